Source: an optimization exercise on an open RTL-to-GDS flow (aim: small area and a short achievable clock period). Production flows keep margins and buffers that such runs may drop.
Where RTL was checked, it was by simulation tests only, not by an equivalence proof against the original.
Runs are listed by start time; runs that overlapped did not see each other's results, and the first one shown may already differ from the original design.
Not every run is shown, and edits may drop behaviour that the tests do not exercise.
For run 1, only the layout was checked, not whether the RTL still works.
The clock cells of runs 7 to 13 come from the design's own scripts or RTL, not from TritonCTS.
The flow treats the clock pin as an ideal source. Dropping or thinning the clock tree relies on that and would not hold on a real chip.

File: flow/config.mk
export PLATFORM = sky130hd
export DESIGN_NAME = top
export DESIGN_NICKNAME = top
export VERILOG_FILES = /design/flow/design.v
export SDC_FILE = /design/flow/constraint.sdc
export NUM_CORES = 4
export LEC_CHECK = 0
export CAP_MARGIN = 20
export CORE_MARGIN = 2
export CORE_UTILIZATION = 40
export SLEW_MARGIN = 20
File: flow/constraint.sdc
create_clock -name core_clock -period 90.0 [get_ports {clk}]
set_input_delay 18.0000 -clock core_clock [delete_from_list [all_inputs] [get_ports {clk}]]
set_output_delay 18.0000 -clock core_clock [all_outputs]
set_load 0.01 [all_outputs]
File: flow/design.v
module tx#(parameter clock_frequency = 100000000)(
	input clk,
	input reset,
	input [31:0]baud_rate,
	input [7:0] data_in,
	input input_valid,
	output reg data_out,
	output valid_out,
	output tx_done
	);
localparam wait1 = 3'd0,
		   send_start = 3'd1,
		   send_data = 3'd2,
		   send_stop = 3'd3,
		   wait2 = 3'd4;
reg [2:0]state;
reg [31:0] count;
reg [3:0]index;
reg [7:0]reg_data_in;
reg reg_valid_out;
reg reg_tx_done;
always @(posedge clk)
if(reset)
	begin
		reg_valid_out <= 1'b0;
		state <= wait1;
		count <= 0;
		index <= 0;
		reg_valid_out <= 0;
		reg_tx_done <= 1'b0;
		data_out <= 1'b1;
	end
else begin
	case(state)
	wait1 : begin
				if(input_valid)
				begin
					reg_data_in <= data_in;
					reg_valid_out = 1'b1;
					state <= send_start;			
				end		
			end
	send_start : begin
					if(count < (clock_frequency/baud_rate) - 1)
					begin
						data_out <= 1'b0;
						count <= count + 1;
					end
					else begin
						count <= 0;
						state <= send_data;
					end
				 end
	send_data :  begin
	                if(index < 8)
	                data_out <= reg_data_in [index];
					if(count  < (clock_frequency/baud_rate) -1)
						count <= count + 1; 
					else begin
						count <= 0;
						if(index < 8)
						begin
						index <= index + 1;
						end
						else begin
							index <= 0;
							state <= send_stop;
						end
					end
				 end
	send_stop : begin
					data_out <= 1'b1;
					if(count < (clock_frequency/baud_rate) -1)
					count <= count + 1;
					else begin
						reg_tx_done <= 1;
						count <= 0;
						reg_valid_out <= 0;
						state <= wait2;
					end
				end
	wait2 : begin
				reg_tx_done <= 1'b0;
				state <= wait1;
			end
	default : state <= wait1;
	endcase	
end
assign valid_out = reg_valid_out;
assign tx_done = reg_tx_done;
endmodule
module rx #(parameter clock_frequency = 100000000 )(  
input clk,
input reset,
input data_in,
input [31:0] baud_rate,
output [7:0]data_out,
output finished
	);
localparam  start_bit = 2'b00 , 
			data_bits = 2'b01 , 
			stop_bit = 2'b10 , 
			wait_state =2'b11;
reg [1:0] state;
reg [7:0] reg_data_out;
reg reg_finished;
reg [31:0]count;
reg [3:0] index;
always @(posedge clk)
if(reset)
begin
	reg_finished <= 1'b0;
	state <= start_bit;
	count <= 0;
	index <= 0;
end
else 
begin
	case(state)
	start_bit : begin
					if(data_in == 1'b0 && count == ((clock_frequency/baud_rate)-1)/2 )		 
					begin
						count <= 0;
						state <= data_bits;
					end
					else if(data_in == 1'b0) begin
						count <= count + 1;
					end
					else begin
						count <= 0;
					end
				end
	data_bits : begin
					if(count == (clock_frequency/baud_rate)-1)
					begin
						count <=0;
						if(index < 8)
						begin
							reg_data_out[index] = data_in;
							index <= index + 1; 
						end
						else begin
							index <= 0;
							state <= stop_bit;
						end
					end
					else begin
						count <= count + 1;
					end
				end
	stop_bit : begin
				   if(data_in == 1'b1)
				   begin
				   	state <= wait_state;
				   	reg_finished <= 1'b1;
				   end
			   end
	wait_state : begin
					reg_finished <= 1'b0;
					state <= start_bit;
				 end
	default : state <= start_bit;
	endcase
end
assign data_out = reg_data_out;
assign finished = reg_finished;
endmodule
module top #(parameter clock_frequency = 100000000 )(
	input clk,
	input reset,
	input [31:0]baud_rate,
	input [7:0]data_in,
	input input_valid,
	output [7:0]data_out,
	output finished
	);
wire tx_data_out;
wire tx_done;
wire valid_out;
tx #(.clock_frequency(clock_frequency)) inst1  (
	.clk(clk), 
	.reset(reset),
	.baud_rate(baud_rate),
	.data_in(data_in),
	.data_out(tx_data_out), 
	.tx_done(tx_done),
	.input_valid(input_valid),
	.valid_out(valid_out)
);
rx #(.clock_frequency(clock_frequency)) inst2  (
	.clk(clk), 
	.reset(reset),
	.baud_rate(baud_rate),
	.data_in(tx_data_out),
	.data_out(data_out), 
	.finished(finished)
);
endmodule
File: flow/run.sh
#!/bin/bash
# synth_recipe.tcl (not shown) runs the flow's synth.tcl, then flattens the netlist and writes it again
# the make line also repeats each setting of config.mk as NAME=value (left out here)
make -C /OpenROAD-flow-scripts/flow DESIGN_CONFIG=/design/flow/config.mk WORK_HOME=/design/flow/orfs CLKGATE_MAP_FILE= SYNTH_SCRIPT=/design/flow/synth_recipe.tcl finish
==> results of run 1 <==
cell type report:
| class | count | area (µm²) | share of cell area, % |
|---|---|---|---|
| multi-input combinational | 5146 | 35520 | 82.01 |
| timing repair buffer | 376 | 3033 | 7.003 |
| sequential | 95 | 2062 | 4.761 |
| tap | 1265 | 1583 | 3.655 |
| inverter | 219 | 822.0 | 1.898 |
| clock buffer | 9 | 225.2 | 0.5201 |
| clock inverter | 7 | 61.31 | 0.1416 |
| antenna | 1 | 2.502 | 0.005778 |
synth_stat cells, drive strengths merged (17+ instances only):
cell / number
a21boi: 33
a2111oi: 18
dfxtp: 79
a21o: 190
xor2: 189
o31a: 22
nor3: 166
a211o: 20
nand4: 83
or3: 62
o21bai: 54
a31o: 22
or2: 37
o22ai: 18
ha: 539
mux2: 74
a31oi: 94
nand3: 182
a22oi: 17
nand2: 593
a211oi: 54
a21oi: 473
o21ai: 373
o221ai: 21
o21a: 143
nand3b: 19
inv: 219
o31ai: 44
nor2b: 55
mux2i: 31
nor2: 663
buf: 60
and3: 79
a311oi: 21
xnor2: 287
and2: 50
nor4: 41
clkbuf: 137
o211ai: 47
nand2b: 88
sequential cells by signal, indices dropped and copies added (netlist names):
| name | flops |
|---|---|
| inst2.reg_data_out | 8 |
| inst2.index | 4 |
| inst1.reg_data_in | 8 |
| inst2.count | 32 |
| inst2.reg_finished | 1 |
| inst1.state | 3 |
| inst1.data_out | 1 |
| inst2.state | 2 |
| inst1.count | 32 |
| inst1.index | 4 |
kinds of logic (layout without fill, tap and decap cells):
kind of cell | count (synthesis) | after routing
multiplexers | 107 | 107
buffers and inverters | 416 | 611
adder cells (fa/ha/maj) | 539 | 539
XOR/XNOR | 480 | 480
flip-flops | 95 | 95
other | 1 | 2
AO/OA/AOI/OAI | 1839 | 1839
AND/OR/NAND/NOR | 2180 | 2180
metal layers:
metal	share of wire [%]	routed length, µm
met5	0.0077	13
met4	3.8	6357
met3	8.5	14410
met2	43	72330
met1	45	76010
worst paths after layout:
path | start | to | slack (ns) | cells after the start
worst max-delay path | baud_rate[31] | inst1.count[25]$_SDFFE_PP0P_ | 3.43 | 315
worst min-delay path | inst2.reg_finished$_SDFFE_PP0P_ | inst2.reg_finished$_SDFFE_PP0P_ | 0.49 | 2
worst max register to register | inst2.count[0]$_SDFFE_PP0P_ | inst2.count[15]$_SDFFE_PP0P_ | 86.16 | 16
worst min register to register | inst2.reg_finished$_SDFFE_PP0P_ | inst2.reg_finished$_SDFFE_PP0P_ | 0.49 | 2
layout by cell type, fill, tap and decap left out, types with 49 or more instances in the layout:
cell type        netlist  final
xnor2_1              287    287
a21oi_1              466    446
nand4_1               81     81
nand2b_1              88     87
o21bai_1              54     53
clkdlybuf4s50_1        0     49
o21a_1               142    140
o21ai_0              351    327
nor3_1               161    151
buf_4                  2    312
a31oi_1               94     87
nor2b_1               55     55
ha_1                 539    535
mux2_2                74     74
a21o_1               190    186
nand3_1              177    177
dfxtp_1               79     79
inv_1                219    212
or3_1                 62     62
xor2_1               189    189
nor2_1               660    650
and3_1                77     76
nand2_1              592    584
stage by stage:
| stage | area [µm²] | setup TNS [ns] | setup WS [ns] | hold WS (ns) |
|---|---|---|---|---|
| floorplan | 38570 | 0 | 0.2614 | 0.4746 |
| detailed placement | 42140 | -66.11 | -1.233 | 0.4800 |
| CTS | 42480 | 0 | 0.1286 | 0.4912 |
| finish | 43310 | 0 | 3.434 | 0.4863 |
| global route | 43310 | -4.421 | -0.1157 | 0.5385 |
| global placement | 42140 | -44.76 | -0.9126 | 0.4801 |
repair_timing:
action	in CTS	in global routing
endpoints found under the hold margin	0	0
setup buffers	0	27
cloned	0	0
pin swaps	0	23
resized for setup	14	167
setup endpoints to repair	85	86
critical path: cells and delay by family:
| family | cells | cell delay (ns) |
|---|---|---|
| xor gates and xnor gates | 3 | 0.61 |
| muxes | 12 | 3.73 |
| and+or+nand+nor | 72 | 13.67 |
| AOI/OAI and AO/OA | 165 | 34.71 |
| buffers and inverters | 31 | 5.92 |
| adders and majority gates | 32 | 9.99 |
==> impl_metrics.csv, run 1 <==
group,metric,value,unit
floorplan,die_w,314.5,µm
clock_network,ctsHtreeMaxLevel,3,
worst_setup_path,cpPeakStageDelay,0.59,ns
clock_network,clkLatencyLatePin,0.38,ns
worst_setup_path,worstSetupPathType,"in -> reg",
global_routing,busiest_layer,"met2",
floorplan,dieArea,0.09892,mm²
global_routing,grt_overflow_total,0,
clock_network,tritoncts,"yes",
place,portBuffers,51,
logic_synthesis,synth_flop_cell,"dfxtp_1",
worst_setup_path,worstPathArrival,86.87,ns
timing,finalSetupViolCount,0,
logic_synthesis,yosys.area.top_type,"ha_1",
clock_network,cts-buffers-inserted,9,
layout,synthToLayoutAreaGrowth,12.29,%
global_routing,grt_pass1_vias,41381,
layout,post-route-util,45.45,%
routing,drtAntennaViolNets,0,
timing,fmax,0.01155,GHz
clock_network,cts_buffer_depth,2,
global_routing,grt_pass1_wl,252.9,mm
global_routing,grt_use_met1,46.18,%
timing,relSlewSlack,26.35,%
routing,dr.first_iter.drc_count,4618,
timing,worstMarginPinSlew,1.090,ns
logic_synthesis,synth_top_cell_area_share,17.49,%
place,dp.cells,7074,
global_routing,use_met3,4.150,%
worst_setup_path,crit_slowest_cell,"or4_4",
logic_synthesis,synth_compound_area_share,31.84,%
clock_network,hold_buffers,0,
logic_synthesis,synth_adder_area_share,17.49,%
logic_synthesis,synthXorXnorAreaFrac,11.04,%
logic_synthesis,async_flop_share,0,%
logic_synthesis,muxShareOfSynthArea,3.082,%
clock_network,path_clk_slew,0.08,ns
logic_synthesis,synthCells,5657,
floorplan,ios,52,
floorplan,initial_utilization,40.47,%
floorplan,num_rows,113,
layout,final_nets,6429,
logic_synthesis,ys_ff_latch,95,
logic_synthesis,synth_top_family_by_area,"compound AO/OA/AOI/OAI gates",
global_routing,met2_usage,51.20,%
routing,viasPerCell,6.334,
worst_setup_path,start_kind,"input port",
job,max-cap-violations,0,
routing,routedWlPerCell,23.76,µm
worst_setup_path,crit_required,90.31,ns
global_routing,grt_max_degree,45,
global_routing,grt.total_usage,32.67,%
clock_network,clock-sinks,95,
layout,fillCellCount,10031,
logic_synthesis,synth_area_leaders,"ha_1, xnor2_1, nor2_1, a21oi_1, nand2_1",
layout,layoutNonFillerInstCount,7118,
worst_setup_path,worstPathMaxFanout,30,
run_status,status,"complete, no violations",
clock_network,cts_root_buffer,"clkbuf_16",
layout,layout-drive-gt1-share,11.52,%
logic_synthesis,synth_area,0.03857,mm²
logic_synthesis,ys_seq_area_share,5.346,%
routing,drt_drc_violations_left,0,
timing,finalCriticalPeriod,86.57,ns
routing,wl,169.1,mm
routing,vias,45083,
timing,fin_crit_sh,96.18,%
timing,hold_violations,0,
place,hpwl,136.0,mm
worst_setup_path,end_kind,"register",
logic_synthesis,ys_types,118,
logic_synthesis,yosys.area_share.simple,26.87,%
global_routing,antenna_found_initial,4,
floorplan,die_y,314.5,µm
place,finalWeightedCongestion,1.014,
logic_synthesis,yosys_warnings,2,
min_path,worst_hold_path_type,"reg -> reg",
worst_setup_path,crit_top_cell,"ha_1",
logic_synthesis,syn_area_per_cell,6.818,µm²
timing,fin_worst_skew,0.01329,ns
floorplan,design.core.area,0.09529,mm²
routing,drtPass1Iterations,6,
timing,final_max_slew_viol_count,0,
logic_synthesis,synth-edff-count,16,
logic_synthesis,syn_nets,6239,
Power of run 1 is not shown: the default activity estimate is doubtful for this run.
==> inputs of run 2 (changes only) <==
==> flow/design.v (replaced) <==
module top #(parameter clock_frequency = 100000000 )(
	input clk,
	input reset,
	input [31:0]baud_rate,
	input [7:0]data_in,
	input input_valid,
	output [7:0]data_out,
	output finished
	);
localparam [26:0] C_FULL = clock_frequency;
localparam [26:0] C_HALF = clock_frequency / 2;
localparam [3:0] S_P8 = 4'd8, S_P9 = 4'd9, S_P10 = 4'd10, S_G2 = 4'd11,
                 S_PAUSE = 4'd12, S_IDLE = 4'd13, S_ST1 = 4'd14, S_ST2 = 4'd15;
reg [25:0] b;         
reg [26:0] acc;
reg [3:0] state;
reg [7:0] data;
reg par;              
reg fin;
wire last = acc[26:1] < b;              
wire ready = (state == S_IDLE) | ((state == S_P10) & last);
wire force_ = (state == S_PAUSE) | (state == S_IDLE) | (state == S_ST1) | (state == S_ST2);
wire half = data[7] & ((state == S_P8) | (state == S_P9) | (state == S_PAUSE));
always @(posedge clk) begin
	b <= baud_rate[25:0];
	if (force_ | last)
		acc <= half ? C_HALF : C_FULL;
	else
		acc <= acc - {1'b0, b};
	par <= ready ? 1'b0 : ~par;
	if (ready & input_valid)
		data <= data_in;
	if (reset) begin
		state <= S_IDLE;
		fin <= 1'b0;
	end else begin
		fin <= (state == S_P9) & last;
		case (state)
		S_IDLE: if (input_valid) state <= S_ST1;
		S_ST1: state <= S_ST2;
		S_ST2: state <= 4'd0;
		S_PAUSE: state <= S_P9;
		S_P8: if (last) state <= (data[7] & ~par) ? S_PAUSE : S_P9;
		S_P9: if (last) state <= data[7] ? S_G2 : S_P10;
		S_G2: if (last) state <= S_P10;
		S_P10: if (last) state <= input_valid ? S_ST1 : S_IDLE;
		default: if (last) state <= state + 4'd1;
		endcase
	end
end
assign data_out = data;
assign finished = fin;
endmodule
==> run 2 against run 1 <==
  * Clock skew is 0.0031 ns higher
  * Sequential cell count is 28 lower
  * Sequential share of layout area is 25 points higher
  * Area after synthesis is 90% lower
  * Highest routed layer is now met4
  * Synthesized cell count is 92% lower
  * Critical path depth is 314 lower
  * Still clean
  * Register-to-register slack better by 0.85 ns
  * Via count is 93% lower
  * Largest cell class unchanged
  * First-iteration DRC count is 98% lower
==> impl_metrics.csv, run 2 <==
group,metric,value,unit
worst_setup_path,cpPeakStageDelay,0.58,ns
floorplan,dieArea,0.01072,mm²
timing,relSlewSlack,51.64,%
logic_synthesis,synth_flop_cell,"dfxtp_1",
timing,fin_crit_sh,21.49,%
worst_setup_path,path_cells,"clkdlybuf4s50_1",
global_routing,grt.total_usage,17.12,%
global_routing,grt_overflow_total,0,
run_status,status,"complete, no violations",
global_routing,antenna_found_initial,0,
logic_synthesis,synth_area_leaders,"dfxtp_1, ha_1, edfxtp_1, a21oi_1, inv_1",
layout,layout-drive-gt1-share,4.938,%
clock_network,hold_buffers,0,
clock_network,cts-buffers-inserted,9,
routing,vias,3234,
logic_synthesis,synth_top_cell_area_share,29.79,%
floorplan,design.core.area,0.009684,mm²
logic_synthesis,yosys.area.top_type,"dfxtp_1",
routing,wl,8.530,mm
logic_synthesis,synth-edff-count,8,
floorplan,num_rows,36,
routing,viasPerCell,5.225,
timing,hold_violations,0,
floorplan,ios,52,
layout,final_common_cell,"dfxtp_1",
layout,reg.largest.list,"acc x27, b x26, data x8",
logic_synthesis,async_flop_share,0,%
logic_synthesis,synth_area,0.003965,mm²
clock_network,post_cts_buffers,0,
logic_synthesis,ys_seq_area_share,35.85,%
place,portBuffers,45,
timing,worstMarginPinSlew,0.7254,ns
logic_synthesis,ys_types,61,
layout,fillCellCount,954,
logic_synthesis,yosysMostFrequentCell,"dfxtp_1",
layout,diodes,0,
routing,drtPass1Iterations,4,
clock_network,clkLatencyLatePin,0.36,ns
floorplan,die_y,103.6,µm
global_routing,grt_pass1_vias,3325,
worst_setup_path,path_buf_inv,1,
logic_synthesis,syn_area_per_cell,9.200,µm²
timing,rsz0062_at_grt,"no",
clock_network,path_clk_slew,0.08,ns
worst_setup_path,reg2reg_slack,87.01,ns
min_path,worst_hold_path_type,"reg -> reg",
floorplan,die_w,103.6,µm
clock_network,cts_root_buffer,"clkbuf_8",
worst_setup_path,start_kind,"register",
timing,finalCriticalPeriod,19.34,ns
logic_synthesis,synthCells,431,
logic_synthesis,synth_common_cells,"dfxtp_1, ha_1, inv_1",
clock_network,ctsHtreeMaxLevel,3,
global_routing,grt_pass1_wl,15.02,mm
logic_synthesis,ys_ff_latch,67,
logic_synthesis,yosys_warnings,1,
worst_setup_path,crit_slowest_cell,"clkdlybuf4s50_1",
worst_setup_path,worstPathArrival,1.34,ns
timing,fin_worst_skew,0.01640,ns
layout,top_register,"acc",
timing,finalSetupTns,0,ns
layout,layout_common_cells,"dfxtp_1, ha_1, clkdlybuf4s50_1",
place,finalWeightedCongestion,0.8156,
clock_network,cts_buffer_depth,2,
timing,finalSetupViolCount,0,
routing,dr.first_iter.drc_count,77,
clock_network,cts-resized-gates,0,
worst_setup_path,worstPathMaxFanout,4,
timing,final_max_slew_viol_count,0,
logic_synthesis,syn_nets,530,
worst_setup_path,end_kind,"output port",
global_routing,grt_max_degree,19,
clock_network,clock-sinks,67,
worst_setup_path,crit_required,72.00,ns
layout,synthToLayoutAreaGrowth,20.57,%
floorplan,initial_utilization,40.94,%
worst_setup_path,cp_top_family,"buffers and inverters",
timing,hold_slack,0.4076,ns
place,hpwl,6.633,mm
layout,largest_register_ffs,27,
layout,post-route-util,49.37,%
routing,drtAntennaViolNets,0,
routing,routedWlPerCell,13.78,µm
clock_network,tritoncts,"yes",
timing,fmax,0.05170,GHz
layout,final_nets,580,
worst_setup_path,worstSetupPathType,"reg -> out",
job,max-cap-violations,0,
routing,drt_drc_violations_left,0,
==> run 2: changes by cell type after synthesis, moves of 182 or more <==
cell,previous run,this run
nor2_1,660,19
nand2_1,592,28
ha_1,539,55
a21oi_1,466,31
o21ai_0,351,16
xnor2_1,287,8
inv_1,219,36
xor2_1,189,7
==> run 2: layout make-up <==
class | instances | area [µm²] | share of cell area [%]
tap | 133 | 166.4 | 3.481
multi-input combinational | 321 | 2379 | 49.75
inverter | 36 | 135.1 | 2.826
clock buffer | 11 | 162.7 | 3.402
sequential | 67 | 1421 | 29.73
timing repair buffer | 46 | 457.9 | 9.579
clock inverter | 5 | 58.81 | 1.230
==> run 2: kinds of logic (layout without fill, tap and decap cells) <==
kind of cell	Yosys count	after routing	synth area share (%)
AO/OA/AOI/OAI	128	128	22.15
AND/OR/NAND/NOR	119	119	15.90
flip-flops	67	67	35.85
adder cells (fa/ha/maj)	56	56	17.86
buffers and inverters	43	98	4.165
XOR/XNOR	15	15	3.313
multiplexers	3	3	0.7574
==> run 2: per-layer routing <==
metal  track usage (%)  vias up  part of all wire [%]
li1                  -     1682                     -
met1             21.18     1485                    47
met3             5.601        8                   5.2
met2             28.19       59                    46
met5                 0        -                     0
met4             5.695        0                   1.3
==> run 2: path summary, 6_finish.rpt <==
kind / startpoint / end / cells past startpoint
hold reg to reg: par$_SDFF_PP0_ / par$_SDFF_PP0_ / 1
hold / removal: par$_SDFF_PP0_ / par$_SDFF_PP0_ / 1
setup reg to reg: b[13]$_DFF_P_ / data[1]$_DFFE_PP_ / 9
setup / recovery: data[7]$_DFFE_PP_ / data_out[7] / 1
==> run 2: through the flow <==
stage	instance area, µm²	instances	setup slack, ns
2_1_floorplan	3965	431	71.13
3_3_place_gp	4559	603	70.54
3_5_place_dp	4559	603	70.50
4_1_cts	4781	619	70.63
5_1_grt	4781	619	70.59
6_report	4781	619	70.66
Power of run 2 is not shown: the default activity estimate is doubtful for this run.
==> inputs of run 3 (changes only) <==
--- a/flow/design.v
+++ b/flow/design.v
@@ -7,8 +7,8 @@
 	output [7:0]data_out,
 	output finished
 	);
-localparam [26:0] C_FULL = clock_frequency;
-localparam [26:0] C_HALF = clock_frequency / 2;
+localparam [27:0] L_FULL = clock_frequency;
+localparam [27:0] L_HALF = clock_frequency / 2;
 localparam [3:0] S_P8 = 4'd8, S_P9 = 4'd9, S_P10 = 4'd10, S_G2 = 4'd11,
                  S_PAUSE = 4'd12, S_IDLE = 4'd13, S_ST1 = 4'd14, S_ST2 = 4'd15;
 reg [25:0] b;         
@@ -17,16 +17,30 @@
 reg [7:0] data;
 reg par;              
 reg fin;
-wire last = acc[26:1] < b;              
+wire [27:0] sum;
+wire [27:0] cy;
+assign cy[0] = 1'b0;
+genvar i;
+generate for (i = 0; i < 27; i = i + 1) begin : add
+	wire bi = (i < 26) ? b[i] : 1'b0;
+	assign sum[i] = acc[i] ^ bi ^ cy[i];
+	assign cy[i+1] = (acc[i] & bi) | (cy[i] & (acc[i] ^ bi));
+end endgenerate
+assign sum[27] = cy[27];
+wire [28:0] gtf, gth;
+assign gtf[0] = 1'b0;
+assign gth[0] = 1'b0;
+generate for (i = 0; i < 28; i = i + 1) begin : cmp
+	assign gtf[i+1] = L_FULL[i] ? (sum[i] & gtf[i]) : (sum[i] | gtf[i]);
+	assign gth[i+1] = L_HALF[i] ? (sum[i] & gth[i]) : (sum[i] | gth[i]);
+end endgenerate
+wire half = (data[7] & (state == S_P9)) | (state == S_G2);
+wire last = half ? gth[28] : gtf[28];
 wire ready = (state == S_IDLE) | ((state == S_P10) & last);
 wire force_ = (state == S_PAUSE) | (state == S_IDLE) | (state == S_ST1) | (state == S_ST2);
-wire half = data[7] & ((state == S_P8) | (state == S_P9) | (state == S_PAUSE));
 always @(posedge clk) begin
 	b <= baud_rate[25:0];
-	if (force_ | last)
-		acc <= half ? C_HALF : C_FULL;
-	else
-		acc <= acc - {1'b0, b};
+	acc <= (force_ | last) ? {1'b0, b} : sum[26:0];
 	par <= ready ? 1'b0 : ~par;
 	if (ready & input_valid)
 		data <= data_in;
==> run 3 against run 2 <==
  * Still clean
  * Area after synthesis down 26%
  * Cell area down 23%
  * Hold slack better by 0.031 ns
  * Sequential share of layout area up 8.9 points
  * Die area down 25%
==> impl_metrics.csv, run 3 <==
group,metric,value,unit
worst_setup_path,worstReg2RegEnd,"data[0]$_DFFE_PP_",
clock_network,cts-buffers-inserted,9,
global_routing,grt_overflow_total,0,
clock_network,cts-resized-gates,0,
routing,wl,4.679,mm
min_path,hold_path_depth,1,
global_routing,grt_use_met1,17.35,%
place,portBuffers,45,
place,place_area,0.003485,mm²
worst_setup_path,worstPathMaxFanout,4,
place,hpwl,3.529,mm
timing,finalSetupTns,0,ns
routing,drt_drc_violations_left,0,
logic_synthesis,async_flop_share,0,%
logic_synthesis,syn_nets,313,
worst_setup_path,cpPeakStageDelay,0.56,ns
timing,fmax,0.05180,GHz
routing,routedWlPerCell,11.88,µm
logic_synthesis,ys_ff_latch,67,
place,finalWeightedCongestion,0.7746,
timing,rsz0062_at_grt,"no",
logic_synthesis,synth-edff-count,8,
logic_synthesis,yosys_warnings,1,
global_routing,grt_max_degree,17,
logic_synthesis,ys_seq_area_share,48.26,%
layout,final_common_cell,"dfxtp_1",
logic_synthesis,synth_area,0.002945,mm²
global_routing,use_met3,3.521,%
min_path,min_to,"par$_SDFF_PP0_",
worst_setup_path,start_kind,"register",
timing,worstMarginPinSlew,0.5960,ns
floorplan,num_rows,31,
job,max-cap-violations,0,
run_status,status,"complete, no violations",
clock_network,ctsHtreeMaxLevel,3,
global_routing,grt_pass1_vias,1868,
layout,stdcell_area,0.003675,mm²
routing,drtAntennaViolNets,0,
min_path,hp-start,"par$_SDFF_PP0_",
logic_synthesis,synth_flop_cell,"dfxtp_1",
clock_network,cts_root_buffer,"clkbuf_8",
floorplan,dieArea,0.008066,mm²
floorplan,initial_utilization,41.05,%
timing,relSlewSlack,60.12,%
worst_setup_path,cp_top_family,"buffers and inverters",
layout,reg.largest.list,"acc x27, b x26, data x8",
worst_setup_path,path_cells,"clkdlybuf4s50_1",
clock_network,clock-sinks,67,
layout,final_nets,364,
layout,multi_input_area,0.001339,mm²
logic_synthesis,yosys.area.top_type,"dfxtp_1",
global_routing,grt.total_usage,13.42,%
layout,layout_common_cells,"dfxtp_1, clkdlybuf4s50_1, inv_1",
logic_synthesis,synth_area_leaders,"dfxtp_1, fa_1, edfxtp_1, inv_1, mux2i_1",
worst_setup_path,rr_worst_depth,35,
global_routing,met2_usage,20.45,%
clock_network,path_clk_slew,0.07,ns
timing,hold_slack,0.4390,ns
worst_setup_path,crit_slowest_cell,"clkdlybuf4s50_1",
worst_setup_path,worstPathArrival,1.30,ns
global_routing,busiest_layer,"met2",
logic_synthesis,syn_area_per_cell,12.32,µm²
worst_setup_path,crit_required,72.00,ns
clock_network,clkLatencyLatePin,0.35,ns
layout,fillCellCount,650,
logic_synthesis,ys_types,46,
routing,vias,1848,
floorplan,ios,52,
routing,viasPerCell,4.690,
clock_network,cts_buffer_depth,2,
timing,final_max_slew_viol_count,0,
timing,finalSetupViolCount,0,
floorplan,die_w,89.81,µm
worst_setup_path,path_buf_inv,1,
layout,largest_register_ffs,27,
timing,fin_worst_skew,0.01485,ns
routing,drtPass1Iterations,4,
clock_network,tritoncts,"yes",
worst_setup_path,reg2reg_slack,79.87,ns
routing,dr.first_iter.drc_count,38,
layout,layout-drive-gt1-share,11.53,%
layout,top_register,"acc",
floorplan,die_y,89.81,µm
timing,fin_crit_sh,21.45,%
layout,diodes,0,
global_routing,grt_pass1_wl,8.549,mm
worst_setup_path,worstSetupPathType,"reg -> out",
worst_setup_path,end_kind,"output port",
global_routing,antenna_found_initial,0,
timing,hold_violations,0,
layout,regArea,0.001421,mm²
clock_network,hold_buffers,0,
floorplan,design.core.area,0.007176,mm²
timing,finalCriticalPeriod,19.30,ns
min_path,worst_hold_path_type,"reg -> reg",
logic_synthesis,synthCells,239,
layout,synthToLayoutAreaGrowth,24.77,%
worst_setup_path,worstReg2RegStart,"b[0]$_DFF_P_",
logic_synthesis,synth_top_cell_area_share,40.10,%
logic_synthesis,synth_common_cells,"dfxtp_1, inv_1, fa_1",
clock_network,post_cts_buffers,0,
logic_synthesis,yosysMostFrequentCell,"dfxtp_1",
-- run 3: cell types whose count changed in the layout (fill, tap and decap cells not counted), moves of 9 or more --
cell	change
nand2b_1	-12
mux2i_1	+10
nand2_1	-26
o21ai_1	-11
nor2_1	-11
nor3_1	-9
fa_1	+24
a21oi_1	-25
ha_1	-49
a21o_1	-10
-- run 3: cell families (layout without fill, tap and decap cells) --
family | after synthesis | count (layout) | synth area share (%)
DFF | 67 | 67 | 48.26
AOI/OAI and AO/OA | 38 | 38 | 9.049
adders and majority gates | 31 | 31 | 19.54
muxes | 26 | 26 | 10.28
and+or+nand+nor | 33 | 33 | 6.585
buffers and inverters | 44 | 100 | 6.287
-- run 3: worst max path at each step --
stage,startpoint,to,depth (start not counted)
floorplan,input_valid,data[0]$_DFFE_PP_,2
CTS,data[7]$_DFFE_PP_,data_out[7],1
detailed placement,input_valid,data[4]$_DFFE_PP_,3
global route,data[7]$_DFFE_PP_,data_out[7],1
finish,data[7]$_DFFE_PP_,data_out[7],1
global placement,input_valid,data[4]$_DFFE_PP_,3
-- run 3: metrics by stage --
stage / std cells / worst slack (ns) / util, %
after floorplan: 239 / 71.20 / -
after global placement: 378 / 70.56 / 48.56
final: 394 / 70.70 / 51.21
after global routing: 394 / 70.65 / 51.21
after CTS: 394 / 70.68 / 51.21
after detailed placement: 378 / 70.55 / 48.56
-- run 3: metal layers --
| metal | share of wire [%] | up-vias | routed length (µm) |
|---|---|---|---|
| li1 | - | 907 | - |
| met2 | 44 | 52 | 2064 |
| met5 | 0 | - | 0 |
| met3 | 5.9 | 11 | 278 |
| met1 | 47 | 878 | 2200 |
| met4 | 2.9 | 0 | 134 |
-- run 3: layout make-up --
| cell class | count | share of cell area, % |
|---|---|---|
| sequential | 67 | 38.68 |
| multi-input combinational | 128 | 36.43 |
| timing repair buffer | 46 | 12.46 |
| clock buffer | 13 | 4.597 |
| inverter | 38 | 3.882 |
| tap | 99 | 3.371 |
| clock inverter | 3 | 0.5788 |
Power of run 3 is not shown: the default activity estimate is doubtful for this run.
==> inputs of run 4 (changes only) <==
--- a/flow/config.mk
+++ b/flow/config.mk
@@ -8,4 +8,5 @@
 export CAP_MARGIN = 20
 export CORE_MARGIN = 2
 export CORE_UTILIZATION = 40
+export CTS_BUF_LIST = sky130_fd_sc_hd__clkbuf_2 sky130_fd_sc_hd__clkbuf_4
 export SLEW_MARGIN = 20
==> run 4 against run 3 <==
  * Die area stayed put
  * Via count is 0.16% higher
  * Fmax is 0.38% lower
  * Sequential share of layout area is 0.89 points higher
  * Critical path depth stayed put
  * Highest routed layer unchanged
==> impl_metrics.csv, run 4 <==
group,metric,value,unit
layout,reg.largest.list,"acc x27, b x26, data x8",
logic_synthesis,synth_area_leaders,"dfxtp_1, fa_1, edfxtp_1, inv_1, mux2i_1",
logic_synthesis,synth_adder_area_share,19.54,%
layout,layout-drive-gt1-share,10.85,%
logic_synthesis,async_flop_share,0,%
routing,viasPerCell,4.698,
floorplan,ios,52,
routing,dr.first_iter.drc_count,40,
timing,finalSetupTns,0,ns
timing,finalCriticalPeriod,19.38,ns
routing,drtAntennaViolNets,0,
logic_synthesis,yosysMostFrequentCell,"dfxtp_1",
clock_network,clock-sinks,67,
worst_setup_path,cpPeakStageDelay,0.55,ns
place,portBuffers,45,
timing,hold_violations,0,
routing,wl,4.678,mm
layout,synthToLayoutAreaGrowth,21.96,%
timing,rsz0062_at_grt,"no",
layout,layout_common_cells,"dfxtp_1, clkdlybuf4s50_1, inv_1",
min_path,worst_hold_path_type,"reg -> reg",
worst_setup_path,crit_slowest_cell,"clkdlybuf4s50_1",
worst_setup_path,path_buf_inv,1,
floorplan,num_rows,31,
layout,top_register,"acc",
clock_network,path_clk_slew,0.11,ns
timing,fmax,0.05160,GHz
timing,hold_slack,0.4458,ns
place,finalWeightedCongestion,0.7746,
clock_network,ctsHtreeMaxLevel,3,
global_routing,antenna_found_initial,0,
logic_synthesis,synthCells,239,
floorplan,dieArea,0.008066,mm²
logic_synthesis,ys_types,46,
worst_setup_path,crit_start,"data[7]$_DFFE_PP_",
timing,finalSetupViolCount,0,
timing,worstMarginPinSlew,0.5974,ns
place,post-place-ws,70.55,ns
logic_synthesis,yosys.area.top_type,"dfxtp_1",
logic_synthesis,yosys.area_share.simple,6.585,%
clock_network,hold_buffers,0,
logic_synthesis,ys_ff_latch,67,
layout,post-route-util,50.06,%
logic_synthesis,ys_seq_area_share,48.26,%
timing,final_max_slew_viol_count,0,
clock_network,cts_buffer_depth,2,
job,max-cap-violations,0,
clock_network,cts-buffers-inserted,9,
timing,relSlewSlack,60.03,%
floorplan,die_w,89.81,µm
logic_synthesis,synth_top_cell_area_share,40.10,%
worst_setup_path,worstSetupPathType,"reg -> out",
logic_synthesis,synth_compound_area_share,9.048,%
timing,fin_worst_skew,0.01873,ns
floorplan,die_y,89.81,µm
worst_setup_path,path_cells,"clkdlybuf4s50_1",
global_routing,grt_pass1_wl,8.576,mm
logic_synthesis,yosys_warnings,1,
logic_synthesis,syn_nets,313,
clock_network,cts_root_buffer,"clkbuf_4",
min_path,hp-start,"par$_SDFF_PP0_",
place,hpwl,3.529,mm
logic_synthesis,synth_top_family_by_area,"adder cells",
routing,routedWlPerCell,11.87,µm
global_routing,grt_overflow_total,0,
global_routing,grt.total_usage,13.46,%
worst_setup_path,worstReg2RegStart,"b[0]$_DFF_P_",
worst_setup_path,end_kind,"output port",
routing,vias,1851,
timing,fin_ws,70.62,ns
logic_synthesis,synth-edff-count,8,
clock_network,clkLatencyLatePin,0.41,ns
worst_setup_path,worstPathMaxFanout,4,
logic_synthesis,synth_flop_cell,"dfxtp_1",
worst_setup_path,worstPathArrival,1.38,ns
logic_synthesis,syn_area_per_cell,12.32,µm²
logic_synthesis,synth_area,0.002945,mm²
run_status,status,"complete, no violations",
worst_setup_path,crit_required,72.00,ns
layout,largest_register_ffs,27,
floorplan,initial_utilization,41.05,%
floorplan,design.core.area,0.007176,mm²
clock_network,cts-resized-gates,0,
worst_setup_path,start_kind,"register",
layout,diodes,0,
logic_synthesis,synth_common_cells,"dfxtp_1, inv_1, fa_1",
clock_network,post_cts_buffers,0,
global_routing,grt_pass1_vias,1878,
layout,final_common_cell,"dfxtp_1",
layout,final_nets,364,
logic_synthesis,muxShareOfSynthArea,10.28,%
clock_network,tritoncts,"yes",
timing,fin_crit_sh,21.53,%
worst_setup_path,cp_top_family,"buffers and inverters",
logic_synthesis,synthXorXnorAreaFrac,0,%
routing,drt_drc_violations_left,0,
global_routing,grt_max_degree,17,
routing,drtPass1Iterations,4,
==> run 4: cell counts after synthesis <==
Identical to the previous run, type by type.
==> run 4: logic make-up after synthesis <==
logic type                 Yosys count
muxes                               26
buffers and inverters               44
and+or+nand+nor                     33
DFF                                 67
AOI/OAI and AO/OA                   38
adders and majority gates           31
==> run 4: stage by stage <==
step | cells | area, µm²
after floorplan | 239 | 2945
after global placement | 378 | 3485
after detailed placement | 378 | 3485
after CTS | 394 | 3592
after global routing | 394 | 3592
final | 394 | 3592
==> run 4: final timing paths <==
path / endpoint / slack [ns] / depth (start not counted)
worst min-delay path: par$_SDFF_PP0_ / 0.45 / 1
worst min register to register: par$_SDFF_PP0_ / 0.45 / 1
worst max-delay path: data_out[7] / 70.62 / 1
worst max register to register: acc[14]$_DFF_P_ / 79.86 / 38
==> run 4: layout make-up <==
| cell class | instances | area (µm²) |
|---|---|---|
| fill | 667 | 3583 |
| tap | 99 | 123.9 |
| multi-input combinational | 128 | 1339 |
| timing repair buffer | 46 | 457.9 |
| clock buffer | 10 | 75.07 |
| inverter | 38 | 142.6 |
| sequential | 67 | 1421 |
| clock inverter | 6 | 32.53 |
==> run 4: layer usage <==
metal,vias to the layer above,track usage [%],wire length (µm)
li1,912,-,-
met1,883,17.55,2198
met2,47,20.39,2127
met3,9,3.521,246
met4,0,7.692,106
met5,-,0,0
Power of run 4 is not shown: the default activity estimate is doubtful for this run.
==> inputs of run 5 (changes only) <==
==> flow/flow/run.sh (new file) <==
#!/bin/bash
# Standard ORFS layout (standard.sh, standard synthesis unchanged),
# with the port buffers made from the smallest buffer cell.
export BUFFER_PORTS_ARGS="-buffer_cell sky130_fd_sc_hd__buf_1"
bash standard.sh > standard.log 2>&1
==> flow/standard.sh (new file) <==
#!/bin/bash
# synth_recipe.tcl (not shown) runs the flow's synth.tcl, then flattens the netlist and writes it again
# the make line also repeats each setting of config.mk as NAME=value (left out here)
make -C /OpenROAD-flow-scripts/flow DESIGN_CONFIG=/design/flow/config.mk WORK_HOME=/design/flow/orfs CLKGATE_MAP_FILE= SYNTH_SCRIPT=/design/flow/synth_recipe.tcl "${@:-finish}"
--- a/flow/config.mk
+++ b/flow/config.mk
@@ -8,5 +8,7 @@
 export CAP_MARGIN = 20
 export CORE_MARGIN = 2
 export CORE_UTILIZATION = 40
-export CTS_BUF_LIST = sky130_fd_sc_hd__clkbuf_2 sky130_fd_sc_hd__clkbuf_4
+export CTS_BUF_LIST = sky130_fd_sc_hd__clkbuf_8 sky130_fd_sc_hd__clkbuf_16
+export CTS_CLUSTER_DIAMETER = 500
+export CTS_CLUSTER_SIZE = 100
 export SLEW_MARGIN = 20
removed: flow/run.sh
==> run 5 against run 4 <==
  * Largest cell class unchanged
  * Synthesized cell count stayed put
  * Critical path type unchanged
  * Area after synthesis stayed put
  * Clock-buffer cell count is 1 higher
  * Critical endpoint unchanged
==> impl_metrics.csv, run 5 <==
group,metric,value,unit
run_status,status,"complete, no violations",
global_routing,grt_pass1_wl,8.300,mm
worst_setup_path,rr_worst_depth,38,
clock_network,cts-buffers-inserted,9,
logic_synthesis,synth-edff-count,8,
routing,viasPerCell,4.690,
floorplan,die_w,89.81,µm
min_path,hold_path_depth,1,
worst_setup_path,worstReg2RegEnd,"acc[14]$_DFF_P_",
logic_synthesis,async_flop_share,0,%
floorplan,die_y,89.81,µm
clock_network,clkLatencyLatePin,0.34,ns
worst_setup_path,cpPeakStageDelay,0.44,ns
logic_synthesis,synth_flop_cell,"dfxtp_1",
layout,synthToLayoutAreaGrowth,14.61,%
global_routing,grt_overflow_total,0,
clock_network,clock-sinks,67,
floorplan,initial_utilization,41.05,%
clock_network,path_clk_slew,0.07,ns
worst_setup_path,start_kind,"register",
place,portBuffers,45,
layout,layout_common_cells,"dfxtp_1, buf_1, inv_1",
clock_network,ctsHtreeMaxLevel,3,
layout,diodes,0,
timing,rsz0062_at_grt,"no",
worst_setup_path,reg2reg_slack,79.70,ns
clock_network,cts-resized-gates,0,
timing,final_max_slew_viol_count,0,
timing,fin_crit_sh,21.04,%
layout,layout-drive-gt1-share,10.85,%
logic_synthesis,synth_area_leaders,"dfxtp_1, fa_1, edfxtp_1, inv_1, mux2i_1",
routing,vias,1848,
worst_setup_path,worstPathArrival,0.93,ns
clock_network,hold_buffers,0,
logic_synthesis,yosys.area.top_type,"dfxtp_1",
timing,finalCriticalPeriod,18.93,ns
worst_setup_path,worstReg2RegStart,"b[0]$_DFF_P_",
timing,relSlewSlack,59.43,%
job,max-cap-violations,0,
clock_network,cts_root_buffer,"clkbuf_8",
timing,fmax,0.05281,GHz
logic_synthesis,syn_nets,313,
floorplan,num_rows,31,
logic_synthesis,ys_ff_latch,67,
layout,top_register,"acc",
timing,hold_violations,0,
floorplan,design.core.area,0.007176,mm²
logic_synthesis,synthCells,239,
worst_setup_path,worstPathMaxFanout,4,
floorplan,dieArea,0.008066,mm²
global_routing,grt_pass1_vias,1825,
timing,worstMarginPinSlew,0.6063,ns
min_path,min_to,"par$_SDFF_PP0_",
logic_synthesis,syn_area_per_cell,12.32,µm²
routing,wl,4.732,mm
worst_setup_path,worstSetupPathType,"reg -> out",
logic_synthesis,synth_common_cells,"dfxtp_1, inv_1, fa_1",
min_path,worst_hold_path_type,"reg -> reg",
layout,largest_register_ffs,27,
clock_network,cts_buffer_depth,2,
min_path,hp-start,"par$_SDFF_PP0_",
layout,reg.largest.list,"acc x27, b x26, data x8",
global_routing,antenna_found_initial,0,
layout,final_common_cell,"dfxtp_1",
timing,fin_worst_skew,0.008546,ns
place,hpwl,3.527,mm
worst_setup_path,crit_start,"data[7]$_DFFE_PP_",
layout,final_nets,364,
worst_setup_path,crit_slowest_cell,"edfxtp_1",
clock_network,post_cts_buffers,0,
routing,routedWlPerCell,12.01,µm
logic_synthesis,synth_top_cell_area_share,40.10,%
worst_setup_path,end_kind,"output port",
clock_network,tritoncts,"yes",
worst_setup_path,path_buf_inv,1,
logic_synthesis,yosysMostFrequentCell,"dfxtp_1",
routing,drtPass1Iterations,4,
routing,drt_drc_violations_left,0,
logic_synthesis,yosys_warnings,1,
layout,fillCellCount,669,
timing,finalSetupViolCount,0,
logic_synthesis,ys_types,46,
routing,drtAntennaViolNets,0,
worst_setup_path,cp_top_family,"flip-flops",
worst_setup_path,path_cells,"buf_1",
worst_setup_path,crit_required,72.00,ns
floorplan,ios,52,
routing,dr.first_iter.drc_count,46,
place,finalWeightedCongestion,0.8404,
global_routing,grt.total_usage,13.24,%
logic_synthesis,ys_seq_area_share,48.26,%
global_routing,grt_max_degree,17,
logic_synthesis,synth_area,0.002945,mm²
timing,finalSetupTns,0,ns
-- run 5: cell counts after synthesis --
Identical to the previous run, type by type.
-- run 5: final cells by class --
cell class | instances | area [µm²] | share of cell area, %
inverter | 38 | 142.6 | 4.225
clock buffer | 11 | 151.4 | 4.485
clock inverter | 5 | 21.27 | 0.6301
tap | 99 | 123.9 | 3.669
sequential | 67 | 1421 | 42.11
timing repair buffer | 46 | 176.4 | 5.226
multi-input combinational | 128 | 1339 | 39.66
-- run 5: per-layer routing --
metal | wire (µm) | track usage (%) | up-vias
met5 | 0 | 0 | -
met4 | 80 | 5.769 | 0
met3 | 309 | 5.700 | 9
met2 | 2122 | 19.82 | 52
met1 | 2219 | 16.77 | 873
li1 | - | - | 914
-- run 5: logic make-up (layout without fill, tap and decap cells) --
logic type / after synthesis / after routing / synth area share, %
flops: 67 / 67 / 48.26
buf+inv: 44 / 100 / 6.287
compound gates: 38 / 38 / 9.049
simple gates: 33 / 33 / 6.585
fa+ha+maj: 31 / 31 / 19.54
mux: 26 / 26 / 10.28
-- run 5: how the worst max path moves through the flow --
stage                              endpoint  slack (ns)  cells after the start
after detailed placement  data[4]$_DFFE_PP_       70.92                      3
final                           data_out[7]       71.07                      1
after global placement    data[4]$_DFFE_PP_       70.94                      3
after CTS                       data_out[7]       71.04                      1
after floorplan           data[0]$_DFFE_PP_       71.20                      2
after global routing            data_out[7]       71.01                      1
-- run 5: per-stage QoR --
| stage | worst slack [ns] | cell area (µm²) | hold slack, ns | util [%] | cells |
|---|---|---|---|---|---|
| after floorplan | 71.20 | 2945 | 0.3929 | - | 239 |
| after global placement | 70.94 | 3203 | 0.4131 | 44.64 | 378 |
| after detailed placement | 70.92 | 3203 | 0.4204 | 44.64 | 378 |
| after CTS | 71.04 | 3376 | 0.4304 | 47.04 | 394 |
| after global routing | 71.01 | 3376 | 0.4552 | 47.04 | 394 |
| final | 71.07 | 3376 | 0.4235 | 47.04 | 394 |
Power of run 5 is not shown: the default activity estimate is doubtful for this run.
==> inputs of run 6 (changes only) <==
--- a/flow/config.mk
+++ b/flow/config.mk
@@ -8,7 +8,5 @@
 export CAP_MARGIN = 20
 export CORE_MARGIN = 2
 export CORE_UTILIZATION = 40
-export CTS_BUF_LIST = sky130_fd_sc_hd__clkbuf_8 sky130_fd_sc_hd__clkbuf_16
-export CTS_CLUSTER_DIAMETER = 500
-export CTS_CLUSTER_SIZE = 100
+export CTS_BUF_LIST = sky130_fd_sc_hd__clkbuf_2 sky130_fd_sc_hd__clkbuf_4
 export SLEW_MARGIN = 20
==> run 6 against run 5 <==
  * Global-route usage is 0.11 points higher
  * Cell area is 1.9% lower
  * Hold slack better by 0.0059 ns
  * Cell count stayed put
  * Critical path depth stayed put
  * Clock skew is 0.0080 ns higher
  * Clock-buffer cell count is 1 higher
  * Via count is 0.97% higher
  * Area after synthesis stayed put
  * Sequential cell count stayed put
==> impl_metrics.csv, run 6 <==
group,metric,value,unit
timing,fin_crit_sh,21.13,%
worst_setup_path,crit_slowest_cell,"edfxtp_1",
global_routing,grt_overflow_total,0,
floorplan,ios,52,
logic_synthesis,yosysMostFrequentCell,"dfxtp_1",
logic_synthesis,ys_seq_area_share,48.26,%
timing,finalSetupTns,0,ns
logic_synthesis,synth_top_cell_area_share,40.10,%
floorplan,dieArea,0.008066,mm²
logic_synthesis,synth_flop_cell,"dfxtp_1",
routing,routedWlPerCell,12.10,µm
worst_setup_path,end_kind,"output port",
routing,viasPerCell,4.736,
global_routing,grt_pass1_vias,1827,
worst_setup_path,path_buf_inv,1,
place,dp.cells,378,
logic_synthesis,yosys.area.top_type,"dfxtp_1",
logic_synthesis,muxShareOfSynthArea,10.28,%
worst_setup_path,crit_start,"data[7]$_DFFE_PP_",
layout,layout-drive-gt1-share,11.19,%
layout,layoutNonFillerInstCount,394,
worst_setup_path,worstSetupPathType,"reg -> out",
worst_setup_path,crit_end,"data_out[7]",
routing,drtAntennaViolNets,0,
floorplan,num_rows,31,
layout,synthToLayoutAreaGrowth,12.40,%
worst_setup_path,cp.depth,1,
global_routing,grt_pass1_wl,8.411,mm
layout,largest_register_ffs,27,
layout,final_nets,364,
clock_network,path_clk_slew,0.11,ns
logic_synthesis,synth_area,0.002945,mm²
layout,reg.largest.list,"acc x27, b x26, data x8",
worst_setup_path,rr_worst_depth,38,
timing,relSlewSlack,59.19,%
worst_setup_path,cp_top_family,"flip-flops",
logic_synthesis,synth_common_cells,"dfxtp_1, inv_1, fa_1",
worst_setup_path,reg2reg_slack,79.69,ns
logic_synthesis,synth_area_leaders,"dfxtp_1, fa_1, edfxtp_1, inv_1, mux2i_1",
floorplan,die_w,89.81,µm
logic_synthesis,synthXorXnorAreaFrac,0,%
logic_synthesis,yosys_warnings,1,
layout,final_common_cell,"dfxtp_1",
worst_setup_path,start_kind,"register",
worst_setup_path,worstReg2RegEnd,"acc[14]$_DFF_P_",
logic_synthesis,ys_ff_latch,67,
logic_synthesis,synth_top_family_by_area,"adder cells",
run_status,status,"complete, no violations",
timing,final_max_slew_viol_count,0,
clock_network,cts_buffer_depth,2,
logic_synthesis,async_flop_share,0,%
logic_synthesis,synth_compound_area_share,9.048,%
global_routing,grt_max_degree,17,
logic_synthesis,yosys.area_share.simple,6.585,%
timing,worstMarginPinSlew,0.6098,ns
worst_setup_path,worstPathMaxFanout,4,
worst_setup_path,worstReg2RegStart,"b[0]$_DFF_P_",
clock_network,ctsHtreeMaxLevel,3,
place,hpwl,3.527,mm
min_path,worst_hold_path_type,"reg -> reg",
logic_synthesis,synthCells,239,
floorplan,design.core.area,0.007176,mm²
timing,fin_worst_skew,0.01655,ns
global_routing,antenna_found_initial,0,
clock_network,tritoncts,"yes",
logic_synthesis,syn_area_per_cell,12.32,µm²
clock_network,cts_root_buffer,"clkbuf_4",
clock_network,hold_buffers,0,
logic_synthesis,synth_adder_area_share,19.54,%
global_routing,grt.total_usage,13.35,%
place,portBuffers,45,
layout,diodes,0,
timing,finalCriticalPeriod,19.02,ns
timing,fmax,0.05258,GHz
layout,fillCellCount,679,
logic_synthesis,ys_types,46,
clock_network,cts-resized-gates,0,
timing,finalSetupViolCount,0,
logic_synthesis,syn_nets,313,
clock_network,clock-sinks,67,
worst_setup_path,crit_required,72.00,ns
worst_setup_path,path_cells,"buf_1",
worst_setup_path,cpPeakStageDelay,0.46,ns
routing,vias,1866,
clock_network,post_cts_buffers,0,
job,max-cap-violations,0,
routing,drt_drc_violations_left,0,
floorplan,die_y,89.81,µm
timing,hold_violations,0,
clock_network,cts-buffers-inserted,9,
routing,drtPass1Iterations,4,
layout,post-route-util,46.14,%
clock_network,clkLatencyLatePin,0.42,ns
floorplan,initial_utilization,41.05,%
place,finalWeightedCongestion,0.8404,
layout,top_register,"acc",
logic_synthesis,synth-edff-count,8,
worst_setup_path,worstPathArrival,1.02,ns
layout,layout_common_cells,"dfxtp_1, buf_1, inv_1",
timing,rsz0062_at_grt,"no",
routing,wl,4.768,mm
routing,dr.first_iter.drc_count,51,
run 6: how the worst min path moves through the flow:
stage | start | slack, ns | to | cells past startpoint
after global routing | par$_SDFF_PP0_ | 0.46 | par$_SDFF_PP0_ | 1
after floorplan | par$_SDFF_PP0_ | 0.39 | par$_SDFF_PP0_ | 1
after CTS | par$_SDFF_PP0_ | 0.44 | par$_SDFF_PP0_ | 1
after detailed placement | par$_SDFF_PP0_ | 0.42 | par$_SDFF_PP0_ | 1
final | par$_SDFF_PP0_ | 0.43 | par$_SDFF_PP0_ | 1
after global placement | par$_SDFF_PP0_ | 0.41 | par$_SDFF_PP0_ | 1
run 6: layout make-up:
cell class	instances	area, µm²	share of cell area (%)
inverters	38	142.6	4.308
clock inverters	4	17.52	0.5291
clock buffers	12	90.09	2.721
flip-flops and latches	67	1421	42.93
well taps	99	123.9	3.741
multi-input cells	128	1339	40.44
repair buffers	46	176.4	5.329
run 6: metrics by stage:
stage | hold WS [ns] | worst slack, ns | instance area [µm²]
floorplan | 0.3929 | 71.20 | 2945
global placement | 0.4131 | 70.94 | 3203
detailed placement | 0.4204 | 70.92 | 3203
CTS | 0.4361 | 70.94 | 3311
global route | 0.4613 | 70.91 | 3311
finish | 0.4294 | 70.98 | 3311
run 6: cells by family after synthesis:
| family | Yosys count |
|---|---|
| DFF | 67 |
| buffers and inverters | 44 |
| AOI/OAI and AO/OA | 38 |
| and+or+nand+nor | 33 |
| adders and majority gates | 31 |
| muxes | 26 |
run 6: layer usage:
metal | vias up | global-route usage, % | wire length (µm)
met5 | - | 0 | 0
met2 | 55 | 20.14 | 2192
met4 | 0 | 5.385 | 40
met1 | 886 | 16.99 | 2231
met3 | 5 | 5.700 | 305
li1 | 920 | - | -
run 6: worst reg2reg max path, delay by kind of cell (launching register included):
| kind | cells | cell delay, ns |
|---|---|---|
| compound gates | 3 | 0.84 |
| mux | 1 | 0.22 |
| flops | 1 | 0.35 |
| fa+ha+maj | 27 | 7.64 |
| simple gates | 1 | 0.52 |
| buf+inv | 6 | 0.69 |
Power of run 6 is not shown: the default activity estimate is doubtful for this run.
==> inputs of run 7 (changes only) <==
==> flow/design.v (replaced) <==
module top #(parameter clock_frequency = 100000000 )(
	input clk,
	input reset,
	input [31:0]baud_rate,
	input [7:0]data_in,
	input input_valid,
	output [7:0]data_out,
	output finished
	);
localparam [27:0] L_FULL = clock_frequency;
localparam [27:0] L_HALF = clock_frequency / 2;
localparam [3:0] S_PAUSE = 4'd10,
                 S_P9 = 4'd5,
                 S_P10 = 4'd11,
                 S_G2 = 4'd7,
                 S_IDLE = 4'd15,
                 S_ST = 4'd14;
reg [25:0] b;         
reg [26:0] acc;
reg [3:0] state;
reg [7:0] data;
reg par;              
reg fin;
wire [27:0] sum;
wire [27:0] cy;
assign cy[0] = 1'b0;
genvar i;
generate for (i = 0; i < 27; i = i + 1) begin : add
	wire bi = (i < 26) ? b[i] : 1'b0;
	assign sum[i] = acc[i] ^ bi ^ cy[i];
	assign cy[i+1] = (acc[i] & bi) | (cy[i] & (acc[i] ^ bi));
end endgenerate
assign sum[27] = cy[27];
wire [28:0] gtf, gth;
assign gtf[0] = 1'b0;
assign gth[0] = 1'b0;
generate for (i = 0; i < 28; i = i + 1) begin : cmp
	assign gtf[i+1] = L_FULL[i] ? (sum[i] & gtf[i]) : (sum[i] | gtf[i]);
	assign gth[i+1] = L_HALF[i] ? (sum[i] & gth[i]) : (sum[i] | gth[i]);
end endgenerate
wire half = (data[7] & (state == S_P9)) | (state == S_G2);
wire last = half ? gth[28] : gtf[28];
wire done = last & ((state == S_G2) | (~data[7] & (state == S_P10)));
wire ready = (state == S_IDLE) | done;
wire force_ = (state == S_PAUSE) | (state == S_IDLE) | (state == S_ST);
wire adv = last | (state == S_ST) | ((state == S_PAUSE) & (par | ~data[7]));
always @(posedge clk) begin
	b <= baud_rate[25:0];
	acc <= (force_ | last) ? {1'b0, b} : sum[26:0];
	par <= ready ? 1'b0 : ~par;
	if (ready)
		data <= data_in;
	if (reset) begin
		state <= S_IDLE;
		fin <= 1'b0;
	end else begin
		fin <= (state == S_P9) & last;
		if (ready)
			state <= input_valid ? S_ST : S_IDLE;
		else if (adv)
			state <= {state[2:0], state[3] ^ state[2]};
	end
end
assign data_out = data;
assign finished = fin;
endmodule
==> flow/flow/run.sh (replaced) <==
#!/bin/bash
# Layout: the standard ORFS flow (standard.sh, standard synthesis
# unchanged) with two changes:
#  - the port buffers are the smallest buffer cell (buf_1);
#  - the clock tree is a single level of clock buffers built by
#    flow/clkbuf.tcl before the CTS step (see that file).
# All tool output goes to standard.log in this folder.
export BUFFER_PORTS_ARGS="-buffer_cell sky130_fd_sc_hd__buf_1"
export PRE_CTS_TCL="$PWD/flow/clkbuf.tcl"
export CLKBUF_N=2
export CLKBUF_CELL=sky130_fd_sc_hd__clkbuf_16
bash standard.sh > standard.log 2>&1
==> flow/flow/clkbuf.tcl (new file) <==
# Clock distribution (runs before ORFS's CTS step, PRE_CTS_TCL).
# The flip-flops are split into CLKBUF_N groups by recursive bisection of
# their placement; each group is driven by one clock buffer (CLKBUF_CELL) at
# the group's centre, and the clock port feeds only these buffers, all of one
# type, so every register sees the same one-buffer clock path. TritonCTS is
# then skipped for this design.
set nbuf [expr {[info exists ::env(CLKBUF_N)] ? $::env(CLKBUF_N) : 2}]
set cell [expr {[info exists ::env(CLKBUF_CELL)] ? $::env(CLKBUF_CELL) : "sky130_fd_sc_hd__clkbuf_16"}]
set block [ord::get_db_block]
set clk_net [$block findNet clk]
set master [[ord::get_db] findMaster $cell]

set sinks {}
foreach it [$clk_net getITerms] {
  set loc [[$it getInst] getLocation]
  lappend sinks [list [lindex $loc 0] [lindex $loc 1] $it]
}

proc split_groups {items n} {
  if {$n <= 1 || [llength $items] < 2} { return [list $items] }
  set xs [lmap s $items {lindex $s 0}]
  set ys [lmap s $items {lindex $s 1}]
  set dx [expr {[tcl::mathfunc::max {*}$xs] - [tcl::mathfunc::min {*}$xs]}]
  set dy [expr {[tcl::mathfunc::max {*}$ys] - [tcl::mathfunc::min {*}$ys]}]
  set key [expr {$dx >= $dy ? 0 : 1}]
  set sorted [lsort -integer -index $key $items]
  set n1 [expr {$n / 2}]
  set cut [expr {([llength $sorted] * $n1) / $n}]
  return [concat [split_groups [lrange $sorted 0 [expr {$cut - 1}]] $n1] \
                 [split_groups [lrange $sorted $cut end] [expr {$n - $n1}]]]
}

set g 0
foreach grp [split_groups $sinks $nbuf] {
  set inst [odb::dbInst_create $block $master clkbuf_root_$g]
  set net [odb::dbNet_create $block clk_root_$g]
  $net setSigType CLOCK
  set sx 0; set sy 0
  foreach s $grp {
    set sx [expr {$sx + [lindex $s 0]}]; set sy [expr {$sy + [lindex $s 1]}]
    set it [lindex $s 2]
    $it disconnect
    $it connect $net
  }
  [$inst findITerm A] connect $clk_net
  [$inst findITerm X] connect $net
  $inst setLocation [expr {$sx / [llength $grp]}] [expr {$sy / [llength $grp]}]
  $inst setPlacementStatus PLACED
  puts "clkbuf.tcl: $cell clkbuf_root_$g drives [llength $grp] clock pins"
  incr g
}
global_connect

# the clock tree is built; leave ORFS's CTS step without TritonCTS
rename clock_tree_synthesis _tritoncts_unused
proc clock_tree_synthesis {args} { puts "clkbuf.tcl: clock tree built by hand, TritonCTS not run" }
--- a/flow/config.mk
+++ b/flow/config.mk
@@ -8,5 +8,4 @@
 export CAP_MARGIN = 20
 export CORE_MARGIN = 2
 export CORE_UTILIZATION = 40
-export CTS_BUF_LIST = sky130_fd_sc_hd__clkbuf_2 sky130_fd_sc_hd__clkbuf_4
 export SLEW_MARGIN = 20
==> run 7 against run 6 <==
  * Synthesized cell count decreased by 6.3%
  * Fmax grew 1.2%
  * Core utilization fell by 0.66 points
  * Still clean
  * Wire length down 18%
  * Cell count is 12% lower
  * Setup slack improved by 0.23 ns
  * Highest routed layer unchanged
==> impl_metrics.csv, run 7 <==
group,metric,value,unit
timing,relSlewSlack,48.87,%
timing,hold_violations,0,
worst_setup_path,cp_top_family,"flip-flops",
worst_setup_path,path_buf_inv,1,
timing,fin_worst_skew,0.009530,ns
worst_setup_path,end_kind,"output port",
global_routing,busiest_layer,"met2",
worst_setup_path,worstSetupPathType,"reg -> out",
floorplan,num_rows,30,
min_path,hold_path_depth,1,
timing,hold_slack,0.4089,ns
global_routing,met2_usage,19.50,%
logic_synthesis,synth_area_leaders,"dfxtp_1, fa_1, edfxtp_1, mux2_1, inv_1",
clock_network,path_clk_slew,0.12,ns
job,max-cap-violations,0,
clock_network,clkLatencyLatePin,0.18,ns
logic_synthesis,synthCells,224,
layout,final_nets,342,
worst_setup_path,worstPathMaxFanout,4,
routing,drt_drc_violations_left,0,
routing,vias,1577,
clock_network,cts-resized-gates,0,
routing,viasPerCell,4.545,
place,portBuffers,45,
routing,drtPass1Iterations,3,
floorplan,design.core.area,0.006719,mm²
global_routing,grt_overflow_total,0,
timing,final_max_slew_viol_count,0,
layout,final_common_cell,"dfxtp_1",
clock_network,hold_buffers,0,
timing,rsz0062_at_grt,"no",
layout,post-route-util,45.47,%
min_path,min_to,"par$_SDFF_PP0_",
min_path,hp-start,"par$_SDFF_PP0_",
floorplan,die_y,86.81,µm
worst_setup_path,crit_required,72.00,ns
place,finalWeightedCongestion,0.7795,
worst_setup_path,cp.depth,1,
logic_synthesis,yosys.area.top_type,"dfxtp_1",
layout,diodes,0,
worst_setup_path,worstReg2RegEnd,"acc[23]$_DFF_P_",
floorplan,ios,52,
logic_synthesis,ys_ff_latch,67,
place,hpwl,3.042,mm
layout,layout_common_cells,"dfxtp_1, buf_1, inv_1",
routing,drtAntennaViolNets,0,
logic_synthesis,ys_types,38,
global_routing,use_met3,0.7619,%
worst_setup_path,worstPathArrival,0.79,ns
logic_synthesis,synth_common_cells,"dfxtp_1, inv_1, fa_1",
logic_synthesis,yosys_warnings,1,
clock_network,post_cts_buffers,0,
timing,finalSetupTns,0,ns
global_routing,antenna_found_initial,0,
global_routing,grt_pass1_vias,1574,
logic_synthesis,syn_area_per_cell,12.24,µm²
global_routing,grt_pass1_wl,7.079,mm
routing,wl,3.891,mm
min_path,worst_hold_path_type,"reg -> reg",
worst_setup_path,path_cells,"buf_1",
timing,fmax,0.05322,GHz
timing,finalCriticalPeriod,18.79,ns
logic_synthesis,synth-edff-count,8,
place,place_area,0.003005,mm²
floorplan,initial_utilization,40.82,%
layout,top_register,"acc",
worst_setup_path,rr_worst_depth,36,
routing,routedWlPerCell,11.21,µm
routing,dr.first_iter.drc_count,59,
layout,largest_register_ffs,27,
global_routing,grt.total_usage,11.18,%
worst_setup_path,cpPeakStageDelay,0.46,ns
timing,finalSetupViolCount,0,
logic_synthesis,syn_nets,297,
logic_synthesis,synth_flop_cell,"dfxtp_1",
layout,layout-drive-gt1-share,2.996,%
layout,reg.largest.list,"acc x27, b x26, data x8",
logic_synthesis,yosysMostFrequentCell,"dfxtp_1",
worst_setup_path,reg2reg_slack,80.16,ns
logic_synthesis,async_flop_share,0,%
worst_setup_path,worstReg2RegStart,"b[0]$_DFF_P_",
global_routing,grt_use_met1,15.84,%
logic_synthesis,ys_seq_area_share,51.82,%
layout,stdcell_area,0.003055,mm²
timing,worstMarginPinSlew,0.7618,ns
run_status,status,"complete, no violations",
worst_setup_path,crit_slowest_cell,"edfxtp_1",
floorplan,dieArea,0.007535,mm²
global_routing,grt_max_degree,40,
timing,fin_crit_sh,20.88,%
floorplan,die_w,86.81,µm
layout,synthToLayoutAreaGrowth,11.41,%
logic_synthesis,synth_area,0.002743,mm²
logic_synthesis,synth_top_cell_area_share,43.07,%
worst_setup_path,start_kind,"register",
## run 7: cell count changes after synthesis, moves of 4 or more
cell | before | now
a21oi_1 | 6 | 14
mux2_1 | 0 | 13
mux2_2 | 6 | 0
mux2_4 | 7 | 0
mux2i_1 | 13 | 3
nand2_1 | 2 | 6
nor2_1 | 8 | 16
o21ai_0 | 9 | 1
o21ai_1 | 0 | 4
## run 7: final cells by class
type                       instances  area (µm²)
fill                             647        3664
sequential                        67        1421
multi-input combinational        117        1176
timing repair buffer              46       176.4
inverter                          35       131.4
tap                               80       100.1
buffer                             2       50.05
## run 7: worst max path at each step
stage | end | start | slack, ns
finish | data_out[7] | data[7]$_DFFE_PP_ | 71.21
global route | data_out[7] | data[7]$_DFFE_PP_ | 71.16
CTS | state[3]$_SDFFE_PP1P_ | reset | 71.38
detailed placement | state[3]$_SDFFE_PP1P_ | reset | 71.39
global placement | state[3]$_SDFFE_PP1P_ | reset | 71.39
floorplan | state[3]$_SDFFE_PP1P_ | reset | 71.56
## run 7: kinds of logic (layout without fill, tap and decap cells)
kind of cell	Yosys count	after routing	synth area share [%]
buffers and inverters	40	83	5.611
and+or+nand+nor	40	40	7.847
muxes	16	16	6.433
AOI/OAI and AO/OA	31	31	7.756
DFF	67	67	51.82
adders and majority gates	30	30	20.53
## run 7: per-stage QoR
stage	cells	worst slack [ns]
global route	347	71.16
finish	347	71.21
global placement	345	71.39
CTS	347	71.38
detailed placement	345	71.39
floorplan	224	71.56
## run 7: routing by layer
layer  share of wire [%]  vias to the layer above
met5                   0                        -
met4                 1.3                        0
met3                 3.1                        4
met2                  49                       22
met1                  47                      724
li1                    -                      827
Power of run 7 is not shown: the default activity estimate is doubtful for this run.
==> inputs of run 8 (changes only) <==
--- a/flow/design.v
+++ b/flow/design.v
@@ -28,7 +28,7 @@
 generate for (i = 0; i < 27; i = i + 1) begin : add
 	wire bi = (i < 26) ? b[i] : 1'b0;
 	assign sum[i] = acc[i] ^ bi ^ cy[i];
-	assign cy[i+1] = (acc[i] & bi) | (cy[i] & (acc[i] ^ bi));
+	assign cy[i+1] = (acc[i] & bi) | (acc[i] & cy[i]) | (bi & cy[i]);
 end endgenerate
 assign sum[27] = cy[27];
 wire [28:0] gtf, gth;
==> flow/flow/run.sh (replaced) <==
#!/bin/bash
# Layout: the standard ORFS flow (standard.sh) with three changes.
#  - Synthesis: the standard flow's synthesis script with one pass left out: the quick
#    "abc -fast" that Yosys's synth runs in its fine stage (synth -noabc), so
#    that the full-adder extraction sees the ripple-carry adder as written in
#    the RTL instead of an ABC-restructured one. Registers are inferred,
#    named and mapped exactly as in the standard synthesis (-nofsm -noshare,
#    flatten and renaming as synth_recipe.tcl does them).
#  - The port buffers are the smallest buffer cell (buf_1).
#  - The clock tree is one level of clock buffers built by flow/clkbuf.tcl
#    before the CTS step (see that file).
# All tool output goes to standard.log in this folder.
set -euo pipefail
sed 's/yosys synth -nofsm -noshare /yosys synth -nofsm -noshare -noabc /' synth_recipe.tcl > flow_synth.tcl
grep -q -- '-noabc' flow_synth.tcl
sed "s#SYNTH_SCRIPT=[^ ]*#SYNTH_SCRIPT=$PWD/flow_synth.tcl#" standard.sh > flow_standard.sh
grep -q "SYNTH_SCRIPT=$PWD/flow_synth.tcl" flow_standard.sh
export BUFFER_PORTS_ARGS="-buffer_cell sky130_fd_sc_hd__buf_1"
export PRE_CTS_TCL="$PWD/flow/clkbuf.tcl"
export CLKBUF_N=2
export CLKBUF_CELL=sky130_fd_sc_hd__clkbuf_16
bash flow_standard.sh > standard.log 2>&1
==> run 8 against run 7 <==
  * Still clean
  * Global-route usage decreased by 0.26 points
  * Wire length increased by 1.1%
  * Via count decreased by 5.3%
  * Setup slack improved by 0.0020 ns
  * Sequential share of layout area increased by 1.6 points
  * Area after synthesis decreased by 2.1%
  * Cell area decreased by 3.3%
  * Die area decreased by 2.1%
  * Critical path depth unchanged
  * Hold slack improved by 0.011 ns
  * First-iteration DRC count decreased by 3.4%
  * Register-to-register slack got worse by 3.7 ns
==> impl_metrics.csv, run 8 <==
group,metric,value,unit
run_status,status,"complete, no violations",
place,post-place-ws,71.43,ns
routing,routedWlPerCell,12.85,µm
logic_synthesis,synth_flop_cell,"dfxtp_1",
routing,drtAntennaViolNets,0,
timing,rsz0062_at_grt,"no",
floorplan,num_rows,29,
logic_synthesis,synth-edff-count,8,
logic_synthesis,syn_nets,260,
logic_synthesis,ys_types,39,
min_path,hold_path_depth,1,
place,hpwl,3.048,mm
worst_setup_path,path_cells,"buf_1",
logic_synthesis,yosys_warnings,1,
place,portBuffers,45,
timing,final_max_slew_viol_count,0,
logic_synthesis,synth_area_leaders,"dfxtp_1, fa_1, mux2_2, edfxtp_1, ha_1",
floorplan,design.core.area,0.006422,mm²
logic_synthesis,yosys.area.top_type,"dfxtp_1",
worst_setup_path,crit_slowest_cell,"edfxtp_1",
layout,final_common_cell,"dfxtp_1",
timing,fin_worst_skew,0.01157,ns
worst_setup_path,start_kind,"register",
layout,layout-drive-gt1-share,14.41,%
layout,diodes,0,
timing,relSlewSlack,56.54,%
layout,synthToLayoutAreaGrowth,10.12,%
routing,vias,1494,
timing,finalSetupTns,0,ns
logic_synthesis,yosysMostFrequentCell,"dfxtp_1",
logic_synthesis,syn_area_per_cell,14.35,µm²
worst_setup_path,cp_top_family,"flip-flops",
clock_network,clkLatencyLatePin,0.18,ns
global_routing,grt_pass1_wl,6.824,mm
worst_setup_path,worstReg2RegEnd,"acc[20]$_DFF_P_",
global_routing,antenna_found_initial,0,
timing,fin_ws,71.21,ns
timing,fin_crit_sh,20.87,%
worst_setup_path,crit_required,72.00,ns
routing,drtPass1Iterations,3,
timing,fmax,0.05323,GHz
worst_setup_path,worstPathArrival,0.79,ns
routing,viasPerCell,4.882,
logic_synthesis,synthCells,187,
worst_setup_path,reg2reg_slack,76.49,ns
worst_setup_path,end_kind,"output port",
clock_network,post_cts_buffers,0,
worst_setup_path,path_buf_inv,1,
routing,drt_drc_violations_left,0,
clock_network,cts-resized-gates,0,
worst_setup_path,worstReg2RegStart,"acc[0]$_DFF_P_",
global_routing,grt.total_usage,10.92,%
layout,top_register,"acc",
place,finalWeightedCongestion,0.7264,
timing,worstMarginPinSlew,0.6496,ns
min_path,hp-start,"par$_SDFF_PP0_",
worst_setup_path,worstSetupPathType,"reg -> out",
logic_synthesis,ys_seq_area_share,52.96,%
global_routing,grt_overflow_total,0,
floorplan,die_w,85.91,µm
floorplan,dieArea,0.007381,mm²
layout,largest_register_ffs,27,
logic_synthesis,synth_area,0.002684,mm²
layout,reg.largest.list,"acc x27, b x26, data x8",
worst_setup_path,rr_worst_depth,34,
routing,wl,3.933,mm
min_path,worst_hold_path_type,"reg -> reg",
logic_synthesis,synth_common_cells,"dfxtp_1, mux2_2, fa_1",
logic_synthesis,synth_top_cell_area_share,44.01,%
floorplan,ios,52,
layout,post-route-util,46.02,%
worst_setup_path,cpPeakStageDelay,0.46,ns
timing,hold_violations,0,
timing,finalCriticalPeriod,18.79,ns
floorplan,initial_utilization,41.79,%
floorplan,die_y,85.91,µm
layout,fillCellCount,591,
layout,layout_common_cells,"dfxtp_1, buf_1, mux2_2",
layout,layoutNonFillerInstCount,306,
place,dp.cells,304,
routing,dr.first_iter.drc_count,57,
logic_synthesis,async_flop_share,0,%
worst_setup_path,worstPathMaxFanout,4,
global_routing,grt_pass1_vias,1498,
min_path,min_to,"par$_SDFF_PP0_",
logic_synthesis,ys_ff_latch,67,
clock_network,hold_buffers,0,
timing,finalSetupViolCount,0,
global_routing,grt_max_degree,35,
layout,final_nets,304,
job,max-cap-violations,0,
clock_network,path_clk_slew,0.12,ns
==> run 8: cell type report <==
| type | count | area (µm²) | share of cell area, % |
|---|---|---|---|
| buffer | 2 | 50.05 | 1.693 |
| inverter | 6 | 22.52 | 0.7621 |
| multi-input combinational | 109 | 1196 | 40.47 |
| sequential | 67 | 1421 | 48.09 |
| tap | 77 | 96.34 | 3.260 |
| timing repair buffer | 45 | 168.9 | 5.716 |
==> run 8: routing by layer <==
layer / GRT usage, % / up-vias / wire, µm
met1: 15.59 / 718 / 1852
met4: 0.7215 / 0 / 28
met2: 18.75 / 34 / 1818
met3: 1.347 / 2 / 234
li1: - / 740 / -
met5: 0 / - / 0
==> run 8: logic make-up after synthesis <==
family,after synthesis,share of synthesized area [%]
simple gates,28,5.968
mux,27,11.28
flops,67,52.96
compound gates,24,6.340
buf+inv,11,2.471
fa+ha+maj,30,20.98
==> run 8: how the worst max path moves through the flow <==
stage / from / to / slack (ns) / cells past startpoint
after detailed placement: data[7]$_DFFE_PP_ / data_out[7] / 71.43 / 1
after CTS: data[7]$_DFFE_PP_ / data_out[7] / 71.43 / 1
final: data[7]$_DFFE_PP_ / data_out[7] / 71.21 / 1
after global routing: data[7]$_DFFE_PP_ / data_out[7] / 71.17 / 1
after floorplan: data[7]$_DFFE_PP_ / data_out[7] / 71.57 / 0
after global placement: data[7]$_DFFE_PP_ / data_out[7] / 71.42 / 1
==> run 8: metrics by stage <==
stage	area [µm²]	hold slack, ns
floorplan	2684	0.3835
global placement	2905	0.3954
detailed placement	2905	0.4055
CTS	2955	0.4055
global route	2955	0.4476
finish	2955	0.4194
Power of run 8 is not shown: the default activity estimate is doubtful for this run.
==> inputs of run 9 (changes only) <==
==> flow/flow/run.sh (replaced) <==
#!/bin/bash
# Layout: the standard ORFS flow (standard.sh) with these changes.
#      * Yosys's synth skips its quick intermediate "abc -fast" (-noabc), so
#        the full-adder extraction sees the ripple-carry adder as written;
#      * the final ABC mapping uses flow/abc_area.script (area-oriented
#        mapping) instead of ORFS's speed script.
#  - The port buffers are the smallest buffer cell (buf_1).
#  - The clock tree is one level of clock buffers built by flow/clkbuf.tcl
#    before the CTS step (see that file).
# All tool output goes to standard.log in this folder.
set -euo pipefail
W=$PWD
sed "s#log_cmd abc {\*}\$abc_args#log_cmd abc {*}[lreplace \$abc_args 1 1 $W/flow/abc_area.script]#" \
  "$FLOW_HOME/scripts/synth.tcl" > flow_synth_main.tcl
grep -q "abc_area.script" flow_synth_main.tcl
sed -e 's/yosys synth -nofsm -noshare /yosys synth -nofsm -noshare -noabc /' \
    -e "s#source \$::env(SCRIPTS_DIR)/synth.tcl#source $W/flow_synth_main.tcl#" \
    synth_recipe.tcl > flow_synth.tcl
grep -q -- '-noabc' flow_synth.tcl
grep -q "flow_synth_main.tcl" flow_synth.tcl
sed "s#SYNTH_SCRIPT=[^ ]*#SYNTH_SCRIPT=$W/flow_synth.tcl#" standard.sh > flow_standard.sh
grep -q "SYNTH_SCRIPT=$W/flow_synth.tcl" flow_standard.sh
export BUFFER_PORTS_ARGS="-buffer_cell sky130_fd_sc_hd__buf_1"
export PRE_CTS_TCL="$W/flow/clkbuf.tcl"
export CLKBUF_N=2
export CLKBUF_CELL=sky130_fd_sc_hd__clkbuf_16
bash flow_standard.sh > standard.log 2>&1
==> flow/flow/abc_area.script (new file) <==
strash
dch
map -a
topo
stime -c
==> run 9 against run 8 <==
  * Die area shrank 3.5%
  * Largest cell class unchanged
  * Hold slack improved by 0.0054 ns
  * Highest routed layer unchanged
  * Setup slack improved by 0.022 ns
==> impl_metrics.csv, run 9 <==
group,metric,value,unit
timing,hold_violations,0,
place,dp.cells,358,
logic_synthesis,yosysMostFrequentCell,"nand2_1",
routing,wl,4.212,mm
layout,synthToLayoutAreaGrowth,12.49,%
layout,layout_common_cells,"nand2_1, dfxtp_1, buf_1",
worst_setup_path,worstPathArrival,0.77,ns
worst_setup_path,end_kind,"output port",
logic_synthesis,async_flop_share,0,%
global_routing,grt_pass1_vias,1723,
place,hpwl,3.203,mm
routing,routedWlPerCell,11.70,µm
worst_setup_path,crit_slowest_cell,"edfxtp_1",
logic_synthesis,ys_ff_latch,67,
worst_setup_path,path_cells,"buf_1",
routing,dr.first_iter.drc_count,57,
worst_setup_path,path_buf_inv,1,
layout,regArea,0.001421,mm²
place,portBuffers,45,
timing,finalSetupViolCount,0,
timing,fin_crit_sh,20.85,%
routing,viasPerCell,4.597,
floorplan,initial_utilization,40.94,%
layout,largest_register_ffs,27,
place,finalWeightedCongestion,0.8682,
worst_setup_path,start_kind,"register",
run_status,status,"complete, no violations",
logic_synthesis,synth_top_cell_area_share,45.69,%
floorplan,die_w,84.39,µm
min_path,worst_hold_path_type,"reg -> reg",
layout,top_register,"acc",
floorplan,die_y,84.39,µm
layout,stdcell_area,0.002908,mm²
routing,drtPass1Iterations,4,
clock_network,post_cts_buffers,0,
timing,fin_worst_skew,0.01482,ns
logic_synthesis,synth_area,0.002585,mm²
place,place_area,0.002858,mm²
logic_synthesis,yosys_warnings,1,
clock_network,path_clk_slew,0.12,ns
logic_synthesis,ys_types,20,
job,max-cap-violations,0,
global_routing,grt_pass1_wl,7.431,mm
worst_setup_path,crit_required,72.00,ns
layout,multi_input_area,0.001100,mm²
global_routing,grt_max_degree,35,
floorplan,dieArea,0.007122,mm²
logic_synthesis,synthCells,235,
worst_setup_path,reg2reg_slack,76.38,ns
clock_network,cts-resized-gates,0,
global_routing,grt.total_usage,12.26,%
logic_synthesis,synth-edff-count,8,
floorplan,design.core.area,0.006314,mm²
timing,relSlewSlack,62.27,%
logic_synthesis,yosys.area.top_type,"dfxtp_1",
logic_synthesis,syn_nets,308,
logic_synthesis,synth_flop_cell,"dfxtp_1",
worst_setup_path,cp_top_family,"flip-flops",
clock_network,hold_buffers,0,
logic_synthesis,synth_area_leaders,"dfxtp_1, fa_1, nand2_1, edfxtp_1, clkinv_1",
timing,fmax,0.05329,GHz
global_routing,antenna_found_initial,0,
clock_network,clkLatencyLatePin,0.18,ns
logic_synthesis,syn_area_per_cell,11.00,µm²
layout,fillCellCount,631,
layout,diodes,0,
routing,drt_drc_violations_left,0,
layout,final_nets,358,
worst_setup_path,cpPeakStageDelay,0.44,ns
layout,reg.largest.list,"acc x27, b x26, data x8",
worst_setup_path,worstSetupPathType,"reg -> out",
timing,finalCriticalPeriod,18.77,ns
logic_synthesis,ys_seq_area_share,54.99,%
timing,rsz0062_at_grt,"no",
layout,layout-drive-gt1-share,1.767,%
timing,final_max_slew_viol_count,0,
timing,finalSetupTns,0,ns
routing,drtAntennaViolNets,0,
floorplan,num_rows,29,
routing,vias,1655,
layout,layoutNonFillerInstCount,360,
layout,final_common_cell,"nand2_1",
logic_synthesis,synth_common_cells,"nand2_1, dfxtp_1, fa_1",
timing,worstMarginPinSlew,0.5624,ns
worst_setup_path,worstPathMaxFanout,3,
global_routing,grt_overflow_total,0,
floorplan,ios,52,
==> run 9: changes by cell type in the layout (fill, tap and decap cells not counted), sizes merged, moves of 3 or more <==
cell / change
nand2: +71
inv: -6
o21ai: +4
clkinv: +17
a21oi: +3
mux2: -26
==> run 9: metal layers <==
layer  GRT usage, %  part of all wire (%)  up-vias
li1               -                     -      861
met1          16.08                    44      769
met2          22.87                    52       20
met3         0.5900                   2.4        5
met4          2.020                   1.5        0
met5              0                     0        -
==> run 9: per-stage QoR <==
stage	hold WS, ns	setup slack [ns]	util, %
after detailed placement	0.4001	71.45	45.26
after CTS	0.4076	71.42	46.06
after global placement	0.4048	71.46	45.26
after floorplan	0.3871	71.58	-
after global routing	0.4568	71.19	46.06
final	0.4249	71.23	46.06
==> run 9: final timing paths <==
check | startpoint | to | cells after the start
max | data[7]$_DFFE_PP_ | data_out[7] | 1
min | par$_SDFF_PP0_ | par$_SDFF_PP0_ | 1
max reg2reg | b[0]$_DFF_P_ | acc[23]$_DFF_P_ | 37
min reg2reg | par$_SDFF_PP0_ | par$_SDFF_PP0_ | 1
==> run 9: cell families after synthesis <==
| family | count (synthesis) | share of synthesized area [%] |
|---|---|---|
| simple gates | 97 | 15.25 |
| compound gates | 24 | 5.518 |
| buf+inv | 17 | 2.468 |
| flops | 67 | 54.99 |
| fa+ha+maj | 30 | 21.78 |
==> run 9: worst register-to-register path: cells and delay by family, from the launching register on <==
family,cells,cell delay (ns)
AO/OA/AOI/OAI,1,0.27
buffers and inverters,4,1.07
AND/OR/NAND/NOR,5,0.57
flip-flops,1,0.34
adder cells (fa/ha/maj),27,11.27
==> run 9: final cells by class <==
type | instances | share of cell area, %
plain buffers | 2 | 1.721
repair buffers | 46 | 6.067
well taps | 77 | 3.313
flip-flops and latches | 67 | 48.88
inverters | 17 | 2.194
multi-input cells | 151 | 37.82
Power of run 9 is not shown: the default activity estimate is doubtful for this run.
==> inputs of run 10 (changes only) <==
--- a/flow/flow/run.sh
+++ b/flow/flow/run.sh
@@ -4,10 +4,13 @@
 #        the full-adder extraction sees the ripple-carry adder as written;
 #      * the final ABC mapping uses flow/abc_area.script (area-oriented
 #        mapping) instead of ORFS's speed script.
+#  - After synthesis, flow/peephole.py merges NAND-NAND (NOR-NOR) triples
+#    into single AND-OR (OR-AND) cells in the synthesized netlist (exact
+#    logic identities; registers untouched).
 #  - The port buffers are the smallest buffer cell (buf_1).
 #  - The clock tree is one level of clock buffers built by flow/clkbuf.tcl
 #    before the CTS step (see that file).
-# All tool output goes to standard.log in this folder.
+# Tool output goes to synth.log, peephole.log and standard.log in this folder.
 set -euo pipefail
 W=$PWD
 sed "s#log_cmd abc {\*}\$abc_args#log_cmd abc {*}[lreplace \$abc_args 1 1 $W/flow/abc_area.script]#" \
@@ -24,4 +27,11 @@
 export PRE_CTS_TCL="$W/flow/clkbuf.tcl"
 export CLKBUF_N=2
 export CLKBUF_CELL=sky130_fd_sc_hd__clkbuf_16
+
+bash flow_standard.sh synth > synth.log 2>&1
+NET=$W/orfs/results/$FLOW_PLATFORM/top/base/1_2_yosys.v
+cp "$NET" 1_2_yosys_orig.v
+python3 flow/peephole.py 1_2_yosys_orig.v 1_2_yosys_pp.v > peephole.log 2>&1
+sleep 1
+cp 1_2_yosys_pp.v "$NET"
 bash flow_standard.sh > standard.log 2>&1
==> flow/flow/peephole.py (new file) <==
#!/usr/bin/env python3
"""Peephole remapping of a Yosys-written gate-level netlist (sky130hd).

Replaces a 2-input NAND whose two inputs are each driven by a 2-input NAND
used nowhere else by one AND-OR cell:
    nand2(nand2(a, b), nand2(c, d)) = (a & b) | (c & d) = a22o(a, b, c, d)
and the dual NOR form by one OR-AND cell:
    nor2(nor2(a, b), nor2(c, d))    = (a | b) & (c | d) = o22a(a, b, c, d)
Both are exact logic identities; no register is touched.
usage: peephole.py IN.v OUT.v
"""
import re, sys, collections

src = open(sys.argv[1]).read()
cell_re = re.compile(r'(\n\s*)(sky130_fd_sc_hd__(\w+?)_(\d+))\s+(\S+)\s*\((.*?)\);', re.S)
pin_re = re.compile(r'\.(\w+)\(\s*([^()]*?)\s*\)')

cells = []
for m in cell_re.finditer(src):
    pins = dict((p, n.strip()) for p, n in pin_re.findall(m.group(6)))
    cells.append(dict(m=m, kind=m.group(3), name=m.group(5), pins=pins))

OUTS = ('X', 'Y', 'Q', 'Q_N', 'SUM', 'COUT', 'HI', 'LO')
driver = {}
uses = collections.Counter()
for i, c in enumerate(cells):
    for p, n in c['pins'].items():
        if p in OUTS:
            driver[n] = i
        else:
            uses[n] += 1

def refs(net):
    # references of a net anywhere in the text other than cell pins and its wire declaration
    pat = re.escape(net) + (r'(?=\s)' if net.startswith('\\') else r'\b')
    return len(re.findall(pat, src))

def single_use(net):
    return (net in driver and uses[net] == 1 and refs(net) == 3)

dead = set()
repl = {}
count = collections.Counter()
for i, c in enumerate(cells):
    if i in dead or c['kind'] not in ('nand2', 'nor2'):
        continue
    a, b = c['pins']['A'], c['pins']['B']
    if not (single_use(a) and single_use(b)):
        continue
    ia, ib = driver[a], driver[b]
    if ia == ib or ia in dead or ib in dead or ia in repl or ib in repl:
        continue
    ca, cb = cells[ia], cells[ib]
    if ca['kind'] != c['kind'] or cb['kind'] != c['kind']:
        continue
    new = 'a22o' if c['kind'] == 'nand2' else 'o22a'
    repl[i] = (new, ca['pins']['A'], ca['pins']['B'], cb['pins']['A'], cb['pins']['B'], c['pins']['Y'])
    dead.update((ia, ib))
    count[new] += 1

def fmt(net):
    return net + (' ' if net.startswith('\\') else '')

out = []
pos = 0
for i, c in enumerate(cells):
    m = c['m']
    if i in dead:
        out.append(src[pos:m.start()])
        pos = m.end()
    elif i in repl:
        new, a1, a2, b1, b2, y = repl[i]
        out.append(src[pos:m.start()])
        out.append('%ssky130_fd_sc_hd__%s_1 %s (.A1(%s), .A2(%s), .B1(%s), .B2(%s), .X(%s));'
                   % (m.group(1), new, c['name'], fmt(a1), fmt(a2), fmt(b1), fmt(b2), fmt(y)))
        pos = m.end()
out.append(src[pos:])
open(sys.argv[2], 'w').write(''.join(out))
sys.stderr.write('peephole: %s\n' % dict(count))
==> run 10 against run 9 <==
  * Area after synthesis fell by 2.0%
  * Core utilization rose by 1.2 points
  * Sequential cell count unchanged
  * Critical path depth is the same
  * Cell count is 13% lower
  * Synthesized cell count decreased by 18%
  * Global-route usage decreased by 0.37 points
  * Via count fell by 7.9%
  * Sequential share of layout area is 1.0 points higher
  * Critical path type unchanged
  * Largest cell class unchanged
==> impl_metrics.csv, run 10 <==
group,metric,value,unit
clock_network,path_clk_slew,0.12,ns
worst_setup_path,worstPathArrival,0.78,ns
routing,dr.first_iter.drc_count,64,
layout,layout_common_cells,"dfxtp_1, buf_1, fa_1",
layout,final_common_cell,"dfxtp_1",
global_routing,grt_overflow_total,0,
place,hpwl,2.970,mm
floorplan,num_rows,28,
global_routing,grt.total_usage,11.89,%
layout,largest_register_ffs,27,
global_routing,antenna_found_initial,0,
floorplan,dieArea,0.006984,mm²
layout,layout-drive-gt1-share,2.083,%
routing,drtAntennaViolNets,0,
floorplan,design.core.area,0.006026,mm²
worst_setup_path,crit_slowest_cell,"edfxtp_1",
timing,worstMarginPinSlew,0.6512,ns
timing,fin_crit_sh,20.87,%
worst_setup_path,worstSetupPathType,"reg -> out",
layout,diodes,0,
clock_network,hold_buffers,0,
timing,fin_worst_skew,0.007187,ns
logic_synthesis,synth_area,0.002532,mm²
timing,relSlewSlack,56.32,%
layout,reg.largest.list,"acc x27, b x26, data x8",
place,place_area,0.002795,mm²
logic_synthesis,syn_nets,266,
timing,fmax,0.05325,GHz
timing,hold_violations,0,
run_status,status,"complete, no violations",
timing,finalSetupViolCount,0,
routing,routedWlPerCell,12.60,µm
timing,finalSetupTns,0,ns
worst_setup_path,end_kind,"output port",
routing,drt_drc_violations_left,0,
worst_setup_path,path_buf_inv,1,
layout,top_register,"acc",
job,max-cap-violations,0,
floorplan,die_w,83.57,µm
logic_synthesis,synthCells,193,
floorplan,die_y,83.57,µm
worst_setup_path,cpPeakStageDelay,0.45,ns
global_routing,grt_pass1_vias,1572,
min_path,worst_hold_path_type,"reg -> reg",
clock_network,clkLatencyLatePin,0.17,ns
routing,vias,1525,
timing,final_max_slew_viol_count,0,
worst_setup_path,path_cells,"buf_1",
place,portBuffers,45,
worst_setup_path,start_kind,"register",
worst_setup_path,worstPathMaxFanout,3,
timing,rsz0062_at_grt,"no",
routing,drtPass1Iterations,4,
clock_network,post_cts_buffers,0,
layout,stdcell_area,0.002848,mm²
worst_setup_path,crit_required,72.00,ns
clock_network,cts-resized-gates,0,
timing,finalCriticalPeriod,18.78,ns
routing,viasPerCell,4.841,
worst_setup_path,cp_top_family,"flip-flops",
global_routing,grt_pass1_wl,7.203,mm
layout,synthToLayoutAreaGrowth,12.45,%
place,finalWeightedCongestion,0.8137,
routing,wl,3.969,mm
layout,fillCellCount,578,
logic_synthesis,yosys_warnings,1,
global_routing,grt_max_degree,35,
logic_synthesis,syn_area_per_cell,13.12,µm²
floorplan,initial_utilization,42.03,%
layout,final_nets,315,
floorplan,ios,52,
==> run 10: cell type report <==
cell class | count | area, µm² | area share (%)
tap | 75 | 93.84 | 3.295
multi-input combinational | 109 | 1050 | 36.86
inverter | 17 | 63.81 | 2.241
buffer | 2 | 50.05 | 1.757
sequential | 67 | 1421 | 49.91
timing repair buffer | 45 | 168.9 | 5.931
==> run 10: routing by layer <==
layer | vias to the layer above | share of wire, % | GRT usage [%]
met4 | 0 | 1.2 | 1.173
met5 | - | 0 | 0
li1 | 773 | - | -
met3 | 4 | 2.7 | 0.7913
met1 | 725 | 47 | 17.09
met2 | 23 | 49 | 20.58
==> run 10: metrics by stage <==
stage / util, % / setup slack, ns / hold slack, ns / std cells
after detailed placement: 46.39 / 71.43 / 0.4091 / 313
after global routing: 47.26 / 71.18 / 0.4567 / 315
after floorplan: - / 71.58 / 0.3871 / 193
final: 47.26 / 71.22 / 0.4247 / 315
after CTS: 47.22 / 71.43 / 0.4146 / 315
after global placement: 46.39 / 71.43 / 0.4057 / 313
==> run 10: path summary, 6_finish.rpt <==
kind / from / end / slack (ns) / depth (start not counted)
setup / recovery: data[7]$_DFFE_PP_ / data_out[7] / 71.22 / 1
hold / removal: par$_SDFF_PP0_ / par$_SDFF_PP0_ / 0.42 / 1
setup reg to reg: b[0]$_DFF_P_ / acc[17]$_DFF_P_ / 76.06 / 35
hold reg to reg: par$_SDFF_PP0_ / par$_SDFF_PP0_ / 0.42 / 1
Power of run 10 is not shown: the default activity estimate is doubtful for this run.
==> inputs of run 11 (changes only) <==
--- a/flow/flow/run.sh
+++ b/flow/flow/run.sh
@@ -8,6 +8,8 @@
 #    into single AND-OR (OR-AND) cells in the synthesized netlist (exact
 #    logic identities; registers untouched).
 #  - The port buffers are the smallest buffer cell (buf_1).
+#  - A register driving an output port buffer and other logic gets a
+#    separate buffer for the other logic (flow/outiso.tcl, before CTS).
 #  - The clock tree is one level of clock buffers built by flow/clkbuf.tcl
 #    before the CTS step (see that file).
 # Tool output goes to synth.log, peephole.log and standard.log in this folder.
@@ -24,7 +26,7 @@
 sed "s#SYNTH_SCRIPT=[^ ]*#SYNTH_SCRIPT=$W/flow_synth.tcl#" standard.sh > flow_standard.sh
 grep -q "SYNTH_SCRIPT=$W/flow_synth.tcl" flow_standard.sh
 export BUFFER_PORTS_ARGS="-buffer_cell sky130_fd_sc_hd__buf_1"
-export PRE_CTS_TCL="$W/flow/clkbuf.tcl"
+export PRE_CTS_TCL="$W/flow/pre_cts.tcl"
 export CLKBUF_N=2
 export CLKBUF_CELL=sky130_fd_sc_hd__clkbuf_16
 
==> flow/flow/outiso.tcl (new file) <==
# Output isolation (runs before ORFS's CTS step, from flow/pre_cts.tcl).
# A register that drives an output port's buffer and also other logic gets
# one more buffer (buf_1) for that other logic, so the register's output
# net to the port buffer carries only the port buffer's load.
set block [ord::get_db_block]
set bufm [[ord::get_db] findMaster sky130_fd_sc_hd__buf_1]
set k 0
foreach bt [$block getBTerms] {
  if {[$bt getIoType] ne "OUTPUT"} continue
  set pnet [$bt getNet]
  # the port buffer: the instance whose output drives the port net
  set pbuf ""
  foreach it [$pnet getITerms] { if {[$it isOutputSignal]} { set pbuf [$it getInst] } }
  if {$pbuf eq ""} continue
  set in [$pbuf findITerm A]
  if {$in eq "NULL" || $in eq ""} continue
  set net [$in getNet]
  set drv ""
  set others {}
  foreach it [$net getITerms] {
    if {[$it isOutputSignal]} { set drv $it } elseif {[$it getInst] ne $pbuf} { lappend others $it }
  }
  if {$drv eq "" || [llength $others] == 0 || [llength [$net getBTerms]] > 0} continue
  if {![[[$drv getInst] getMaster] isSequential]} continue
  set inst [odb::dbInst_create $block $bufm outiso_$k]
  set nnet [odb::dbNet_create $block outiso_net_$k]
  foreach it $others { $it disconnect; $it connect $nnet }
  [$inst findITerm A] connect $net
  [$inst findITerm X] connect $nnet
  set loc [[$drv getInst] getLocation]
  $inst setLocation [lindex $loc 0] [lindex $loc 1]
  $inst setPlacementStatus PLACED
  puts "outiso.tcl: [[$drv getInst] getName] -> [$pbuf getName] isolated from [llength $others] other load(s) by outiso_$k"
  incr k
}
global_connect
==> flow/flow/pre_cts.tcl (new file) <==
# Hook run before ORFS's CTS step (PRE_CTS_TCL).
source [file join [file dirname [info script]] outiso.tcl]
source [file join [file dirname [info script]] clkbuf.tcl]
==> run 11 against run 10 <==
  * Core utilization is 0.062 points higher
  * Die area unchanged
  * Wire length hardly changed
  * Area after synthesis is the same
  * Critical path depth is the same
  * Synthesized cell count unchanged
==> impl_metrics.csv, run 11 <==
group,metric,value,unit
routing,vias,1526,
layout,diodes,0,
global_routing,grt.total_usage,11.89,%
global_routing,grt_overflow_total,0,
layout,regArea,0.001421,mm²
floorplan,die_w,83.57,µm
timing,final_max_slew_viol_count,0,
layout,synthToLayoutAreaGrowth,12.60,%
worst_setup_path,start_kind,"register",
clock_network,cts-resized-gates,0,
timing,finalCriticalPeriod,18.73,ns
logic_synthesis,syn_nets,266,
clock_network,post_cts_buffers,0,
floorplan,ios,52,
timing,finalSetupTns,0,ns
routing,dr.first_iter.drc_count,56,
routing,viasPerCell,4.829,
routing,drtPass1Iterations,4,
timing,rsz0062_at_grt,"no",
min_path,worst_hold_path_type,"reg -> reg",
layout,reg.largest.list,"acc x27, b x26, data x8",
timing,hold_slack,0.4248,ns
timing,hold_violations,0,
worst_setup_path,end_kind,"output port",
worst_setup_path,worstPathMaxFanout,2,
place,dp.cells,313,
timing,fmax,0.05340,GHz
timing,fin_worst_skew,0.007206,ns
worst_setup_path,cpPeakStageDelay,0.41,ns
worst_setup_path,path_cells,"buf_1",
layout,final_nets,316,
global_routing,grt_pass1_wl,7.210,mm
clock_network,path_clk_slew,0.12,ns
worst_setup_path,crit_required,72.00,ns
clock_network,clkLatencyLatePin,0.17,ns
layout,fillCellCount,578,
layout,layout-drive-gt1-share,2.075,%
timing,worstMarginPinSlew,0.6512,ns
timing,fin_crit_sh,20.81,%
layout,largest_register_ffs,27,
routing,routedWlPerCell,12.57,µm
floorplan,design.core.area,0.006026,mm²
worst_setup_path,worstPathArrival,0.73,ns
routing,drtAntennaViolNets,0,
layout,multi_input_area,0.001050,mm²
worst_setup_path,cp_top_family,"flip-flops",
logic_synthesis,syn_area_per_cell,13.12,µm²
job,max-cap-violations,0,
logic_synthesis,synth_area,0.002532,mm²
global_routing,grt_max_degree,35,
global_routing,grt_pass1_vias,1576,
place,portBuffers,45,
timing,relSlewSlack,56.32,%
logic_synthesis,synthCells,193,
place,hpwl,2.970,mm
routing,wl,3.971,mm
routing,drt_drc_violations_left,0,
floorplan,dieArea,0.006984,mm²
layout,layoutNonFillerInstCount,316,
logic_synthesis,yosys_warnings,1,
layout,final_common_cell,"dfxtp_1",
worst_setup_path,worstSetupPathType,"reg -> out",
floorplan,initial_utilization,42.03,%
worst_setup_path,crit_slowest_cell,"edfxtp_1",
layout,top_register,"acc",
run_status,status,"complete, no violations",
global_routing,antenna_found_initial,0,
floorplan,num_rows,28,
layout,layout_common_cells,"dfxtp_1, buf_1, fa_1",
timing,finalSetupViolCount,0,
layout,post-route-util,47.32,%
clock_network,hold_buffers,0,
place,finalWeightedCongestion,0.8137,
floorplan,die_y,83.57,µm
worst_setup_path,path_buf_inv,1,
[run 11: path summary, 6_finish.rpt]
check / startpoint / to / slack, ns / cells past startpoint
setup / recovery: data[7]$_DFFE_PP_ / data_out[7] / 71.27 / 1
hold reg to reg: par$_SDFF_PP0_ / par$_SDFF_PP0_ / 0.42 / 1
hold / removal: par$_SDFF_PP0_ / par$_SDFF_PP0_ / 0.42 / 1
setup reg to reg: b[0]$_DFF_P_ / acc[17]$_DFF_P_ / 76.06 / 35
[run 11: area by class of cell]
cell class / count / share of cell area [%]
buffer: 3 / 1.887
sequential: 67 / 49.85
tap: 75 / 3.291
multi-input combinational: 109 / 36.81
inverter: 17 / 2.238
timing repair buffer: 45 / 5.924
[run 11: layer usage]
layer	share of wire (%)	GRT usage (%)
met1	47	17.09
met2	49	20.58
met3	2.7	0.7913
met4	1.2	1.173
met5	0	0
[run 11: metrics by stage]
stage                     setup WS, ns  cell area, µm²
after floorplan                  71.58            2532
after global placement           71.43            2795
after detailed placement         71.43            2795
after CTS                        71.46            2849
after global routing             71.23            2851
final                            71.27            2851
Power of run 11 is not shown: the default activity estimate is doubtful for this run.
==> inputs of run 12 (changes only) <==
--- a/flow/design.v
+++ b/flow/design.v
@@ -9,12 +9,12 @@
 	);
 localparam [27:0] L_FULL = clock_frequency;
 localparam [27:0] L_HALF = clock_frequency / 2;
-localparam [3:0] S_PAUSE = 4'd10,
-                 S_P9 = 4'd5,
-                 S_P10 = 4'd11,
-                 S_G2 = 4'd7,
-                 S_IDLE = 4'd15,
-                 S_ST = 4'd14;
+localparam [3:0] S_PAUSE = 4'd1,
+                 S_P9 = 4'd3,
+                 S_P10 = 4'd7,
+                 S_G2 = 4'd15,
+                 S_IDLE = 4'd14,
+                 S_ST = 4'd13;
 reg [25:0] b;         
 reg [26:0] acc;
 reg [3:0] state;
@@ -58,7 +58,7 @@
 		if (ready)
 			state <= input_valid ? S_ST : S_IDLE;
 		else if (adv)
-			state <= {state[2:0], state[3] ^ state[2]};
+			state <= {state[2:0], state[3] ^ state[0]};
 	end
 end
 assign data_out = data;
==> run 12 against run 11 <==
  * Still clean on timing, DRC and antenna
  * Critical path depth unchanged
  * Sequential share of layout area is 0.42 points higher
  * Wire length is 0.30% higher
  * Cell area shrank 0.83%
  * Register-to-register slack got worse by 0.31 ns
  * Core utilization shrank 0.12 points
  * Setup slack got worse by 0.0086 ns
  * Sequential cell count unchanged
  * Highest routed layer unchanged
==> impl_metrics.csv, run 12 <==
group,metric,value,unit
worst_setup_path,crit_slowest_cell,"edfxtp_1",
logic_synthesis,synthCells,190,
min_path,worst_hold_path_type,"reg -> reg",
floorplan,design.core.area,0.005991,mm²
worst_setup_path,start_kind,"register",
layout,stdcell_area,0.002828,mm²
logic_synthesis,syn_area_per_cell,13.18,µm²
timing,fin_crit_sh,20.82,%
floorplan,num_rows,28,
place,place_area,0.002774,mm²
timing,final_max_slew_viol_count,0,
global_routing,antenna_found_initial,0,
worst_setup_path,path_buf_inv,1,
global_routing,grt_max_degree,35,
timing,fmax,0.05338,GHz
layout,synthToLayoutAreaGrowth,12.94,%
place,dp.cells,311,
clock_network,path_clk_slew,0.12,ns
routing,viasPerCell,4.860,
layout,reg.largest.list,"acc x27, b x26, data x8",
worst_setup_path,cp_top_family,"flip-flops",
timing,finalSetupViolCount,0,
worst_setup_path,cp.depth,1,
timing,hold_violations,0,
logic_synthesis,yosys_warnings,1,
logic_synthesis,syn_nets,260,
layout,layout_common_cells,"dfxtp_1, buf_1, fa_1",
global_routing,grt_pass1_wl,7.031,mm
place,portBuffers,45,
layout,multi_input_area,0.001022,mm²
floorplan,die_w,83.12,µm
layout,top_register,"acc",
timing,relSlewSlack,57.47,%
floorplan,dieArea,0.006908,mm²
min_path,hold_path_depth,1,
job,max-cap-violations,0,
clock_network,hold_buffers,0,
routing,drt_drc_violations_left,0,
worst_setup_path,worstPathArrival,0.73,ns
logic_synthesis,synth_area,0.002504,mm²
layout,layout-drive-gt1-share,2.092,%
floorplan,initial_utilization,41.79,%
routing,vias,1526,
floorplan,ios,52,
layout,layoutNonFillerInstCount,314,
worst_setup_path,cpPeakStageDelay,0.41,ns
place,hpwl,3.034,mm
worst_setup_path,end_kind,"output port",
worst_setup_path,rr_worst_depth,35,
routing,routedWlPerCell,12.68,µm
worst_setup_path,path_cells,"buf_1",
worst_setup_path,worstSetupPathType,"reg -> out",
worst_setup_path,worstPathMaxFanout,2,
layout,fillCellCount,558,
routing,drtPass1Iterations,4,
global_routing,grt_overflow_total,0,
layout,largest_register_ffs,27,
timing,fin_worst_skew,0.01564,ns
worst_setup_path,crit_required,72.00,ns
timing,fin_ws,71.27,ns
timing,finalSetupTns,0,ns
global_routing,grt.total_usage,11.81,%
timing,finalCriticalPeriod,18.73,ns
timing,rsz0062_at_grt,"no",
clock_network,cts-resized-gates,0,
timing,worstMarginPinSlew,0.6341,ns
clock_network,clkLatencyLatePin,0.18,ns
place,post-place-ws,71.42,ns
routing,dr.first_iter.drc_count,78,
routing,drtAntennaViolNets,0,
global_routing,grt_pass1_vias,1536,
layout,final_common_cell,"dfxtp_1",
layout,diodes,0,
routing,wl,3.983,mm
place,finalWeightedCongestion,0.7756,
floorplan,die_y,83.12,µm
layout,regArea,0.001421,mm²
run_status,status,"complete, no violations",
layout,final_nets,311,
clock_network,post_cts_buffers,0,
==> run 12: final timing paths <==
check,from,end,slack (ns)
max,data[7]$_DFFE_PP_,data_out[7],71.27
min,par$_SDFF_PP0_,par$_SDFF_PP0_,0.43
max reg2reg,b[0]$_DFF_P_,acc[17]$_DFF_P_,75.75
min reg2reg,par$_SDFF_PP0_,par$_SDFF_PP0_,0.43
==> run 12: per-stage QoR <==
stage,utilization (%),hold WS (ns)
detailed placement,46.30,0.4031
global route,47.20,0.4535
CTS,47.20,0.4106
global placement,46.30,0.4057
floorplan,-,0.3871
finish,47.20,0.4303
==> run 12: area by class of cell <==
type / instances / share of cell area (%)
flip-flops and latches: 67 / 50.27
multi-input cells: 107 / 36.15
repair buffers: 46 / 6.239
well taps: 75 / 3.319
inverters: 16 / 2.124
plain buffers: 3 / 1.903
==> run 12: metal layers <==
metal  routed length, µm  up-vias  share of wire, %  track usage (%)
li1                    -      774                 -                -
met1                1873      728                47            17.67
met2                1958       20                49            19.87
met3                 107        4               2.7           0.6958
met4                  43        0               1.1           0.8942
met5                   0        -                 0                0
Power of run 12 is not shown: the default activity estimate is doubtful for this run.
==> inputs of run 13 (changes only) <==
--- a/flow/flow/run.sh
+++ b/flow/flow/run.sh
@@ -27,8 +27,8 @@
 grep -q "SYNTH_SCRIPT=$W/flow_synth.tcl" flow_standard.sh
 export BUFFER_PORTS_ARGS="-buffer_cell sky130_fd_sc_hd__buf_1"
 export PRE_CTS_TCL="$W/flow/pre_cts.tcl"
-export CLKBUF_N=2
-export CLKBUF_CELL=sky130_fd_sc_hd__clkbuf_16
+export CLKBUF_N=3
+export CLKBUF_CELL=sky130_fd_sc_hd__clkbuf_8
 
 bash flow_standard.sh synth > synth.log 2>&1
 NET=$W/orfs/results/$FLOW_PLATFORM/top/base/1_2_yosys.v
--- a/flow/config.mk
+++ b/flow/config.mk
@@ -7,5 +7,5 @@
 export LEC_CHECK = 0
 export CAP_MARGIN = 20
 export CORE_MARGIN = 2
-export CORE_UTILIZATION = 40
+export CORE_UTILIZATION = 70
 export SLEW_MARGIN = 20
==> run 13 against run 12 <==
  * Sequential cell count unchanged
  * Highest routed layer unchanged
  * Critical path depth unchanged
  * Area after synthesis unchanged
  * First-iteration DRC count is 22% higher
  * Clock skew fell by 0.012 ns
==> impl_metrics.csv, run 13 <==
group,metric,value,unit
clock_network,hold_buffers,0,
timing,fin_worst_skew,0.003946,ns
logic_synthesis,syn_area_per_cell,13.18,µm²
floorplan,ios,52,
global_routing,grt_max_degree,34,
worst_setup_path,worstPathArrival,0.76,ns
worst_setup_path,path_cells,"buf_1",
worst_setup_path,crit_required,72.00,ns
floorplan,num_rows,21,
timing,fin_ws,71.24,ns
logic_synthesis,synth_area,0.002504,mm²
min_path,min_to,"par$_SDFF_PP0_",
layout,layout_common_cells,"dfxtp_1, buf_1, fa_1",
min_path,hold_path_depth,1,
layout,synthToLayoutAreaGrowth,11.04,%
routing,wl,4.535,mm
floorplan,dieArea,0.004071,mm²
timing,fin_crit_sh,20.85,%
global_routing,grt_pass1_wl,7.707,mm
worst_setup_path,rr_worst_depth,34,
routing,vias,1639,
layout,final_common_cell,"dfxtp_1",
job,max-cap-violations,0,
timing,hold_violations,0,
worst_setup_path,reg2reg_slack,75.19,ns
layout,stdcell_area,0.002780,mm²
timing,rsz0062_at_grt,"no",
worst_setup_path,start_kind,"register",
timing,finalCriticalPeriod,18.76,ns
global_routing,antenna_found_initial,0,
layout,diodes,0,
layout,layout-drive-gt1-share,2.510,%
global_routing,grt_overflow_total,0,
routing,drtAntennaViolNets,0,
logic_synthesis,yosys_warnings,1,
worst_setup_path,cp_top_family,"flip-flops",
worst_setup_path,path_buf_inv,1,
clock_network,post_cts_buffers,0,
min_path,worst_hold_path_type,"reg -> reg",
place,hpwl,3.493,mm
logic_synthesis,syn_nets,260,
global_routing,grt.total_usage,23.82,%
routing,dr.first_iter.drc_count,95,
global_routing,grt_pass1_vias,1737,
floorplan,initial_utilization,73.86,%
run_status,status,"complete, no violations",
timing,worstMarginPinSlew,0.7624,ns
timing,finalSetupTns,0,ns
logic_synthesis,synthCells,190,
routing,viasPerCell,5.751,
worst_setup_path,end_kind,"output port",
timing,fmax,0.05329,GHz
timing,relSlewSlack,48.53,%
timing,finalSetupViolCount,0,
routing,drtPass1Iterations,4,
worst_setup_path,crit_slowest_cell,"edfxtp_1",
place,portBuffers,45,
layout,top_register,"acc",
layout,largest_register_ffs,27,
floorplan,die_w,63.81,µm
worst_setup_path,worstSetupPathType,"reg -> out",
floorplan,die_y,63.81,µm
routing,drt_drc_violations_left,0,
min_path,hp-start,"par$_SDFF_PP0_",
clock_network,path_clk_slew,0.12,ns
layout,layoutNonFillerInstCount,285,
routing,routedWlPerCell,15.91,µm
worst_setup_path,worstPathMaxFanout,2,
worst_setup_path,worstReg2RegStart,"b[0]$_DFF_P_",
layout,reg.largest.list,"acc x27, b x26, data x8",
place,dp.cells,281,
worst_setup_path,worstReg2RegEnd,"acc[13]$_DFF_P_",
layout,final_nets,311,
place,post-place-ws,71.42,ns
worst_setup_path,cpPeakStageDelay,0.44,ns
place,finalWeightedCongestion,0.7594,
floorplan,design.core.area,0.003390,mm²
timing,final_max_slew_viol_count,0,
clock_network,clkLatencyLatePin,0.17,ns
place,place_area,0.002730,mm²
clock_network,cts-resized-gates,0,
==> run 13: per-stage QoR <==
step / hold slack, ns / utilization [%]
detailed placement: 0.4039 / 80.55
floorplan: 0.3871 / -
CTS: 0.4039 / 81.88
global placement: 0.3988 / 80.55
global route: 0.4294 / 82.02
finish: 0.4374 / 82.02
==> run 13: area by class of cell <==
| class | count | area (µm²) |
|---|---|---|
| repair buffers | 45 | 168.9 |
| inverters | 16 | 60.06 |
| multi-input cells | 107 | 1027 |
| flip-flops and latches | 67 | 1421 |
| fillers | 212 | 609.3 |
| well taps | 46 | 57.56 |
| plain buffers | 4 | 45.04 |
==> run 13: layer usage <==
metal / share of wire [%] / track usage [%] / routed length (µm) / vias to the layer above
met5: 0 / 0 / 0 / -
met4: 3.1 / 8.152 / 139 / 0
met3: 5.6 / 1.937 / 252 / 15
met2: 51 / 42.06 / 2333 / 69
met1: 40 / 31.14 / 1809 / 779
li1: - / - / - / 776
==> run 13: worst max path at each step <==
stage,start,to,slack [ns],cells past startpoint
floorplan,data[7]$_DFFE_PP_,data_out[7],71.58,0
global placement,data[7]$_DFFE_PP_,data_out[7],71.43,1
finish,data[7]$_DFFE_PP_,data_out[7],71.24,1
detailed placement,data[7]$_DFFE_PP_,data_out[7],71.42,1
CTS,reset,state[0]$_SDFFE_PP0P_,71.44,4
global route,data[7]$_DFFE_PP_,data_out[7],71.20,1
Power of run 13 is not shown: the default activity estimate is doubtful for this run.

what the ideal ports hide:
No port has a modelled driver above. Below, the same layouts with a new extraction and two added sets of constraints.
Step 1, drivers: a clkbuf_16 drives clk and a buf_2 each remaining input, both assumed.
Step 2 also shifts input and output timing later by t, the mid clock arrival at the registers, as if the neighbouring blocks saw the same clock.
Slacks: ideal / step 1 / step 2; pairs: ideal / step 1.
run | shift t [ns] | setup WS [ns] | slew at the worst register clock pin (ns)
run 1 | 0.419 | 3.434 / 3.456 / 3.037 | 0.08 / 0.08
run 2 | 0.382 | 70.658 / 70.626 / 70.503 | 0.08 / 0.08
run 3 | 0.367 | 70.696 / 70.666 / 70.569 | 0.08 / 0.08
run 4 | 0.422 | 70.621 / 70.595 / 70.570 | 0.11 / 0.11
run 5 | 0.367 | 71.066 / 71.037 / 70.941 | 0.07 / 0.07
run 6 | 0.436 | 70.981 / 70.955 / 70.942 | 0.11 / 0.11
run 7 | 0.221 | 71.211 / 71.162 / 71.382 | 0.12 / 0.12
run 8 | 0.216 | 71.213 / 71.166 / 71.382 | 0.12 / 0.12
run 9 | 0.218 | 71.235 / 71.189 / 71.407 | 0.12 / 0.12
run 10 | 0.217 | 71.220 / 71.173 / 71.390 | 0.12 / 0.12
run 11 | 0.217 | 71.274 / 71.227 / 71.445 | 0.12 / 0.12
run 12 | 0.216 | 71.266 / 71.219 / 71.435 | 0.12 / 0.12
run 13 | 0.219 | 71.236 / 71.187 / 71.406 | 0.12 / 0.12
After both steps every run listed still meets setup and hold. For run 1, which loses most, drivers alone change the setup slack by +0.022 ns; drivers and shift together by -0.397 ns.
